What follows belongs to an exercise in optimizing a design on an open flow for small area; a production flow would make more cautious choices.
RTL that was checked went through simulation tests only; none was proved equivalent to the original.
The runs stand in the order in which they began. Some may have run side by side, so a run need not build on the results above it, and the first need not be the original design.
The series may have gaps, and a smaller design here may also do less where the tests do not look.
Only the layout flow was run in run 1; the RTL was not checked for function there.
Power and IR drop assume default switching activity. The clock port is modelled as an ideal driver; clocking choices that lean on that would not hold on a real chip.

$ cat flow/run.sh
#!/bin/bash
# synth_recipe.tcl (not shown) runs the flow's synth.tcl, then flattens the netlist and writes it again
# the make line also repeats each setting of config.mk as NAME=value (left out here)
make -C /OpenROAD-flow-scripts/flow DESIGN_CONFIG=/design/flow/config.mk WORK_HOME=/design/flow/orfs CLKGATE_MAP_FILE= SYNTH_SCRIPT=/design/flow/synth_recipe.tcl finish
$ cat flow/config.mk
export PLATFORM = sky130hd
export DESIGN_NAME = param_synch_fifo
export DESIGN_NICKNAME = param_synch_fifo
export VERILOG_FILES = /design/flow/design.v
export SDC_FILE = /design/flow/constraint.sdc
export NUM_CORES = 4
export LEC_CHECK = 0
export CAP_MARGIN = 20
export CORE_MARGIN = 2
export CORE_UTILIZATION = 40
export SLEW_MARGIN = 20
$ cat flow/constraint.sdc
create_clock -name core_clock -period 5.0 [get_ports {clk}]
set_input_delay 1.0000 -clock core_clock [delete_from_list [all_inputs] [get_ports {clk}]]
set_output_delay 1.0000 -clock core_clock [all_outputs]
set_load 0.01 [all_outputs]
$ cat flow/design.v
module param_synch_fifo #(parameter WIDTH = 16,
													parameter DEPTH = 32,
													parameter PTR_WIDTH = 6) (clk,rstn,write,read,din,dout,empty,full);
input clk,rstn;
input write,read;
input [WIDTH-1:0] din;
output reg [WIDTH-1:0] dout;
output wire empty, full;
reg [WIDTH-1:0] mem [0:DEPTH-1];
reg [PTR_WIDTH-1:0] wr_ptr;
reg [PTR_WIDTH-1:0] rd_ptr;
integer i;
assign empty = (wr_ptr[PTR_WIDTH-1:0] == rd_ptr[PTR_WIDTH-1:0]) ? 1'b1 : 1'b0;
assign full = ((wr_ptr[PTR_WIDTH-1] == ~rd_ptr[PTR_WIDTH-1]) &&
							(wr_ptr[PTR_WIDTH-2:0] == rd_ptr[PTR_WIDTH-2:0])) ? 1'b1 : 1'b0;
always@(posedge clk or negedge rstn)
begin
		if(!rstn)
		begin
				dout <= {WIDTH{1'b0}};
				rd_ptr <= {PTR_WIDTH{1'b0}};
		end
		else
		begin
				if(read && !empty)
				begin
						dout <= mem[rd_ptr[PTR_WIDTH-2:0]];
						rd_ptr <= rd_ptr + 1'b1;
				end
				else
				begin
						dout <= dout;
						rd_ptr <= rd_ptr;
				end
		end
end
always@(posedge clk or negedge rstn)
begin
		if(!rstn)
		begin
				for(i=0;i<DEPTH;i=i+1)
				begin
						mem[i] <= {WIDTH{1'b0}};
				end
				wr_ptr <= {PTR_WIDTH{1'b0}};
		end
		else
		begin
				if(write && !full)
				begin
						mem[wr_ptr[PTR_WIDTH-2:0]] <= din;
						wr_ptr <= wr_ptr + 1'b1;
				end
				else
				begin
						mem[wr_ptr[PTR_WIDTH-2:0]] <= mem[wr_ptr[PTR_WIDTH-2:0]];
						wr_ptr <= wr_ptr;
				end
		end
end
endmodule
==> results.cfg, run 1 <==
[die]
die_w_um = 271
rows = 97
start_util = 0.405
dieArea_um2 = 73300
io_pins = 38
die_height_um = 271
core_region_area_um2 = 70300

[placement]
routabilityCongestion = 1.04
dp_hpwl_um = 108000
port_buffers = 37

[logic_synthesis]
synth.top_cell.area_share = 0.475
synth_cell_types = 79
synth_edf_count = 0
yosysWarnings = 2
yosysMostFrequentCell = nand2_1
yosys.area.top_type = dfrtp_1
synth_cells = 3049
synth.area.top_cells = dfrtp_1, o21ai_0, nand2_1
synth-async-reset-ratio = 1.00
synthesis.nets = 3081
synth_area_um2 = 28500
synth_common_cells = nand2_1, dfrtp_1, o21ai_0
ys_seq_area_frac = 0.475
synth.avg_cell_area_um2 = 9.33
yosys_register_bits = 540
ys.flop_type = dfrtp_1

[route]
drt_iter0_markers = 4291
firstDrtPassIters = 8
drc = 0
viasPerCell = 6.88
drt-total-wl_um = 158000
vias = 27700
wire_per_inst_um = 39.2
ant_nets = 0

[sta]
setup_violations = 0
rsz0062_at_grt = false
relSlewSlack = 0.155
hold_viol = 0
final_max_slew_viol_count = 0
period_minus_slack_ns = 4.27
clock_skew_ns = 0.0256
fmax_mhz = 234
tns_ns = 0
tightest_slew_ns = 1.27
timing.hold.ws_ns = 0.360
finalCritPeriodShare = 0.854

[global_route]
overflow = 0
grt_pass1_vias = 26300
grt_max_degree = 104
grt_usage = 0.426
grt_pass1_wl_um = 218000
antenna_found_initial = 8

[setup_path]
reg2reg_from = wr_ptr[3]
path_common_cell = buf_4
reg2reg_depth = 9
cp.required_ns = 5.46
timing.rr.end = mem[5][2]
path_class = flip-flop to flip-flop
cp_top_family = simple AND/OR/NAND/NOR gates
cp_slowest_cell = dfrtp_4
cp_slowest_stage_delay_ns = 0.76
critPathMaxFanout = 43
path_depth = 9
critPathLaunchType = flip-flop
crit_chain = buf_4 > nand2b_1 > buf_4 > a21oi_1 > nor4_1 > nand4b_1 > o21ai_1 > buf_4 > o21ai_0
reg2reg_slack_ns = 0.73
worstSetupEndpointType = flip-flop
crit_buf_inv = 3
crit_arrival_ns = 4.73

[cts]
insertion_delay_ns = 0.63
numCtsBuffers = 67
clk_pin_slew_ns = 0.06
cts-root-buf = clkbuf_16
cts_resized = 0
cts_tree = built
cts-htree-levels = 3
cts-hold-fix-buffers = 0
cts.sinks = 540
clockBufferDepth = 3
cts_setup_buffers = 0

[layout]
fillers = 6706
fin_nets = 3065
seqCellArea_um2 = 13500
drive_gt1_frac = 0.145
synthToLayoutAreaGrowth_pct = 15.0
multi_input_area_um2 = 13700

[worst_hold_path]
hp-class = input port to async pin

[pwr]
ir_drop_mv = 0.454
leakage_uw = 0.0142
powerDensity_nw_per_um2 = 856

[job]
maxCapViolations = 0

[run_status]
status = complete, no violations
[through the flow]
| step | cells | util | total power [uW] | area [um2] | setup slack, ns |
|---|---|---|---|---|---|
| 2_1_floorplan | 3049 | - | 15400 | 28500 | 1.26 |
| 3_3_place_gp | 3902 | 0.432 | 21800 | 30400 | 0.913 |
| 3_5_place_dp | 3903 | 0.432 | 22000 | 30400 | 1.02 |
| 6_report | 4032 | 0.466 | 28000 | 32700 | 0.729 |
| 4_1_cts | 4022 | 0.465 | 27200 | 32700 | 0.863 |
| 5_1_grt | 4023 | 0.465 | 28800 | 32700 | 0.732 |
[report_power, final]
part	leakage, uW	switching (uW)	total [uW]	internal [uW]
clock	0.00113	2070	5200	3140
combinational	0.00695	9350	13700	4350
sequential	0.00614	2580	9130	6550
total	0.0142	14000	28000	14000
[layout make-up]
| type | instances | area share |
|---|---|---|
| clock inverters | 28 | 0.0125 |
| repair buffers | 214 | 0.0553 |
| clock buffers | 91 | 0.0580 |
| multi-input cells | 2159 | 0.418 |
| inverters | 51 | 0.00585 |
| diodes | 9 | 0.000688 |
| well taps | 940 | 0.0359 |
| flip-flops and latches | 540 | 0.413 |
[placed cells by master, fill, tap and decap left out, drive strengths merged, types with 9 or more instances in the layout]
master / count
mux2: 86
diode: 9
and4: 13
and2: 12
nand2: 587
a22oi: 171
xnor2: 12
buf: 177
nand3b: 39
clkdlybuf4s50: 36
nand4: 25
a32oi: 44
dfrtp: 540
nand2b: 22
nor4: 10
clkbuf: 92
nor4bb: 18
nor3: 10
o2111ai: 17
a32o: 21
o22ai: 34
a22o: 42
o21ai: 520
nor2b: 18
inv: 54
a222oi: 25
o31ai: 10
mux2i: 107
ha: 12
o211ai: 9
bufinv: 9
clkinv: 14
nor3b: 10
or4: 13
nor2: 55
a221oi: 19
a21oi: 21
and4b: 15
nand3: 62
[state kept, by name, summed over array words and instances, names as in the netlist]
signal  count
dout       16
rd_ptr      6
wr_ptr      6
mem       512
[kinds of logic after synthesis]
kind of cell,synth area share
mux,0.0742
flops,0.475
buf+inv,0.0541
xor+xnor,0.00431
compound gates,0.231
simple gates,0.156
fa+ha+maj,0.00528
[per-layer routing]
layer,GRT usage,vias to the layer above,part of all wire
met5,0.00658,-,0.00018
met4,0.257,4,0.072
met3,0.160,588,0.13
met2,0.582,2163,0.40
met1,0.569,13900,0.39
li1,-,11100,-
[worst max-delay path by stage]
| stage | startpoint | to | slack, ns |
|---|---|---|---|
| 4_1_cts | wr_ptr[4] | empty | 0.86 |
| 3_3_place_gp | rd_ptr[0] | dout[15] | 0.91 |
| 2_1_floorplan | wr_ptr[2] | mem[28][13] | 1.26 |
| 3_5_place_dp | wr_ptr[3] | mem[24][2] | 1.02 |
| 6_report | wr_ptr[3] | mem[5][2] | 0.73 |
| 5_1_grt | wr_ptr[3] | mem[14][2] | 0.73 |
==> inputs of run 2 (changes only) <==
==> flow/design.v (replaced) <==
module param_synch_fifo #(parameter WIDTH = 16,
                          parameter DEPTH = 32,
                          parameter PTR_WIDTH = 6) (clk,rstn,write,read,din,dout,empty,full);
input clk,rstn;
input write,read;
input [WIDTH-1:0] din;
output reg [WIDTH-1:0] dout;
output wire empty, full;
localparam AW = PTR_WIDTH-1;
reg [WIDTH*DEPTH-1:0] sr;
reg [AW-1:0] idx;
reg e;
assign empty = e;
assign full = ~e & (&idx);
wire push = write & ~full;
wire pop  = read & ~e;
always @(posedge clk)
begin
		if (push)
				sr <= {sr[WIDTH*(DEPTH-1)-1:0], din};
end
always @(posedge clk)
begin
		if (push & ~pop)
				idx <= e ? {AW{1'b0}} : idx + 1'b1;
		else if (pop & ~push & (idx != {AW{1'b0}}))
				idx <= idx - 1'b1;
end
always @(posedge clk or negedge rstn)
begin
		if (!rstn)
				e <= 1'b1;
		else if (push)
				e <= 1'b0;
		else if (pop & (idx == {AW{1'b0}}))
				e <= 1'b1;
end
reg [WIDTH-1:0] rdata;
integer k;
always @(*)
begin
		rdata = pop ? {WIDTH{1'b0}} : dout;
		for (k = 0; k < DEPTH; k = k + 1)
				rdata = rdata | ({WIDTH{pop & (idx == k)}} & sr[WIDTH*k +: WIDTH]);
end
always @(posedge clk or negedge rstn)
begin
		if (!rstn)
				dout <= {WIDTH{1'b0}};
		else
				dout <= rdata;
end
endmodule
==> results.cfg, run 2 <==
[run_status]
status = complete, no violations

[die]
die_w_um = 226
dieArea_um2 = 51000
rows = 81
io_pins = 38
start_util = 0.404
core_region_area_um2 = 48700
die_height_um = 226

[global_route]
grt_pass1_wl_um = 78500
grt_pass1_vias = 11000
antenna_found_initial = 0
grt_usage = 0.217
grt_max_degree = 181
overflow = 0

[sta]
rsz0062_at_grt = false
fmax_mhz = 263
period_minus_slack_ns = 3.81
finalCritPeriodShare = 0.761
clock_skew_ns = 0.0156
final_max_slew_viol_count = 0
fin_ws_ns = 1.19
hold_viol = 0
tightest_slew_ns = 1.17
relSlewSlack = 0.220
setup_violations = 0

[logic_synthesis]
yosys.area.top_type = edfxtp_1
ys.flop_type = edfxtp_1
synth.area.top_cells = edfxtp_1, a22oi_1, dfrtp_1
synth_cells = 1087
synth-async-reset-ratio = 0.0318
synth_common_cells = edfxtp_1, a22oi_1, and3_1
synth.avg_cell_area_um2 = 18.1
synth_cell_types = 40
synth.top_cell.area_share = 0.789
yosysWarnings = 1
synth_edf_count = 517
yosysMostFrequentCell = edfxtp_1
ys_seq_area_frac = 0.811
synthesis.nets = 1114
yosys_register_bits = 534
synth_area_um2 = 19700

[layout]
largest_register_ffs = 512
fillers = 4068
top_regs = sr (512), dout (16), idx (5)
drive_gt1_frac = 0.116
n_antenna_cell = 0
regMostFlops = sr
synthToLayoutAreaGrowth_pct = 15.4
mostFrequentLayoutCell = edfxtp_1
layout_common_cells = edfxtp_1, a22oi_1, clkbuf_16, and3_1, nand4_1
final_area_um2 = 22700
fin_nets = 1166

[setup_path]
critPathLaunchType = input port
path_class = input port to flip-flop
worstSetupEndpointType = flip-flop
cp.required_ns = 5.46
critPathMaxFanout = 11
crit_arrival_ns = 4.26

[cts]
cts-hold-fix-buffers = 0
numCtsBuffers = 54
clockBufferDepth = 3
cts-htree-levels = 2
clk_pin_slew_ns = 0.06
insertion_delay_ns = 0.60
cts-root-buf = clkbuf_16
cts_resized = 0
cts.sinks = 534
cts_tree = built
cts_setup_buffers = 0

[route]
wire_per_inst_um = 30.0
drt-total-wl_um = 55400
vias = 11400
ant_nets = 0
drc = 0
drt_iter0_markers = 1775
viasPerCell = 6.14
firstDrtPassIters = 5

[pwr]
leakage_uw = 0.00777
powerDensity_nw_per_um2 = 463
ir_drop_mv = 0.270

[placement]
routabilityCongestion = 0.881
port_buffers = 37
dp_hpwl_um = 32900
post_dp_cell_area_um2 = 20900
preCtsSetupSlack_ns = 0.682

[worst_hold_path]
hp-class = flip-flop to flip-flop

[job]
maxCapViolations = 0
[run 2: changes by cell type after synthesis, moves of 44 or more]
cell,change
nand2_1,-567
dfrtp_1,-524
edfxtp_1,+517
o21ai_0,-477
clkbuf_1,-154
mux2i_1,-107
mux2_2,-83
and3_1,+48
inv_1,-45
a32oi_1,-44
nor2_1,-44
[run 2: worst paths after layout]
| path | startpoint | endpoint | slack [ns] | cells after the start |
|---|---|---|---|---|
| setup reg to reg | e | dout[1] | 1.40 | 5 |
| hold reg to reg | sr[441] | sr[457] | 0.44 | 0 |
| hold / removal | sr[441] | sr[457] | 0.44 | 0 |
| setup / recovery | read | dout[1] | 1.19 | 6 |
| max in group asynchronous | rstn | e | 3.84 | 2 |
| min in group asynchronous | rstn | dout[2] | 0.83 | 2 |
[run 2: cell families (layout without fill, tap and decap cells)]
group	Yosys count	in the layout	share of synthesized area
buf+inv	77	175	0.0170
flops	534	534	0.811
xor+xnor	1	1	0.000445
compound gates	251	251	0.0986
simple gates	216	216	0.0684
fa+ha+maj	7	7	0.00445
mux	1	1	0.000572
[run 2: routing by layer]
| metal | track usage | wire, um | up-vias |
|---|---|---|---|
| li1 | - | - | 4661 |
| met1 | 0.310 | 22800 | 5794 |
| met2 | 0.331 | 24900 | 785 |
| met3 | 0.0489 | 6080 | 111 |
| met4 | 0.0718 | 1560 | 0 |
| met5 | 0 | 0 | - |
[run 2: cell type report]
cell class	count	area [um2]	area share
tap	664	831	0.0366
clock inverter	15	151	0.00667
multi-input combinational	476	3440	0.152
clock buffer	87	1680	0.0739
timing repair buffer	67	633	0.0279
inverter	6	26.3	0.00116
sequential	534	16000	0.702
[run 2: report_power, final]
group,leakage [uW],total (uW),internal [uW],switching (uW)
Clock,0.000900,4120,2440,1680
Sequential,0.00525,5690,5390,298
Combinational,0.00161,701,291,410
[run 2: critical path, stage by stage]
cell and delay [ns]:
clkdlybuf4s50_1 0.62, and4bb_4 0.39, and3_1 0.54, a2111oi_0 1.00, nand3_1 0.15, or4_1 0.55
[run 2: stage by stage]
step	utilization	hold WS, ns	power, uW	cells	setup TNS, ns
floorplan	-	0.417	6060	1087	-2229.87
global placement	0.428	0.422	6450	1747	0
detailed placement	0.428	0.428	6460	1747	0
CTS	0.466	0.438	10600	1849	0
global route	0.466	0.450	10800	1849	0
finish	0.466	0.438	10500	1849	0
==> inputs of run 3 (changes only) <==
--- a/flow/config.mk
+++ b/flow/config.mk
@@ -7,5 +7,7 @@
 export LEC_CHECK = 0
 export CAP_MARGIN = 20
 export CORE_MARGIN = 2
-export CORE_UTILIZATION = 40
+export CORE_UTILIZATION = 65
+export CTS_BUF_LIST = sky130_fd_sc_hd__clkbuf_4
+export PLACE_DENSITY = 0.75
 export SLEW_MARGIN = 20
==> results.cfg, run 3 <==
[logic_synthesis]
synth.top_cell.area_share = 0.789
synthesis.nets = 1114
synth-async-reset-ratio = 0.0318
muxShareOfSynthArea = 0.000572
synth.area.top_cells = edfxtp_1, a22oi_1, dfrtp_1
ys_seq_area_frac = 0.811
synth.avg_cell_area_um2 = 18.1
synth_cell_types = 40
synth_edf_count = 517
yosys.area.top_type = edfxtp_1
synth_common_cells = edfxtp_1, a22oi_1, and3_1
synth-simple-area-share = 0.0684
synth_cells = 1087
yosysWarnings = 1
synth_xor_area_frac = 0.000445
synth_top_family_by_area = compound AO/OA/AOI/OAI gates
synth_area_um2 = 19700
synth_compound_area_frac = 0.0986
yosys_register_bits = 534
synth_fa_ha_area_frac = 0.00445
ys.flop_type = edfxtp_1
yosysMostFrequentCell = edfxtp_1

[global_route]
grt_pass1_vias = 12000
grt_max_degree = 127
grt_pass1_wl_um = 77100
antenna_found_initial = 3
overflow = 0
grt_usage = 0.347

[layout]
drive_gt1_frac = 0.199
synthToLayoutAreaGrowth_pct = 13.5
largest_register_ffs = 512
fin_nets = 1242
final_cells = 1713
regMostFlops = sr
mostFrequentLayoutCell = edfxtp_1
top_regs = sr (512), dout (16), idx (5)
layout_common_cells = edfxtp_1, clkbuf_4, a22oi_1, and3_1, nand4_1

[setup_path]
worstSetupEndpointType = primary output
cp_slowest_stage_delay_ns = 0.53
path_class = flip-flop to primary output
reg2reg_slack_ns = 1.35
endpoint = full
crit_start = idx[0]
cp.required_ns = 4.00
critPathLaunchType = flip-flop
cp_slowest_cell = clkdlybuf4s50_1
reg2reg_depth = 7
timing.rr.end = dout[11]
crit_chain = ha_2 > and3_4 > ha_4 > nand2b_4 > inv_1 > clkdlybuf4s50_1
crit_arrival_ns = 2.93
path_depth = 6
critPathMaxFanout = 11
reg2reg_from = idx[0]
cp_top_family = adder cells
crit_buf_inv = 2

[pwr]
ir_drop_mv = 0.245
net-switching-power_uw = 2480
p_int_uw = 7730
p_clk_frac = 0.376
p_seq_frac = 0.556
powerDensity_nw_per_um2 = 457
leakage_uw = 0.00791
netSwitchingFraction = 0.243
combPwrFrac = 0.069

[placement]
routabilityCongestion = 0.880
place_inst = 1470
dp_hpwl_um = 31200
preCtsSetupSlack_ns = 0.790
port_buffers = 37

[cts]
insertion_delay_ns = 0.82
cts_setup_buffers = 0
cts-htree-levels = 4
cts-hold-fix-buffers = 0
clk_pin_slew_ns = 0.07
clockBufferDepth = 3
cts_resized = 0
cts_tree = built
numCtsBuffers = 133
cts-root-buf = clkbuf_4
cts.sinks = 534

[die]
start_util = 0.662
core_region_area_um2 = 29700
die_w_um = 178
io_pins = 38
dieArea_um2 = 31700
rows = 63
die_height_um = 178

[route]
drc = 0
vias = 12400
firstDrtPassIters = 6
drt_iter0_markers = 2627
wire_per_inst_um = 31.2
drt-total-wl_um = 53500
ant_nets = 0
viasPerCell = 7.23

[sta]
rsz0062_at_grt = false
fmax_mhz = 254
fin_ws_ns = 1.07
setup_violations = 0
tightest_slew_ns = 1.29
final_max_slew_viol_count = 0
relSlewSlack = 0.143
hold_viol = 0
finalCritPeriodShare = 0.786
period_minus_slack_ns = 3.93
clock_skew_ns = 0.0865

[worst_hold_path]
hp-class = flip-flop to flip-flop

[run_status]
status = complete, no violations

[job]
maxCapViolations = 0
## run 3: how the worst min path moves through the flow
stage | from | to | slack (ns) | cells past startpoint
after global routing | sr[77] | sr[93] | 0.42 | 0
final | sr[20] | sr[36] | 0.42 | 0
after CTS | sr[77] | sr[93] | 0.38 | 0
after floorplan | sr[84] | sr[100] | 0.42 | 0
after global placement | sr[84] | sr[100] | 0.42 | 0
after detailed placement | sr[59] | sr[75] | 0.43 | 0
## run 3: metal layers
metal / GRT usage / part of all wire / up-vias
met2: 0.490 / 0.44 / 1248
met4: 0.149 / 0.041 / 0
met3: 0.126 / 0.16 / 182
met5: 0 / 0 / -
met1: 0.493 / 0.36 / 6056
li1: - / - / 4893
## run 3: layout make-up
type,instances,area (um2)
sequential,534,16000
fill,1680,7380
multi-input combinational,476,3440
clock buffer,201,1510
timing repair buffer,64,636
tap,390,488
clock inverter,40,278
inverter,6,26.3
antenna,2,5.00
## run 3: power by group through the flow
stage                     clock (uW)  sequential [uW]  combinational, uW
after floorplan                    0             5710                350
after CTS                       3860             5660                690
after global routing            4110             5690                744
final                           3840             5670                704
after detailed placement           0             5740                686
after global placement             0             5730                667
## run 3: cells by family (layout without fill, tap and decap cells)
kind of cell | after synthesis | after routing
AOI/OAI and AO/OA | 251 | 251
other | 0 | 2
and+or+nand+nor | 216 | 216
DFF | 534 | 534
adders and majority gates | 7 | 7
xor gates and xnor gates | 1 | 1
muxes | 1 | 1
buffers and inverters | 77 | 311
## run 3: metrics by stage
stage / utilization / hold slack (ns) / setup TNS [ns] / area (um2) / power, uW
2_1_floorplan: - / 0.417 / -2229.87 / 19700 / 6060
3_3_place_gp: 0.691 / 0.422 / 0 / 20500 / 6400
3_5_place_dp: 0.691 / 0.428 / 0 / 20500 / 6430
4_1_cts: 0.751 / 0.384 / 0 / 22300 / 10200
5_1_grt: 0.752 / 0.418 / 0 / 22300 / 10500
6_report: 0.752 / 0.416 / 0 / 22300 / 10200
==> inputs of run 4 (changes only) <==
--- a/flow/design.v
+++ b/flow/design.v
@@ -19,12 +19,11 @@
 		if (push)
 				sr <= {sr[WIDTH*(DEPTH-1)-1:0], din};
 end
+wire up = push & ~pop;
+wire dn = pop & ~push;
 always @(posedge clk)
 begin
-		if (push & ~pop)
-				idx <= e ? {AW{1'b0}} : idx + 1'b1;
-		else if (pop & ~push & (idx != {AW{1'b0}}))
-				idx <= idx - 1'b1;
+		idx <= e ? {AW{1'b0}} : idx + {{(AW-1){dn}}, up | dn};
 end
 always @(posedge clk or negedge rstn)
 begin
@@ -35,14 +34,28 @@
 		else if (pop & (idx == {AW{1'b0}}))
 				e <= 1'b1;
 end
-reg [WIDTH-1:0] rdata;
-integer k;
-always @(*)
-begin
-		rdata = pop ? {WIDTH{1'b0}} : dout;
-		for (k = 0; k < DEPTH; k = k + 1)
-				rdata = rdata | ({WIDTH{pop & (idx == k)}} & sr[WIDTH*k +: WIDTH]);
-end
+wire [DEPTH:0] sel;
+genvar g, b;
+generate
+		for (g = 0; g < DEPTH; g = g + 1) begin : gsel
+				assign sel[g] = pop & (idx == g);
+		end
+endgenerate
+assign sel[DEPTH] = ~pop;
+localparam NG = (DEPTH+1)/3;
+wire [WIDTH*(DEPTH+1)-1:0] src = {dout, sr};
+wire [WIDTH-1:0] rdata;
+generate
+		for (b = 0; b < WIDTH; b = b + 1) begin : gbit
+				wire [NG-1:0] p;
+				for (g = 0; g < NG; g = g + 1) begin : ggrp
+						fifo_aoi222 u (.a1(sel[3*g]),   .a2(src[WIDTH*(3*g)+b]),
+						               .b1(sel[3*g+1]), .b2(src[WIDTH*(3*g+1)+b]),
+						               .c1(sel[3*g+2]), .c2(src[WIDTH*(3*g+2)+b]), .y(p[g]));
+				end
+				assign rdata[b] = ~(&p);
+		end
+endgenerate
 always @(posedge clk or negedge rstn)
 begin
 		if (!rstn)
@@ -51,3 +64,8 @@
 				dout <= rdata;
 end
 endmodule
+module fifo_aoi222 (a1, a2, b1, b2, c1, c2, y);
+input a1, a2, b1, b2, c1, c2;
+output y;
+assign y = ~((a1 & a2) | (b1 & b2) | (c1 & c2));
+endmodule
--- a/flow/config.mk
+++ b/flow/config.mk
@@ -7,7 +7,10 @@
 export LEC_CHECK = 0
 export CAP_MARGIN = 20
 export CORE_MARGIN = 2
-export CORE_UTILIZATION = 65
-export CTS_BUF_LIST = sky130_fd_sc_hd__clkbuf_4
-export PLACE_DENSITY = 0.75
+export CORE_UTILIZATION = 55
+export CTS_BUF_LIST = sky130_fd_sc_hd__clkbuf_8
+export CTS_CLUSTER_DIAMETER = 50
+export CTS_CLUSTER_SIZE = 16
+export PLACE_DENSITY = 0.7
 export SLEW_MARGIN = 20
+export SYNTH_HIERARCHICAL = 1
==> results.cfg, run 4 <==
[sta]
rsz0062_at_grt = false
period_minus_slack_ns = 3.54
finalCritPeriodShare = 0.707
setup_violations = 0
tightest_slew_ns = 1.16
final_max_slew_viol_count = 0
fmax_mhz = 283
relSlewSlack = 0.229
hold_viol = 0
clock_skew_ns = 0.0152

[logic_synthesis]
yosysMostFrequentCell = edfxtp_1
synth_fa_ha_area_frac = 0.00269
synth_xor_area_frac = 0.000941
yosysWarnings = 7
synth-simple-area-share = 0.0379
synth_common_cells = edfxtp_1, a222oi_1, nand4_1
yosys.area.top_type = edfxtp_1
synth_cells = 877
synth_edf_count = 512
synth-async-reset-ratio = 0.0318
synth_top_family_by_area = compound AO/OA/AOI/OAI gates
synth_cell_types = 37
ys_seq_area_frac = 0.855
yosys_register_bits = 534
synthesis.nets = 901
synth.top_cell.area_share = 0.826
synth_compound_area_frac = 0.100
ys.flop_type = edfxtp_1
synth_area_um2 = 18600
muxShareOfSynthArea = 0
synth.area.top_cells = edfxtp_1, a222oi_1, dfrtp_1
synth.avg_cell_area_um2 = 21.2

[placement]
post_dp_cell_area_um2 = 19900
routabilityCongestion = 0.791
dp_hpwl_um = 23000
port_buffers = 37

[setup_path]
crit_arrival_ns = 2.54
reg2reg_depth = 5
reg2reg_from = e
cp_slowest_cell = dfxtp_1
worstSetupEndpointType = primary output
cp_slowest_stage_delay_ns = 0.73
critPathLaunchType = flip-flop
crit_chain = nand4b_1 > nor2_1 > clkdlybuf4s50_1
critPathMaxFanout = 17
timing.rr.end = sr[180]
reg2reg_slack_ns = 1.68
path_class = flip-flop to primary output
cp.required_ns = 4.00

[global_route]
antenna_found_initial = 0
use_met2 = 0.282
grt_usage = 0.196
grt_max_degree = 218
overflow = 0
grt_use_met1 = 0.319
grt_pass1_vias = 9130
grt-busiest-layer = met1
grtUsageMet3 = 0.0309
grt_pass1_wl_um = 53800

[cts]
cts-hold-fix-buffers = 0
cts_tree = built
cts-htree-levels = 2
cts.sinks = 534
cts_setup_buffers = 0
cts_resized = 0
numCtsBuffers = 48
cts-root-buf = clkbuf_8
insertion_delay_ns = 0.58
clk_pin_slew_ns = 0.09
clockBufferDepth = 3

[layout]
fillers = 2243
final_area_um2 = 20900
layout_common_cells = edfxtp_1, a222oi_1, nand4_1, clkbuf_8, nor2_1
top_regs = sr (512), dout (16), idx (5)
synthToLayoutAreaGrowth_pct = 12.6
drive_gt1_frac = 0.127
mostFrequentLayoutCell = edfxtp_1
regMostFlops = sr
post-route-util = 0.626
n_antenna_cell = 0
largest_register_ffs = 512
fin_nets = 1016

[run_status]
status = complete, no violations

[route]
vias = 9629
drt_iter0_markers = 2169
drc = 0
ant_nets = 0
drt-total-wl_um = 35200
viasPerCell = 6.54
wire_per_inst_um = 23.9
firstDrtPassIters = 9

[die]
die_height_um = 188
rows = 67
core_region_area_um2 = 33400
start_util = 0.556
dieArea_um2 = 35300
io_pins = 38
die_w_um = 188

[pwr]
powerDensity_nw_per_um2 = 483
p_int_uw = 7490
netSwitchingFraction = 0.260
leakage_uw = 0.00683
ir_drop_mv = 0.203
p_clk_frac = 0.283
p_seq_frac = 0.591
net-switching-power_uw = 2630
combPwrFrac = 0.127
total_power_uw = 10100

[worst_hold_path]
whs_path_depth = 0
hp-class = flip-flop to flip-flop
hold_end = sr[95]
min_from = sr[79]

[job]
maxCapViolations = 0
[run 4: cell types whose count changed after synthesis, moves of 14 or more]
cell	change
a2111oi_0	-14
and2_1	-23
nand3_1	-22
and3_1	-55
a22oi_1	-191
a222oi_1	+171
buf_2	-17
nor2_1	+37
clkbuf_1	-42
or4_1	-16
[run 4: metrics by stage]
step                      std cells  hold WS [ns]  TNS (ns)  setup WS, ns
after global routing           1472         0.445         0          1.34
after detailed placement       1390         0.431         0          1.07
after CTS                      1472         0.437         0          1.47
final                          1472         0.444         0          1.46
after global placement         1390         0.426         0          1.16
after floorplan                 877         0.425  -2168.30         -5.82
[run 4: worst max-delay path by stage]
stage          cells after the start  slack [ns]    from     end
3_5_place_dp                       5        1.07   write  sr[36]
2_1_floorplan                     12       -5.82   write  idx[4]
5_1_grt                            3        1.34  idx[2]    full
4_1_cts                            3        1.47  idx[1]    full
6_report                           3        1.46  idx[1]    full
3_3_place_gp                       5        1.16   write  sr[54]
[run 4: cell families (layout without fill, tap and decap cells)]
| family | after synthesis | in the layout |
|---|---|---|
| flip-flops | 534 | 534 |
| AO/OA/AOI/OAI | 192 | 192 |
| AND/OR/NAND/NOR | 132 | 132 |
| buffers and inverters | 13 | 160 |
| adder cells (fa/ha/maj) | 4 | 4 |
| XOR/XNOR | 2 | 2 |
[run 4: final cells by class]
type / count / area, um2 / share of cell area
multi-input cells: 330 / 2700 / 0.129
repair buffers: 73 / 666 / 0.0318
flip-flops and latches: 534 / 15900 / 0.759
clock inverters: 33 / 414 / 0.0198
clock buffers: 49 / 674 / 0.0322
well taps: 448 / 561 / 0.0268
inverters: 5 / 25.0 / 0.00119
[run 4: power groups by stage]
stage	Combinational, uW	Clock (uW)	Sequential [uW]
6_report	1280	2860	5980
5_1_grt	1390	3100	6050
4_1_cts	1280	2930	5970
3_5_place_dp	1270	0	6070
3_3_place_gp	1230	0	6020
2_1_floorplan	782	0	6010
[run 4: per-module statistics from Yosys (local to each module, per instance)]
module            cell area, um2  cells inside
fifo_aoi222                 10.0             1
param_synch_fifo           16800           701
[run 4: worst max-delay path, delay by kind of cell (launching register included)]
| family | cells | cell delay, ns |
|---|---|---|
| buf+inv | 1 | 0.60 |
| flops | 1 | 0.73 |
| simple gates | 2 | 0.63 |
[run 4: routing by layer]
metal / share of wire / wire [um] / vias up
met3: 0.080 / 2810 / 43
met4: 0.014 / 501 / 0
met5: 0 / 0 / -
met2: 0.44 / 15500 / 434
li1: - / - / 4273
met1: 0.46 / 16300 / 4879
==> inputs of run 5 (changes only) <==
==> flow/flow/run.sh (new file) <==
#!/bin/bash
# Own layout flow: the standard flow (standard.sh) with two changes:
#  - port buffers use the smallest buffer cell (buf_1) instead of the
#    default pick, still one buffer on every input and output port;
#  - clock tree synthesis without dummy loads, with clkbuf_8 leaf buffers.
# Each tool's output goes to a log in this folder.
set -o pipefail
cp standard.sh standard_sh_copy.log
export BUFFER_PORTS_ARGS="-buffer_cell sky130_fd_sc_hd__buf_1"
export CTS_ARGS="-sink_clustering_enable -repair_clock_nets -dont_use_dummy_load -buf_list sky130_fd_sc_hd__clkbuf_8 -sink_clustering_size 16 -sink_clustering_max_diameter 50"
bash standard.sh > standard_flow.log 2>&1
==> flow/standard.sh (new file) <==
#!/bin/bash
# synth_recipe.tcl (not shown) runs the flow's synth.tcl, then flattens the netlist and writes it again
# the make line also repeats each setting of config.mk as NAME=value (left out here)
make -C /OpenROAD-flow-scripts/flow DESIGN_CONFIG=/design/flow/config.mk WORK_HOME=/design/flow/orfs CLKGATE_MAP_FILE= SYNTH_SCRIPT=/design/flow/synth_recipe.tcl "${@:-finish}"
removed: flow/run.sh
==> results.cfg, run 5 <==
[run_status]
status = complete, no violations

[layout]
drive_gt1_frac = 0.101
synthToLayoutAreaGrowth_pct = 8.86
layout_common_cells = edfxtp_1, a222oi_1, nand4_1, clkbuf_8, nor2_1
fin_nets = 1008
mostFrequentLayoutCell = edfxtp_1
regMostFlops = sr
largest_register_ffs = 512
n_antenna_cell = 0
fillers = 2326
top_regs = sr (512), dout (16), idx (5)

[setup_path]
path_class = flip-flop to flip-flop
crit_buf_inv = 3
crit_arrival_ns = 3.47
critPathLaunchType = flip-flop
path_common_cell = buf_12
cp.required_ns = 5.18
cp_top_family = buffers and inverters
cp_slowest_stage_delay_ns = 0.56
critPathMaxFanout = 157
reg2reg_slack_ns = 1.71
worstSetupEndpointType = flip-flop
cp_slowest_cell = dfxtp_1
crit_chain = nand2_1 > nor2_1 > nor2_4 > buf_12 > buf_12 > buf_16

[route]
firstDrtPassIters = 10
drt-total-wl_um = 36400
ant_nets = 0
viasPerCell = 6.77
wire_per_inst_um = 25.5
vias = 9688
drc = 0
drt_iter0_markers = 2122

[worst_hold_path]
hp-class = input port to async pin

[job]
maxCapViolations = 0

[die]
die_w_um = 188
dieArea_um2 = 35300
rows = 67
io_pins = 38
die_height_um = 188
core_region_area_um2 = 33400
start_util = 0.556

[pwr]
leakage_uw = 0.00648
ir_drop_mv = 0.197
powerDensity_nw_per_um2 = 458

[logic_synthesis]
synthesis.nets = 901
synth_common_cells = edfxtp_1, a222oi_1, nand4_1
yosys_register_bits = 534
synth_cell_types = 37
synth-async-reset-ratio = 0.0318
synth.avg_cell_area_um2 = 21.2
synth_cells = 877
synth_area_um2 = 18600
ys.flop_type = edfxtp_1
ys_seq_area_frac = 0.855
synth.area.top_cells = edfxtp_1, a222oi_1, dfrtp_1
yosysWarnings = 7
synth_edf_count = 512
yosys.area.top_type = edfxtp_1
synth.top_cell.area_share = 0.826
yosysMostFrequentCell = edfxtp_1

[cts]
clk_pin_slew_ns = 0.10
cts-root-buf = clkbuf_8
cts-htree-levels = 2
cts-hold-fix-buffers = 0
cts_setup_buffers = 0
cts_resized = 0
insertion_delay_ns = 0.59
clockBufferDepth = 3
cts_tree = built
cts.sinks = 534
numCtsBuffers = 45

[sta]
hold_viol = 0
relSlewSlack = 0.300
rsz0062_at_grt = false
period_minus_slack_ns = 3.29
tns_ns = 0
finalCritPeriodShare = 0.658
final_max_slew_viol_count = 0
tightest_slew_ns = 1.04
clock_skew_ns = 0.0619
fmax_mhz = 304
setup_violations = 0
fin_ws_ns = 1.71

[global_route]
antenna_found_initial = 0
grt_pass1_vias = 9235
grt_max_degree = 239
grt_usage = 0.205
grt_pass1_wl_um = 55600
overflow = 0

[placement]
routabilityCongestion = 0.851
preCtsSetupSlack_ns = 1.35
port_buffers = 37
dp_hpwl_um = 24300
## run 5: cell counts after synthesis
No cell type changed its count.
## run 5: power breakdown
| part | total (uW) | switching [uW] | leakage, uW | internal, uW |
|---|---|---|---|---|
| Sequential | 6030 | 413 | 0.00525 | 5610 |
| Clock | 2070 | 1270 | 0.000324 | 806 |
| Combinational | 1180 | 764 | 0.000898 | 416 |
| Total | 9280 | 2440 | 0.00648 | 6840 |
## run 5: cell type report
class	instances	area [um2]	share of cell area
Tap cell	448	561	0.0277
Multi-Input combinational cell	330	2730	0.135
Inverter	5	25.0	0.00124
Timing Repair Buffer	68	420	0.0208
Sequential cell	534	15900	0.785
Clock buffer	45	619	0.0306
## run 5: through the flow
step | instances | cell area [um2] | util | power (uW) | hold slack (ns)
after floorplan | 877 | 18700 | - | 6790 | 0.425
after global placement | 1384 | 19600 | 0.586 | 7180 | 0.427
after detailed placement | 1384 | 19600 | 0.586 | 7270 | 0.432
after CTS | 1429 | 20200 | 0.604 | 9330 | 0.348
after global routing | 1430 | 20300 | 0.606 | 9690 | 0.366
final | 1430 | 20300 | 0.606 | 9280 | 0.369
## run 5: logic make-up (layout without fill, tap and decap cells)
logic type	Yosys count	after routing	synth area share
DFF	534	534	0.855
AOI/OAI and AO/OA	192	192	0.100
adders and majority gates	4	4	0.00269
buffers and inverters	13	118	0.00363
and+or+nand+nor	132	132	0.0379
xor gates and xnor gates	2	2	0.000942
## run 5: layer usage
layer / GRT usage / vias to the layer above / wire (um)
met4: 0.0421 / 0 / 561
met3: 0.0488 / 53 / 4050
met5: 0 / - / 0
met2: 0.278 / 526 / 15300
met1: 0.340 / 4889 / 16600
li1: - / 4220 / -
## run 5: Yosys stat by module (local to each module, per instance)
module / cells inside / area [um2]
param_synch_fifo: 701 / 16800
fifo_aoi222: 1 / 10.0
## run 5: worst reg2reg max path, delay by kind of cell, from the launching register on
kind / cells / cell delay [ns]
buffers and inverters: 3 / 1.57
DFF: 1 / 0.56
and+or+nand+nor: 3 / 0.60
## run 5: final timing paths
| check | cells after the start | to | start |
|---|---|---|---|
| hold / removal | 2 | dout[6] | rstn |
| min in group core_clock | 0 | sr[276] | sr[260] |
| hold reg to reg | 0 | sr[276] | sr[260] |
| setup reg to reg | 6 | sr[24] | idx[2] |
| setup / recovery | 6 | sr[24] | idx[2] |
| max in group asynchronous | 2 | e | rstn |
==> inputs of run 6 (changes only) <==
==> flow/design.v (replaced) <==
module param_synch_fifo #(parameter WIDTH = 16,
                          parameter DEPTH = 32,
                          parameter PTR_WIDTH = 6) (clk,rstn,write,read,din,dout,empty,full);
input clk,rstn;
input write,read;
input [WIDTH-1:0] din;
output reg [WIDTH-1:0] dout;
output wire empty, full;
localparam AW = PTR_WIDTH-1;
reg [AW-1:0] idx;
reg e;
reg p;
assign empty = e;
assign full = ~e & (&idx);
wire push = write & ~full;
wire pop  = read & ~e;
wire pushn = ~push;
always @(posedge clk or negedge rstn)
begin
		if (!rstn)
				p <= 1'b0;
		else
				p <= ~p;
end
wire [WIDTH-1:0] word [0:DEPTH];
assign word[0] = din ^ {WIDTH{p}};
genvar g, b;
generate
		for (g = 0; g < DEPTH; g = g + 1) begin : gw
				reg [WIDTH-1:0] w;
				wire [WIDTH-1:0] nx;
				for (b = 0; b < WIDTH; b = b + 1) begin : gb
						fifo_o22ai u (.a1(word[g][b]), .a2(pushn), .b1(w[b]), .b2(push), .y(nx[b]));
				end
				always @(posedge clk)
						w <= nx;
				assign word[g+1] = w;
		end
endgenerate
wire up = push & ~pop;
wire dn = pop & ~push;
always @(posedge clk)
begin
		idx <= e ? {AW{1'b0}} : idx + {{(AW-1){dn}}, up | dn};
end
always @(posedge clk or negedge rstn)
begin
		if (!rstn)
				e <= 1'b1;
		else if (push)
				e <= 1'b0;
		else if (pop & (idx == {AW{1'b0}}))
				e <= 1'b1;
end
wire [DEPTH:0] sel;
generate
		for (g = 0; g < DEPTH; g = g + 1) begin : gsel
				assign sel[g] = pop & (idx == g);
		end
endgenerate
assign sel[DEPTH] = ~pop;
localparam NG = (DEPTH+1)/3;
wire [WIDTH-1:0] src [0:DEPTH];
generate
		for (g = 0; g < DEPTH; g = g + 1) begin : gsrc
				assign src[g] = word[g+1];
		end
endgenerate
assign src[DEPTH] = dout;
wire [WIDTH-1:0] rdata;
wire fix = pop & p;
generate
		for (b = 0; b < WIDTH; b = b + 1) begin : gbit
				wire [NG-1:0] q;
				for (g = 0; g < NG; g = g + 1) begin : ggrp
						fifo_aoi222 u (.a1(sel[3*g]),   .a2(src[3*g][b]),
						               .b1(sel[3*g+1]), .b2(src[3*g+1][b]),
						               .c1(sel[3*g+2]), .c2(src[3*g+2][b]), .y(q[g]));
				end
				assign rdata[b] = ~(&q) ^ fix;
		end
endgenerate
always @(posedge clk or negedge rstn)
begin
		if (!rstn)
				dout <= {WIDTH{1'b0}};
		else
				dout <= rdata;
end
endmodule
module fifo_o22ai (a1, a2, b1, b2, y);
input a1, a2, b1, b2;
output y;
assign y = ~((a1 | a2) & (b1 | b2));
endmodule
module fifo_aoi222 (a1, a2, b1, b2, c1, c2, y);
input a1, a2, b1, b2, c1, c2;
output y;
assign y = ~((a1 & a2) | (b1 & b2) | (c1 & c2));
endmodule
==> flow/run.sh (new file) <==
#!/bin/bash
# synth_recipe.tcl (not shown) runs the flow's synth.tcl, then flattens the netlist and writes it again
# the make line also repeats each setting of config.mk as NAME=value (left out here)
make -C /OpenROAD-flow-scripts/flow DESIGN_CONFIG=/design/flow/config.mk WORK_HOME=/design/flow/orfs CLKGATE_MAP_FILE= SYNTH_SCRIPT=/design/flow/synth_recipe.tcl finish
removed: flow/flow/run.sh
removed: flow/standard.sh
==> results.cfg, run 6 <==
[run_status]
status = complete, no violations

[layout]
drive_gt1_frac = 0.0770
final_area_um2 = 19100
regMostFlops = gw.w
fin_nets = 1550
largest_register_ffs = 512
post-route-util = 0.625
fillers = 2532
layout_common_cells = dfxtp_1, o22ai_1, a222oi_1, clkbuf_8, clkdlybuf4s50_1
mostFrequentLayoutCell = dfxtp_1
top_regs = gw.w (512), dout (16), idx (5)
synthToLayoutAreaGrowth_pct = 12.3
n_antenna_cell = 0

[setup_path]
reg2reg_from = idx[3]
path_class = flip-flop to primary output
crit_arrival_ns = 2.48
reg2reg_slack_ns = 1.65
reg2reg_depth = 12
cp.required_ns = 4.00
critPathMaxFanout = 11
timing.rr.end = idx[4]
worstSetupEndpointType = primary output
critPathLaunchType = flip-flop

[die]
dieArea_um2 = 32300
core_region_area_um2 = 30500
io_pins = 38
rows = 64
start_util = 0.556
die_height_um = 180
die_w_um = 180

[route]
firstDrtPassIters = 7
drt_iter0_markers = 2191
vias = 14100
wire_per_inst_um = 25.5
ant_nets = 0
drc = 0
drt-total-wl_um = 49500
viasPerCell = 7.26

[sta]
tightest_slew_ns = 1.13
hold_viol = 0
period_minus_slack_ns = 3.48
rsz0062_at_grt = false
final_max_slew_viol_count = 0
finalCritPeriodShare = 0.695
fmax_mhz = 288
tns_ns = 0
setup_violations = 0
clock_skew_ns = 0.0188
relSlewSlack = 0.247

[logic_synthesis]
synth_area_um2 = 17000
synth.top_cell.area_share = 0.610
ys_seq_area_frac = 0.636
synth.area.top_cells = dfxtp_1, o22ai_1, a222oi_1
yosysWarnings = 7
synth.avg_cell_area_um2 = 12.0
synth_common_cells = dfxtp_1, o22ai_1, a222oi_1
yosys.area.top_type = dfxtp_1
synth_edf_count = 0
synth_cells = 1410
synth_cell_types = 35
yosysMostFrequentCell = dfxtp_1
synth-async-reset-ratio = 0.0336
ys.flop_type = dfxtp_1
synthesis.nets = 1436
yosys_register_bits = 535

[cts]
cts_tree = built
numCtsBuffers = 42
cts-root-buf = clkbuf_8
insertion_delay_ns = 0.59
cts-htree-levels = 2
cts-hold-fix-buffers = 0
clk_pin_slew_ns = 0.10
cts.sinks = 535
cts_resized = 0
cts_setup_buffers = 0
clockBufferDepth = 3

[global_route]
grt_usage = 0.293
grt_max_degree = 275
grt_pass1_vias = 13200
overflow = 0
antenna_found_initial = 0
grt_pass1_wl_um = 75500

[worst_hold_path]
hold_end = gw[31].w[2]
hp-class = flip-flop to flip-flop
whs_path_depth = 1
min_from = gw[31].w[2]

[placement]
routabilityCongestion = 0.901
post_dp_cell_area_um2 = 18300
port_buffers = 37
dp_hpwl_um = 29700

[pwr]
leakage_uw = 0.00692
powerDensity_nw_per_um2 = 635
ir_drop_mv = 0.362

[job]
maxCapViolations = 0
-- run 6: cell count changes after synthesis, moves of 16 or more --
cell      previous run  this run
edfxtp_1           512         0
nand3_1              2        19
o22ai_1              0       512
nor3_1               8        24
nand4_1             50        32
dfxtp_1              5       517
nor2_1              48        26
xor2_1               1        33
-- run 6: power by group --
| part | total, uW | internal, uW | switching, uW |
|---|---|---|---|
| Sequential | 7310 | 5870 | 1430 |
| Combinational | 2490 | 1210 | 1280 |
| Clock | 2320 | 947 | 1370 |
-- run 6: Yosys stat by module, one instance, submodules excluded --
module | times used | area, um2
param_synch_fifo | 1 | 12000
fifo_aoi222 | 176 | 10.0
fifo_o22ai | 512 | 6.26
-- run 6: worst max path at each step --
| stage | from | endpoint | slack (ns) | cells after the start |
|---|---|---|---|---|
| final | idx[3] | full | 1.52 | 3 |
| after floorplan | idx[3] | gw[0].w[0] | -7.95 | 6 |
| after detailed placement | read | dout[10] | 1.24 | 10 |
| after global routing | idx[1] | full | 1.44 | 3 |
| after global placement | read | dout[8] | 1.29 | 10 |
| after CTS | idx[1] | full | 1.50 | 3 |
-- run 6: cell type report --
cell class              instances  area, um2  share of cell area
well taps                     396        495              0.0260
multi-input cells             860       6160               0.323
clock buffers                  45        619              0.0325
clock inverters                21        161             0.00847
repair buffers                 78        786              0.0412
flip-flops and latches        535      10800               0.567
inverters                       7       33.8             0.00177
-- run 6: logic make-up (layout without fill, tap and decap cells) --
| kind of cell | after synthesis | after routing | share of synthesized area |
|---|---|---|---|
| AO/OA/AOI/OAI | 694 | 694 | 0.295 |
| XOR/XNOR | 34 | 34 | 0.0175 |
| adder cells (fa/ha/maj) | 6 | 6 | 0.00486 |
| buffers and inverters | 15 | 151 | 0.00501 |
| flip-flops | 535 | 535 | 0.636 |
| AND/OR/NAND/NOR | 126 | 126 | 0.0416 |
-- run 6: per-layer routing --
layer  vias to the layer above  part of all wire  track usage
met5                         -                 0            0
met4                         0             0.048        0.151
met3                       128             0.097       0.0490
met2                       710              0.45        0.442
met1                      6843              0.41        0.407
li1                       6412                 -            -
-- run 6: metrics by stage --
step	setup slack, ns	hold slack, ns	instances	power, uW
6_report	1.52	0.444	1942	12100
5_1_grt	1.44	0.453	1942	12700
4_1_cts	1.50	0.443	1941	12100
3_5_place_dp	1.24	0.428	1875	9790
3_3_place_gp	1.29	0.419	1875	9660
2_1_floorplan	-7.95	0.411	1410	8720
-- run 6: worst max-delay path: stages, from the launching register on --
cell	delay (ns)
dfxtp_1	0.77
nand4_2	0.25
nor3b_2	0.30
clkdlybuf4s50_1	0.57
==> inputs of run 7 (changes only) <==
==> flow/flow/run.sh (new file) <==
#!/bin/bash
# Own layout flow: the standard flow (standard.sh) with two changes:
#  - port buffers use the smallest buffer cell (buf_1) instead of the
#    default pick, still one buffer on every input and output port;
#  - clock tree synthesis without dummy loads, with clkbuf_8 leaf buffers.
# Each tool's output goes to a log in this folder.
set -o pipefail
cp standard.sh standard_sh_copy.log
export BUFFER_PORTS_ARGS="-buffer_cell sky130_fd_sc_hd__buf_1"
export CTS_ARGS="-sink_clustering_enable -repair_clock_nets -dont_use_dummy_load -buf_list sky130_fd_sc_hd__clkbuf_8 -sink_clustering_size 16 -sink_clustering_max_diameter 50"
bash standard.sh > standard_flow.log 2>&1
==> flow/standard.sh (new file) <==
#!/bin/bash
# synth_recipe.tcl (not shown) runs the flow's synth.tcl, then flattens the netlist and writes it again
# the make line also repeats each setting of config.mk as NAME=value (left out here)
make -C /OpenROAD-flow-scripts/flow DESIGN_CONFIG=/design/flow/config.mk WORK_HOME=/design/flow/orfs CLKGATE_MAP_FILE= SYNTH_SCRIPT=/design/flow/synth_recipe.tcl "${@:-finish}"
removed: flow/run.sh
==> results.cfg, run 7 <==
[sta]
tightest_slew_ns = 1.18
relSlewSlack = 0.215
rsz0062_at_grt = false
hold_viol = 0
clock_skew_ns = 0.0651
final_max_slew_viol_count = 0
period_minus_slack_ns = 3.30
finalCritPeriodShare = 0.661
fmax_mhz = 303
setup_violations = 0

[placement]
routabilityCongestion = 0.914
place_inst = 1863
dp_hpwl_um = 28900
port_buffers = 37
post_dp_cell_area_um2 = 17900

[pwr]
ir_drop_mv = 0.351
p_seq_frac = 0.623
combPwrFrac = 0.204
leakage_uw = 0.00660
netSwitchingFraction = 0.337
p_clk_frac = 0.173
powerDensity_nw_per_um2 = 630
net-switching-power_uw = 3930
p_int_uw = 7730

[cts]
cts_tree = built
numCtsBuffers = 42
cts.sinks = 535
cts-htree-levels = 2
clockBufferDepth = 3
cts-root-buf = clkbuf_8
cts_setup_buffers = 0
insertion_delay_ns = 0.59
cts_resized = 0
cts-hold-fix-buffers = 0
clk_pin_slew_ns = 0.10

[layout]
drive_gt1_frac = 0.0695
synthToLayoutAreaGrowth_pct = 9.07
fin_nets = 1538
fillers = 2556
top_regs = gw.w (512), dout (16), idx (5)
largest_register_ffs = 512
multi_input_area_um2 = 6180
final_cells = 1906
regMostFlops = gw.w
layout_common_cells = dfxtp_1, o22ai_1, a222oi_1, clkbuf_8, buf_1
seqCellArea_um2 = 10800
mostFrequentLayoutCell = dfxtp_1
post-route-util = 0.607
n_antenna_cell = 0
final_area_um2 = 18500

[global_route]
antenna_found_initial = 0
grt_usage = 0.283
grt_pass1_wl_um = 73300
grt_max_degree = 277
overflow = 0
grt_pass1_vias = 12900

[route]
vias = 14100
wire_per_inst_um = 25.2
viasPerCell = 7.39
ant_nets = 0
drt-total-wl_um = 48000
route.met3.wl_um = 4480
firstDrtPassIters = 8
drt_iter0_markers = 2349
highest_layer = met4
wl_met1_um = 19700
route.met2.wl_um = 21800
drc = 0

[logic_synthesis]
synth.top_cell.area_share = 0.610
synth-simple-area-share = 0.0416
yosysWarnings = 7
yosysMostFrequentCell = dfxtp_1
ys_seq_area_frac = 0.636
synth_edf_count = 0
synth-async-reset-ratio = 0.0336
synth_compound_area_frac = 0.295
synthesis.nets = 1436
synth_cells = 1410
ys.flop_type = dfxtp_1
synth_common_cells = dfxtp_1, o22ai_1, a222oi_1
synth_fa_ha_area_frac = 0.00486
synth.area.top_cells = dfxtp_1, o22ai_1, a222oi_1
yosys.area.top_type = dfxtp_1
synth_cell_types = 35
muxShareOfSynthArea = 0
synth.avg_cell_area_um2 = 12.0
synth_top_family_by_area = compound AO/OA/AOI/OAI gates
synth_area_um2 = 17000
synth_xor_area_frac = 0.0175
yosys_register_bits = 535

[setup_path]
cp.required_ns = 5.46
crit_arrival_ns = 3.76
critPathMaxFanout = 20
worstSetupEndpointType = flip-flop
path_class = flip-flop to flip-flop
critPathLaunchType = flip-flop

[job]
maxCapViolations = 0

[die]
rows = 64
io_pins = 38
die_height_um = 180
dieArea_um2 = 32300
start_util = 0.556
core_region_area_um2 = 30500
die_w_um = 180

[run_status]
status = complete, no violations

[worst_hold_path]
hp-class = input port to async pin
==> run 7: final timing paths <==
path	startpoint	to	slack (ns)	cells after the start
setup / recovery	idx[1]	idx[4]	1.70	12
hold / removal	rstn	dout[5]	0.41	2
setup reg to reg	idx[1]	idx[4]	1.70	12
hold reg to reg	gw[31].w[6]	gw[31].w[6]	0.44	1
max in group asynchronous	rstn	e	4.20	2
min in group core_clock	gw[31].w[6]	gw[31].w[6]	0.44	1
==> run 7: metrics by stage <==
step	worst slack, ns	TNS [ns]	hold slack, ns	total power [uW]
2_1_floorplan	-7.95	-4069.75	0.411	8720
3_3_place_gp	1.46	0	0.421	9520
3_5_place_dp	1.40	0	0.428	9650
4_1_cts	1.68	0	0.404	11600
5_1_grt	1.45	0	0.431	12200
6_report	1.70	0	0.409	11700
==> run 7: power groups by stage <==
stage | logic (uW) | clock network, uW | registers, uW
3_3_place_gp | 2240 | 0 | 7280
5_1_grt | 2580 | 2220 | 7450
4_1_cts | 2340 | 2050 | 7230
2_1_floorplan | 1850 | 0 | 6880
6_report | 2380 | 2020 | 7260
3_5_place_dp | 2330 | 0 | 7320
==> run 7: logic make-up (layout without fill, tap and decap cells) <==
kind of cell	count (synthesis)	count (layout)
buffers and inverters	15	115
AND/OR/NAND/NOR	126	126
AO/OA/AOI/OAI	694	694
XOR/XNOR	34	34
flip-flops	535	535
adder cells (fa/ha/maj)	6	6
==> run 7: cell type report <==
class / instances / area share
well taps: 396 / 0.0268
multi-input cells: 860 / 0.334
repair buffers: 66 / 0.0230
inverters: 7 / 0.00182
flip-flops and latches: 535 / 0.583
clock buffers: 42 / 0.0312
==> run 7: critical path: stages, from the launching register on <==
cell      delay [ns]
dfxtp_1         0.75
nand4_2         0.32
nor3b_2         0.30
nand2b_4        0.36
ha_1            0.29
inv_1           0.06
ha_1            0.15
inv_1           0.05
fa_1            0.37
nor2b_1         0.18
o21a_1          0.14
o21ai_0         0.07
a21oi_1         0.14
==> run 7: layer usage <==
metal  vias to the layer above  track usage
met5                         -            0
met4                         0        0.116
met3                       105       0.0365
met2                       683        0.437
met1                      6909        0.405
li1                       6382            -
==> run 7: per-module statistics from Yosys, one instance, submodules excluded <==
module,cell area [um2],times used,flip-flops and latches
param_synch_fifo,12000,1,535
fifo_o22ai,6.26,512,0
fifo_aoi222,10.0,176,0
==> inputs of run 8 (changes only) <==
--- a/flow/flow/run.sh
+++ b/flow/flow/run.sh
@@ -7,5 +7,5 @@
 set -o pipefail
 cp standard.sh standard_sh_copy.log
 export BUFFER_PORTS_ARGS="-buffer_cell sky130_fd_sc_hd__buf_1"
-export CTS_ARGS="-sink_clustering_enable -repair_clock_nets -dont_use_dummy_load -buf_list sky130_fd_sc_hd__clkbuf_8 -sink_clustering_size 16 -sink_clustering_max_diameter 50"
+export CTS_ARGS="-sink_clustering_enable -repair_clock_nets -dont_use_dummy_load -buf_list sky130_fd_sc_hd__clkbuf_8 -sink_clustering_size 18 -sink_clustering_max_diameter 45"
 bash standard.sh > standard_flow.log 2>&1
==> flow/config.mk (replaced) <==
export PLATFORM = sky130hd
export DESIGN_NAME = param_synch_fifo
export DESIGN_NICKNAME = param_synch_fifo
export VERILOG_FILES = /design/flow/design.v
export SDC_FILE = /design/flow/constraint.sdc
export NUM_CORES = 4
export LEC_CHECK = 0
export CAP_MARGIN = 5
export CORE_MARGIN = 2
export CORE_UTILIZATION = 65
export PLACE_DENSITY = 0.75
export SLEW_MARGIN = 5
export SYNTH_HIERARCHICAL = 1
==> results.cfg, run 8 <==
[route]
drc = 0
firstDrtPassIters = 7
viasPerCell = 7.59
ant_nets = 0
drt_iter0_markers = 2509
vias = 13900
drt-total-wl_um = 46500
wire_per_inst_um = 25.3

[die]
core_region_area_um2 = 25800
dieArea_um2 = 27400
io_pins = 38
rows = 59
die_w_um = 166
die_height_um = 166
start_util = 0.657

[sta]
rsz0062_at_grt = false
relSlewSlack = 0.166
fmax_mhz = 281
finalCritPeriodShare = 0.713
tightest_slew_ns = 1.25
setup_violations = 0
period_minus_slack_ns = 3.56
clock_skew_ns = 0.0808
final_max_slew_viol_count = 0
fin_ws_ns = 1.44
hold_viol = 0

[pwr]
powerDensity_nw_per_um2 = 635
ir_drop_mv = 0.429
leakage_uw = 0.00655

[logic_synthesis]
synthesis.nets = 1436
synth_cells = 1410
synth.top_cell.area_share = 0.610
ys.flop_type = dfxtp_1
ys_seq_area_frac = 0.636
yosys_register_bits = 535
yosysMostFrequentCell = dfxtp_1
yosys.area.top_type = dfxtp_1
synth-async-reset-ratio = 0.0336
synth_edf_count = 0
synth.avg_cell_area_um2 = 12.0
synth_common_cells = dfxtp_1, o22ai_1, a222oi_1
synth_cell_types = 35
synth_area_um2 = 17000
yosysWarnings = 7
synth.area.top_cells = dfxtp_1, o22ai_1, a222oi_1

[placement]
dp_hpwl_um = 27600
port_buffers = 37
routabilityCongestion = 0.882
preCtsSetupSlack_ns = 1.44

[cts]
clk_pin_slew_ns = 0.10
cts-htree-levels = 2
clockBufferDepth = 3
cts.sinks = 535
cts_tree = built
cts-root-buf = clkbuf_8
cts_resized = 0
insertion_delay_ns = 0.61
cts_setup_buffers = 0
numCtsBuffers = 44
cts-hold-fix-buffers = 0

[setup_path]
critPathLaunchType = flip-flop
cp_top_family = simple AND/OR/NAND/NOR gates
crit_arrival_ns = 4.03
cp_slowest_stage_delay_ns = 0.71
cp.required_ns = 5.47
cp_slowest_cell = dfxtp_1
path_class = flip-flop to flip-flop
crit_chain = nand4_2 > nor3b_2 > nand2b_4 > ha_1 > inv_1 > ha_1 > inv_1 > fa_1 > nor2b_1 > o21a_1 > o21ai_0 > a21oi_1
critPathMaxFanout = 69
worstSetupEndpointType = flip-flop
crit_buf_inv = 2

[layout]
fin_nets = 1530
n_antenna_cell = 0
regMostFlops = gw.w
drive_gt1_frac = 0.0692
mostFrequentLayoutCell = dfxtp_1
synthToLayoutAreaGrowth_pct = 8.29
post-route-util = 0.712
top_regs = gw.w (512), dout (16), idx (5)
layout_common_cells = dfxtp_1, o22ai_1, a222oi_1, clkbuf_8, buf_1
largest_register_ffs = 512

[global_route]
grt_usage = 0.327
overflow = 0
grt_pass1_wl_um = 72300
grt_max_degree = 271
grt_pass1_vias = 12900
antenna_found_initial = 0

[job]
maxCapViolations = 0

[run_status]
status = complete, no violations

[worst_hold_path]
hp-class = input port to async pin
run 8: cell counts after synthesis:
No cell type changed its count.
run 8: Yosys stat by module, one instance, submodules excluded:
module	cells inside	flops+latches
param_synch_fifo	722	535
fifo_aoi222	1	0
fifo_o22ai	1	0
run 8: cells by family after synthesis:
| logic type | after synthesis | synth area share |
|---|---|---|
| flops | 535 | 0.636 |
| xor+xnor | 34 | 0.0175 |
| buf+inv | 15 | 0.00501 |
| compound gates | 694 | 0.295 |
| simple gates | 126 | 0.0416 |
| fa+ha+maj | 6 | 0.00486 |
run 8: final timing paths:
check | depth (start not counted) | slack, ns | startpoint | to
max reg2reg | 12 | 1.44 | idx[1] | idx[4]
min reg2reg | 1 | 0.42 | gw[10].w[3] | gw[11].w[3]
min | 2 | 0.37 | rstn | dout[11]
min in group core_clock | 1 | 0.42 | gw[10].w[3] | gw[11].w[3]
max | 12 | 1.44 | idx[1] | idx[4]
max in group asynchronous | 2 | 4.28 | rstn | e
run 8: layout make-up:
| type | instances | area, um2 |
|---|---|---|
| tap | 335 | 419 |
| clock buffer | 44 | 606 |
| inverter | 7 | 33.8 |
| timing repair buffer | 56 | 319 |
| sequential | 535 | 10800 |
| fill | 1974 | 7450 |
| multi-input combinational | 860 | 6200 |
run 8: metal layers:
layer | share of wire | global-route usage | wire, um | up-vias
met5 | 0 | 0 | 0 | -
li1 | - | - | - | 6373
met3 | 0.094 | 0.0476 | 4370 | 121
met4 | 0.041 | 0.132 | 1920 | 0
met1 | 0.40 | 0.456 | 18600 | 6754
met2 | 0.46 | 0.516 | 21600 | 687
run 8: per-stage QoR:
stage          power [uW]  setup TNS (ns)  instance area [um2]  instances  hold slack, ns
6_report            11700               0                18400       1837           0.373
5_1_grt             12300               0                18400       1837           0.372
4_1_cts             11600               0                18400       1837           0.357
3_5_place_dp         9620               0                17800       1793           0.427
3_3_place_gp         9460               0                17800       1793           0.421
2_1_floorplan        8720        -4069.75                17000       1410           0.411
run 8: power breakdown:
group	switching [uW]	internal (uW)
registers	1370	5880
clock network	1270	788
logic	1290	1090
total	3920	7750
==> inputs of run 9 (changes only) <==
==> flow/flow/run.sh (replaced) <==
#!/bin/bash
# Own layout flow: the standard flow (standard.sh) with two changes:
#  - port buffers use the smallest buffer cell (buf_1) instead of the
#    default pick, still one buffer on every input and output port;
#  - clock tree synthesis without dummy loads, with clkbuf_16 leaf buffers.
# Each tool's output goes to a log in this folder.
set -o pipefail
cp standard.sh standard_sh_copy.log
export BUFFER_PORTS_ARGS="-buffer_cell sky130_fd_sc_hd__buf_1"
export CTS_ARGS="-sink_clustering_enable -repair_clock_nets -dont_use_dummy_load -buf_list sky130_fd_sc_hd__clkbuf_16 -sink_clustering_size 30 -sink_clustering_max_diameter 80"
bash standard.sh > standard_flow.log 2>&1
==> flow/config.mk (replaced) <==
export PLATFORM = sky130hd
export DESIGN_NAME = param_synch_fifo
export DESIGN_NICKNAME = param_synch_fifo
export VERILOG_FILES = /design/flow/design.v
export SDC_FILE = /design/flow/constraint.sdc
export NUM_CORES = 4
export LEC_CHECK = 0
export CAP_MARGIN = 20
export CORE_MARGIN = 2
export CORE_UTILIZATION = 55
export PLACE_DENSITY = 0.7
export SLEW_MARGIN = 20
export SYNTH_HIERARCHICAL = 1
==> results.cfg, run 9 <==
[run_status]
status = complete, no violations

[logic_synthesis]
ys_seq_area_frac = 0.636
synth_common_cells = dfxtp_1, o22ai_1, a222oi_1
synth_cells = 1410
synth-async-reset-ratio = 0.0336
yosys_register_bits = 535
synth_cell_types = 35
yosys.area.top_type = dfxtp_1
synth.top_cell.area_share = 0.610
ys.flop_type = dfxtp_1
yosysWarnings = 7
synth.area.top_cells = dfxtp_1, o22ai_1, a222oi_1
synth.avg_cell_area_um2 = 12.0
synthesis.nets = 1436
yosysMostFrequentCell = dfxtp_1
synth_edf_count = 0
synth_area_um2 = 17000

[layout]
layout_common_cells = dfxtp_1, o22ai_1, a222oi_1, buf_1, xor2_1
largest_register_ffs = 512
regMostFlops = gw.w
fin_nets = 1517
top_regs = gw.w (512), dout (16), idx (5)
final_area_um2 = 18500
drive_gt1_frac = 0.0564
mostFrequentLayoutCell = dfxtp_1
synthToLayoutAreaGrowth_pct = 8.76
n_antenna_cell = 0

[cts]
insertion_delay_ns = 0.55
cts.sinks = 535
cts-hold-fix-buffers = 0
cts_tree = built
cts_setup_buffers = 0
cts_resized = 0
numCtsBuffers = 21
cts-htree-levels = 1
cts-root-buf = clkbuf_16
clk_pin_slew_ns = 0.11
clockBufferDepth = 3

[die]
die_w_um = 180
rows = 64
start_util = 0.556
core_region_area_um2 = 30500
io_pins = 38
dieArea_um2 = 32300
die_height_um = 180

[sta]
relSlewSlack = 0.208
hold_viol = 0
clock_skew_ns = 0.0289
finalCritPeriodShare = 0.652
tightest_slew_ns = 1.19
final_max_slew_viol_count = 0
setup_violations = 0
timing.hold.ws_ns = 0.444
rsz0062_at_grt = false
fmax_mhz = 307
period_minus_slack_ns = 3.26

[route]
ant_nets = 0
wire_per_inst_um = 25.3
vias = 13900
drc = 0
drt-total-wl_um = 47700
firstDrtPassIters = 9
drt_iter0_markers = 2489
viasPerCell = 7.39

[setup_path]
crit_arrival_ns = 3.76
critPathMaxFanout = 20
cp_slowest_cell = dfxtp_1
crit_chain = nand4_2 > nor3b_2 > nand2b_4 > ha_1 > inv_1 > ha_1 > inv_1 > fa_1 > nor2b_1 > o21a_1 > o21ai_0 > a21oi_1
path_class = flip-flop to flip-flop
cp.required_ns = 5.50
critPathLaunchType = flip-flop
reg2reg_slack_ns = 1.74
cp_top_family = simple AND/OR/NAND/NOR gates
cp_slowest_stage_delay_ns = 0.76
worstSetupEndpointType = flip-flop
crit_buf_inv = 2

[global_route]
grt_usage = 0.280
antenna_found_initial = 0
grt_max_degree = 277
grt_pass1_wl_um = 72800
grt_pass1_vias = 12700
overflow = 0

[pwr]
powerDensity_nw_per_um2 = 629
ir_drop_mv = 0.391
leakage_uw = 0.00655

[placement]
routabilityCongestion = 0.914
post_dp_cell_area_um2 = 17900
dp_hpwl_um = 28900
port_buffers = 37

[worst_hold_path]
hp-class = flip-flop to flip-flop

[job]
maxCapViolations = 0
==> run 9: power breakdown <==
part	switching, uW	total [uW]	internal [uW]	leakage (uW)
registers	1390	7260	5870	0.00458
clock network	1220	1980	762	0.000259
logic	1280	2370	1100	0.00172
==> run 9: cell type report <==
type / instances / area (um2)
inverter: 7 / 33.8
fill: 2551 / 12000
clock buffer: 21 / 526
sequential: 535 / 10800
timing repair buffer: 66 / 427
tap: 396 / 495
multi-input combinational: 860 / 6180
==> run 9: metal layers <==
layer  up-vias  GRT usage  wire length, um  share of wire
met4         0     0.0972             1770          0.037
li1       6357          -                -              -
met3        88     0.0284             4110          0.086
met5         -          0                0              0
met1      6847      0.406            20000           0.42
met2       643      0.439            21800           0.46
==> run 9: final timing paths <==
path | to | cells past startpoint | from
worst max-delay path | idx[4] | 12 | idx[1]
worst min register to register | gw[31].w[6] | 1 | gw[31].w[6]
worst min-delay path | gw[31].w[6] | 1 | gw[31].w[6]
min in group asynchronous | dout[6] | 2 | rstn
max in group asynchronous | e | 2 | rstn
worst max register to register | idx[4] | 12 | idx[1]
==> run 9: through the flow <==
step | power, uW | TNS (ns) | util | std cells | worst slack (ns)
floorplan | 8720 | -4069.75 | - | 1410 | -7.95
global placement | 9520 | 0 | 0.587 | 1863 | 1.46
detailed placement | 9650 | 0 | 0.587 | 1863 | 1.40
CTS | 11600 | 0 | 0.604 | 1884 | 1.72
global route | 12200 | 0 | 0.605 | 1885 | 1.49
finish | 11600 | 0 | 0.605 | 1885 | 1.74
==> run 9: worst reg2reg max path: cells and delay by family (launching register included) <==
family	cells	cell delay (ns)
compound gates	3	0.35
buf+inv	2	0.11
fa+ha+maj	3	0.82
simple gates	4	1.16
flops	1	0.76
==> run 9: Yosys stat by module (local to each module, per instance) <==
module | copies in the design | cell area (um2) | cells inside | flip-flops and latches
fifo_aoi222 | 176 | 10.0 | 1 | 0
fifo_o22ai | 512 | 6.26 | 1 | 0
param_synch_fifo | 1 | 12000 | 722 | 535
==> run 9: logic make-up after synthesis <==
logic type,Yosys count,synth area share
compound gates,694,0.295
flops,535,0.636
simple gates,126,0.0416
xor+xnor,34,0.0175
buf+inv,15,0.00501
fa+ha+maj,6,0.00486
==> inputs of run 10 (changes only) <==
==> flow/config.mk (replaced) <==
export PLATFORM = sky130hd
export DESIGN_NAME = param_synch_fifo
export DESIGN_NICKNAME = param_synch_fifo
export VERILOG_FILES = /design/flow/design.v
export SDC_FILE = /design/flow/constraint.sdc
export NUM_CORES = 4
export LEC_CHECK = 0
export CAP_MARGIN = 5
export CORE_MARGIN = 2
export CORE_UTILIZATION = 65
export PLACE_DENSITY = 0.75
export SLEW_MARGIN = 5
export SYNTH_HIERARCHICAL = 1
==> results.cfg, run 10 <==
[layout]
final_area_um2 = 18300
synthToLayoutAreaGrowth_pct = 7.82
mostFrequentLayoutCell = dfxtp_1
largest_register_ffs = 512
fin_nets = 1507
n_antenna_cell = 0
multi_input_area_um2 = 6200
final_cells = 1814
top_regs = gw.w (512), dout (16), idx (5)
layout_common_cells = dfxtp_1, o22ai_1, a222oi_1, buf_1, xor2_1
post-route-util = 0.708
regMostFlops = gw.w
drive_gt1_frac = 0.0548
fillers = 1966
seqCellArea_um2 = 10800

[logic_synthesis]
ys.flop_type = dfxtp_1
synth_edf_count = 0
synth-async-reset-ratio = 0.0336
ys_seq_area_frac = 0.636
synth.area.top_cells = dfxtp_1, o22ai_1, a222oi_1
synth_area_um2 = 17000
synth.avg_cell_area_um2 = 12.0
synth_common_cells = dfxtp_1, o22ai_1, a222oi_1
yosysWarnings = 7
yosys.area.top_type = dfxtp_1
yosys_register_bits = 535
yosysMostFrequentCell = dfxtp_1
synth.top_cell.area_share = 0.610
synth_cell_types = 35
synth_cells = 1410
synthesis.nets = 1436

[placement]
routabilityCongestion = 0.882
post_dp_cell_area_um2 = 17800
port_buffers = 37
place_inst = 1793
dp_hpwl_um = 27600

[job]
maxCapViolations = 0

[sta]
period_minus_slack_ns = 3.52
relSlewSlack = 0.174
hold_viol = 0
clock_skew_ns = 0.0307
setup_violations = 0
rsz0062_at_grt = false
fmax_mhz = 284
tightest_slew_ns = 1.24
tns_ns = 0
finalCritPeriodShare = 0.704
final_max_slew_viol_count = 0
timing.hold.ws_ns = 0.408

[setup_path]
critPathMaxFanout = 69
cp.required_ns = 5.47
path_class = flip-flop to flip-flop
crit_arrival_ns = 3.99
critPathLaunchType = flip-flop
worstSetupEndpointType = flip-flop
reg2reg_depth = 12

[global_route]
grt_max_degree = 271
grt_usage = 0.323
grt_pass1_wl_um = 71600
overflow = 0
antenna_found_initial = 0
grt_pass1_vias = 12600

[worst_hold_path]
hp-class = input port to async pin

[route]
firstDrtPassIters = 11
wire_per_inst_um = 25.5
drc = 0
viasPerCell = 7.60
vias = 13800
drt_iter0_markers = 2539
drt-total-wl_um = 46200
ant_nets = 0

[cts]
cts-htree-levels = 1
cts_resized = 0
numCtsBuffers = 21
cts_tree = built
cts-hold-fix-buffers = 0
cts-root-buf = clkbuf_16
clockBufferDepth = 3
cts_setup_buffers = 0
clk_pin_slew_ns = 0.11
insertion_delay_ns = 0.55
cts.sinks = 535

[pwr]
ir_drop_mv = 0.513
powerDensity_nw_per_um2 = 633
leakage_uw = 0.00649

[die]
die_w_um = 166
core_region_area_um2 = 25800
io_pins = 38
dieArea_um2 = 27400
die_height_um = 166
start_util = 0.657
rows = 59

[run_status]
status = complete, no violations
run 10: Yosys stat by module (local to each module, per instance):
module,area [um2],flip-flops and latches,times used,cells
fifo_o22ai,6.26,0,512,1
param_synch_fifo,12000,535,1,722
fifo_aoi222,10.0,0,176,1
run 10: path summary, 6_finish.rpt:
path	slack, ns	start	end
worst max register to register	1.48	idx[1]	idx[4]
worst min-delay path	0.41	rstn	dout[6]
worst min register to register	0.44	gw[31].w[4]	gw[31].w[4]
max in group asynchronous	4.27	rstn	e
min in group core_clock	0.44	gw[31].w[4]	gw[31].w[4]
worst max-delay path	1.48	idx[1]	idx[4]
run 10: final cells by class:
type                       count  share of cell area
clock buffer                  21              0.0287
inverter                       7             0.00185
multi-input combinational    860               0.339
sequential                   535               0.590
tap                          335              0.0229
timing repair buffer          56              0.0174
run 10: per-stage QoR:
| stage | setup WS (ns) | total power [uW] |
|---|---|---|
| 2_1_floorplan | -7.95 | 8720 |
| 3_3_place_gp | 1.55 | 9460 |
| 3_5_place_dp | 1.44 | 9620 |
| 4_1_cts | 1.46 | 11500 |
| 5_1_grt | 1.25 | 12100 |
| 6_report | 1.48 | 11600 |
run 10: logic make-up (layout without fill, tap and decap cells):
family          Yosys count  in the layout  synth area share
fa+ha+maj                 6              6           0.00486
xor+xnor                 34             34            0.0175
buf+inv                  15             84           0.00501
flops                   535            535             0.636
compound gates          694            694             0.295
simple gates            126            126            0.0416
run 10: power by group:
part | switching (uW) | leakage [uW] | internal (uW) | total (uW)
Clock | 1210 | 0.000259 | 762 | 1970
Combinational | 1290 | 0.00166 | 1090 | 2380
Sequential | 1370 | 0.00458 | 5870 | 7240
Total | 3870 | 0.00649 | 7720 | 11600
run 10: per-layer routing:
metal | vias up | part of all wire | track usage
li1 | 6317 | - | -
met5 | - | 0 | 0
met4 | 0 | 0.043 | 0.125
met1 | 6707 | 0.41 | 0.461
met2 | 654 | 0.47 | 0.511
met3 | 109 | 0.084 | 0.0346
run 10: critical path: stages, from the launching register on:
cell and delay [ns]:
dfxtp_1 0.73, nand4_2 0.28, nor3b_2 0.29, nand2b_4 0.66, ha_1 0.35, inv_1 0.06, ha_1 0.15, inv_1 0.05
fa_1 0.37, nor2b_1 0.16, o21a_1 0.14, o21ai_0 0.07, a21oi_1 0.14
==> inputs of run 11 (changes only) <==
==> flow/flow/run.sh (replaced) <==
#!/bin/bash
# Own layout flow: the standard flow (standard.sh) with these changes:
#  - port buffers use the smallest buffer cell (buf_1) instead of the
#    default pick, still one buffer on every input and output port;
#  - clock tree synthesis without dummy loads, with clkbuf_16 buffers;
#  - after global routing, cells on paths with positive slack are
#    downsized (ORFS's RECOVER_POWER step, any footprint).
# Each tool's output goes to a log in this folder.
set -o pipefail
cp standard.sh standard_sh_copy.log
export BUFFER_PORTS_ARGS="-buffer_cell sky130_fd_sc_hd__buf_1"
export CTS_ARGS="-sink_clustering_enable -repair_clock_nets -dont_use_dummy_load -buf_list sky130_fd_sc_hd__clkbuf_16 -sink_clustering_size 30 -sink_clustering_max_diameter 80"
export RECOVER_POWER=100
export MATCH_CELL_FOOTPRINT=0
bash standard.sh > standard_flow.log 2>&1
==> results.cfg, run 11 <==
[layout]
n_antenna_cell = 0
fin_nets = 1507
synthToLayoutAreaGrowth_pct = 7.53
top_regs = gw.w (512), dout (16), idx (5)
largest_register_ffs = 512
regMostFlops = gw.w
mostFrequentLayoutCell = dfxtp_1
final_cells = 1814
layout_common_cells = dfxtp_1, o22ai_1, a222oi_1, buf_1
drive_gt1_frac = 0.0467

[logic_synthesis]
synth_compound_area_frac = 0.295
yosysMostFrequentCell = dfxtp_1
synth.area.top_cells = dfxtp_1, o22ai_1, a222oi_1
muxShareOfSynthArea = 0
yosys.area.top_type = dfxtp_1
yosysWarnings = 7
synth_fa_ha_area_frac = 0.00486
yosys_register_bits = 535
ys.flop_type = dfxtp_1
synth-simple-area-share = 0.0416
ys_seq_area_frac = 0.636
synth.avg_cell_area_um2 = 12.0
synth_top_family_by_area = compound AO/OA/AOI/OAI gates
synth_xor_area_frac = 0.0175
synth_common_cells = dfxtp_1, o22ai_1, a222oi_1
synthesis.nets = 1436
synth.top_cell.area_share = 0.610
synth_cell_types = 35
synth_edf_count = 0
synth_area_um2 = 17000
synth_cells = 1410
synth-async-reset-ratio = 0.0336

[route]
vias = 13800
viasPerCell = 7.60
ant_nets = 0
drt-total-wl_um = 46400
firstDrtPassIters = 9
drt_iter0_markers = 2444
wire_per_inst_um = 25.6
drc = 0

[global_route]
grt_max_degree = 271
grtUsageMet3 = 0.0346
grt_pass1_vias = 12600
grt_usage = 0.323
use_met2 = 0.511
overflow = 0
grt-busiest-layer = met2
grt_pass1_wl_um = 71600
grt_use_met1 = 0.461
antenna_found_initial = 0

[cts]
clk_pin_slew_ns = 0.11
cts.sinks = 535
cts-htree-levels = 1
numCtsBuffers = 21
cts_resized = 0
cts-root-buf = clkbuf_16
clockBufferDepth = 3
cts-hold-fix-buffers = 0
cts_tree = built
insertion_delay_ns = 0.56
cts_setup_buffers = 0

[worst_hold_path]
min_from = gw[31].w[2]
hp-class = flip-flop to flip-flop
whs_path_depth = 1
hold_end = gw[31].w[2]

[pwr]
ir_drop_mv = 0.516
leakage_uw = 0.00645
powerDensity_nw_per_um2 = 635

[sta]
hold_viol = 0
clock_skew_ns = 0.0333
setup_violations = 0
timing.hold.ws_ns = 0.440
finalCritPeriodShare = 0.811
relSlewSlack = -0.0593
fmax_mhz = 247
rsz0062_at_grt = false
final_max_slew_viol_count = 40
tightest_slew_ns = 1.59
period_minus_slack_ns = 4.06

[placement]
routabilityCongestion = 0.882
place_inst = 1793
port_buffers = 37
dp_hpwl_um = 27600

[setup_path]
critPathMaxFanout = 18
crit_arrival_ns = 4.52
cp.required_ns = 5.46
reg2reg_depth = 9
reg2reg_from = e
critPathLaunchType = flip-flop
path_class = flip-flop to flip-flop
timing.rr.end = dout[13]
worstSetupEndpointType = flip-flop
cp_slowest_stage_delay_ns = 0.95
reg2reg_slack_ns = 0.94
cp_slowest_cell = a222oi_1
crit_chain = nor2b_1 > inv_1 > or3_1 > nor2_1 > clkbuf_1 > a222oi_1 > nand4_1 > nor3_1 > xor2_1

[run_status]
so.violations = capacitance limit, slew limit
status = finished with violations

[die]
core_region_area_um2 = 25800
die_w_um = 166
io_pins = 38
die_height_um = 166
dieArea_um2 = 27400
start_util = 0.657
rows = 59

[job]
maxCapViolations = 1
==> run 11: cell counts after synthesis <==
No cell type changed its count.
==> run 11: metal layers <==
layer	routed length, um	part of all wire
met5	0	0
met4	1950	0.042
met3	4220	0.091
met2	21500	0.46
met1	18700	0.40
==> run 11: worst max path at each step <==
stage,start,to,slack [ns],cells past startpoint
floorplan,idx[3],gw[0].w[0],-7.95,6
global placement,read,dout[5],1.55,9
detailed placement,read,dout[5],1.44,9
CTS,idx[1],idx[4],1.46,12
global route,idx[1],gw[13].w[13],0.64,6
finish,e,dout[13],0.94,9
==> run 11: cells by family (layout without fill, tap and decap cells) <==
group           count (synthesis)  count (layout)
fa+ha+maj                       6               6
xor+xnor                       34              34
flops                         535             535
simple gates                  126             126
compound gates                694             694
buf+inv                        15              84
==> run 11: cell type report <==
cell class	instances	area (um2)
inverter	7	33.8
clock buffer	21	526
sequential	535	10800
tap	335	419
multi-input combinational	860	6180
fill	1976	7580
timing repair buffer	56	294
==> run 11: Yosys stat by module, one instance, submodules excluded <==
module,flops+latches,cells inside,cell area (um2)
param_synch_fifo,535,722,12000
fifo_aoi222,0,1,10.0
fifo_o22ai,0,1,6.26
==> run 11: metrics by stage <==
step | util | area, um2 | setup TNS [ns] | setup WS, ns | power (uW)
3_5_place_dp | 0.688 | 17800 | 0 | 1.44 | 9620
3_3_place_gp | 0.688 | 17800 | 0 | 1.55 | 9460
4_1_cts | 0.708 | 18300 | 0 | 1.46 | 11500
6_report | 0.707 | 18300 | 0 | 0.944 | 11600
2_1_floorplan | - | 17000 | -4069.75 | -7.95 | 8720
5_1_grt | 0.707 | 18300 | 0 | 0.643 | 12100
==> run 11: power by group <==
group / switching (uW) / internal [uW]
sequential: 1360 / 5870
combinational: 1290 / 1080
clock: 1210 / 762
==> run 11: critical path: cells and delay by family (launching register included) <==
family / cells / cell delay [ns]
AND/OR/NAND/NOR: 5 / 0.94
AO/OA/AOI/OAI: 1 / 0.95
buffers and inverters: 2 / 1.16
flip-flops: 1 / 0.76
XOR/XNOR: 1 / 0.17
==> inputs of run 12 (changes only) <==
==> flow/flow/run.sh (replaced) <==
#!/bin/bash
# Own layout flow: the standard flow (standard.sh) with these changes:
#  - port buffers use the smallest buffer cell (buf_1) instead of the
#    default pick, still one buffer on every input and output port;
#  - clock tree synthesis without dummy loads, with clkbuf_16 buffers;
# Each tool's output goes to a log in this folder.
set -o pipefail
cp standard.sh standard_sh_copy.log
export BUFFER_PORTS_ARGS="-buffer_cell sky130_fd_sc_hd__buf_1"
export CTS_ARGS="-sink_clustering_enable -repair_clock_nets -dont_use_dummy_load -buf_list sky130_fd_sc_hd__clkbuf_16 -sink_clustering_size 34 -sink_clustering_max_diameter 90"
bash standard.sh > standard_flow.log 2>&1
==> results.cfg, run 12 <==
[layout]
post-route-util = 0.706
multi_input_area_um2 = 6200
fillers = 1978
n_antenna_cell = 0
seqCellArea_um2 = 10800
top_regs = gw.w (512), dout (16), idx (5)
mostFrequentLayoutCell = dfxtp_1
drive_gt1_frac = 0.0535
largest_register_ffs = 512
synthToLayoutAreaGrowth_pct = 7.53
regMostFlops = gw.w
layout_common_cells = dfxtp_1, o22ai_1, a222oi_1, buf_1, xor2_1
fin_nets = 1505
final_cells = 1812

[pwr]
p_int_uw = 7650
leakage_uw = 0.00646
ir_drop_mv = 0.489
combPwrFrac = 0.207
p_seq_frac = 0.629
total_power_uw = 11500
net-switching-power_uw = 3860
p_clk_frac = 0.165
powerDensity_nw_per_um2 = 631
netSwitchingFraction = 0.335

[logic_synthesis]
ys_seq_area_frac = 0.636
synth-async-reset-ratio = 0.0336
synth_area_um2 = 17000
synth_cells = 1410
yosys.area.top_type = dfxtp_1
yosysMostFrequentCell = dfxtp_1
synthesis.nets = 1436
synth.top_cell.area_share = 0.610
synth_cell_types = 35
yosysWarnings = 7
yosys_register_bits = 535
synth.area.top_cells = dfxtp_1, o22ai_1, a222oi_1
synth_edf_count = 0
synth_common_cells = dfxtp_1, o22ai_1, a222oi_1
ys.flop_type = dfxtp_1
synth.avg_cell_area_um2 = 12.0

[global_route]
grt_pass1_wl_um = 71900
overflow = 0
grt_usage = 0.324
grt_pass1_vias = 12700
antenna_found_initial = 0
grt_max_degree = 271

[setup_path]
path_class = flip-flop to flip-flop
reg2reg_slack_ns = 1.49
crit_buf_inv = 2
cp_slowest_stage_delay_ns = 0.74
reg2reg_depth = 12
reg2reg_from = idx[1]
critPathLaunchType = flip-flop
worstSetupEndpointType = flip-flop
crit_arrival_ns = 3.98
cp_top_family = simple AND/OR/NAND/NOR gates
cp_slowest_cell = dfxtp_1
timing.rr.end = idx[4]
crit_chain = nand4_2 > nor3b_2 > nand2b_4 > ha_1 > inv_1 > ha_1 > inv_1 > fa_1 > nor2b_1 > o21a_1 > o21ai_0 > a21oi_1
critPathMaxFanout = 69
cp.required_ns = 5.48

[sta]
period_minus_slack_ns = 3.51
tightest_slew_ns = 1.27
tns_ns = 0
clock_skew_ns = 0.0424
relSlewSlack = 0.154
finalCritPeriodShare = 0.701
setup_violations = 0
rsz0062_at_grt = false
final_max_slew_viol_count = 0
hold_viol = 0
fmax_mhz = 285

[cts]
cts_resized = 0
cts_tree = built
insertion_delay_ns = 0.56
cts.sinks = 535
clk_pin_slew_ns = 0.12
cts-root-buf = clkbuf_16
clockBufferDepth = 3
cts_setup_buffers = 0
numCtsBuffers = 19
cts-hold-fix-buffers = 0
cts-htree-levels = 1

[die]
core_region_area_um2 = 25800
start_util = 0.657
io_pins = 38
rows = 59
dieArea_um2 = 27400
die_height_um = 166
die_w_um = 166

[route]
drc = 0
viasPerCell = 7.61
vias = 13800
drt_iter0_markers = 2676
drt-total-wl_um = 46400
firstDrtPassIters = 10
ant_nets = 0
wire_per_inst_um = 25.6

[placement]
dp_hpwl_um = 27600
place_inst = 1793
routabilityCongestion = 0.882
port_buffers = 37

[worst_hold_path]
hp-class = input port to async pin

[job]
maxCapViolations = 0

[run_status]
status = complete, no violations
[run 12: cell counts after synthesis]
Identical to the previous run, type by type.
[run 12: logic make-up (layout without fill, tap and decap cells)]
family | Yosys count | in the layout | synth area share
fa+ha+maj | 6 | 6 | 0.00486
simple gates | 126 | 126 | 0.0416
xor+xnor | 34 | 34 | 0.0175
flops | 535 | 535 | 0.636
compound gates | 694 | 694 | 0.295
buf+inv | 15 | 82 | 0.00501
[run 12: stage by stage]
step	area (um2)	hold WS, ns	setup slack, ns
detailed placement	17800	0.427	1.44
finish	18300	0.404	1.49
global placement	17800	0.421	1.55
CTS	18300	0.403	1.48
global route	18300	0.409	1.25
floorplan	17000	0.411	-7.95
[run 12: worst register-to-register path: cells and delay by family, from the launching register on]
kind / cells / cell delay (ns)
buffers and inverters: 2 / 0.12
and+or+nand+nor: 4 / 1.38
AOI/OAI and AO/OA: 3 / 0.35
DFF: 1 / 0.74
adders and majority gates: 3 / 0.88
[run 12: layout make-up]
class	count	share of cell area
sequential	535	0.592
multi-input combinational	860	0.340
clock buffer	19	0.0260
tap	335	0.0230
timing repair buffer	56	0.0175
inverter	7	0.00185
[run 12: Yosys stat by module, one instance, submodules excluded]
| module | copies in the design | cells inside | area, um2 |
|---|---|---|---|
| fifo_aoi222 | 176 | 1 | 10.0 |
| fifo_o22ai | 512 | 1 | 6.26 |
| param_synch_fifo | 1 | 722 | 12000 |
[run 12: per-layer routing]
layer  track usage  up-vias  share of wire
li1              -     6314              -
met1         0.461     6746           0.41
met2         0.514      624           0.47
met3        0.0330       99          0.082
met4         0.132        0          0.044
met5             0        -              0
[run 12: worst max path at each step]
stage,startpoint,to,depth (start not counted)
global placement,read,dout[5],9
CTS,idx[1],idx[4],12
floorplan,idx[3],gw[0].w[0],6
detailed placement,read,dout[5],9
global route,idx[1],idx[4],12
finish,idx[1],idx[4],12
[run 12: power groups by stage]
stage / combinational (uW) / sequential [uW] / clock (uW)
6_report: 2380 / 7240 / 1900
5_1_grt: 2590 / 7430 / 2040
4_1_cts: 2340 / 7200 / 1910
3_5_place_dp: 2330 / 7290 / 0
3_3_place_gp: 2230 / 7240 / 0
2_1_floorplan: 1850 / 6880 / 0
==> inputs of run 13 (changes only) <==
==> flow/flow/run.sh (replaced) <==
#!/bin/bash
# Own layout flow: the standard flow (standard.sh) with two changes:
#  - port buffers use the smallest buffer cell (buf_1) instead of the
#    default pick, still one buffer on every input and output port;
#  - clock tree synthesis without dummy loads, with clkbuf_16 leaf buffers.
# Each tool's output goes to a log in this folder.
set -o pipefail
cp standard.sh standard_sh_copy.log
export BUFFER_PORTS_ARGS="-buffer_cell sky130_fd_sc_hd__buf_1"
export CTS_ARGS="-sink_clustering_enable -repair_clock_nets -dont_use_dummy_load -buf_list sky130_fd_sc_hd__clkbuf_16 -sink_clustering_size 30 -sink_clustering_max_diameter 80"
bash standard.sh > standard_flow.log 2>&1
--- a/flow/config.mk
+++ b/flow/config.mk
@@ -8,6 +8,7 @@
 export CAP_MARGIN = 5
 export CORE_MARGIN = 2
 export CORE_UTILIZATION = 65
+export GPL_TIMING_DRIVEN = 0
 export PLACE_DENSITY = 0.75
 export SLEW_MARGIN = 5
 export SYNTH_HIERARCHICAL = 1
==> results.cfg, run 13 <==
[pwr]
leakage_uw = 0.00665
p_seq_frac = 0.612
p_int_uw = 7790
powerDensity_nw_per_um2 = 623
netSwitchingFraction = 0.330
total_power_uw = 11600
ir_drop_mv = 0.361
combPwrFrac = 0.219
net-switching-power_uw = 3830
p_clk_frac = 0.169

[logic_synthesis]
synth_area_um2 = 17000
synth_cell_types = 35
synth_cells = 1410
synth_fa_ha_area_frac = 0.00486
ys_seq_area_frac = 0.636
synth.avg_cell_area_um2 = 12.0
synth.top_cell.area_share = 0.610
synthesis.nets = 1436
yosysWarnings = 7
muxShareOfSynthArea = 0
ys.flop_type = dfxtp_1
synth_edf_count = 0
synth_compound_area_frac = 0.295
synth.area.top_cells = dfxtp_1, o22ai_1, a222oi_1
yosysMostFrequentCell = dfxtp_1
synth-async-reset-ratio = 0.0336
synth-simple-area-share = 0.0416
synth_xor_area_frac = 0.0175
yosys.area.top_type = dfxtp_1
synth_top_family_by_area = compound AO/OA/AOI/OAI gates
synth_common_cells = dfxtp_1, o22ai_1, a222oi_1
yosys_register_bits = 535

[setup_path]
worstSetupEndpointType = flip-flop
cp.required_ns = 5.39
crit_arrival_ns = 4.44
critPathLaunchType = flip-flop
critPathMaxFanout = 177
path_class = flip-flop to flip-flop

[cts]
cts.sinks = 535
cts_setup_buffers = 0
insertion_delay_ns = 0.55
cts-htree-levels = 1
cts_tree = built
cts-hold-fix-buffers = 0
clockBufferDepth = 3
numCtsBuffers = 21
cts_resized = 0
cts-root-buf = clkbuf_16
clk_pin_slew_ns = 0.11

[sta]
tightest_slew_ns = 1.34
hold_viol = 0
fmax_mhz = 247
rsz0062_at_grt = false
period_minus_slack_ns = 4.05
finalCritPeriodShare = 0.809
relSlewSlack = 0.104
final_max_slew_viol_count = 0
setup_violations = 0
timing.hold.ws_ns = 0.441
clock_skew_ns = 0.0194

[placement]
port_buffers = 37
routabilityCongestion = 0.846
dp_hpwl_um = 29200
post_dp_cell_area_um2 = 18100

[job]
maxCapViolations = 0

[layout]
largest_register_ffs = 512
layout_common_cells = dfxtp_1, o22ai_1, a222oi_1, buf_1, xor2_1
synthToLayoutAreaGrowth_pct = 9.77
top_regs = gw.w (512), dout (16), idx (5)
regMostFlops = gw.w
final_area_um2 = 18600
mostFrequentLayoutCell = dfxtp_1
n_antenna_cell = 0
drive_gt1_frac = 0.0668
fin_nets = 1525

[run_status]
status = complete, no violations

[die]
die_height_um = 166
core_region_area_um2 = 25800
die_w_um = 166
io_pins = 38
dieArea_um2 = 27400
start_util = 0.657
rows = 59

[route]
ant_nets = 0
drc = 0
drt-total-wl_um = 45400
vias = 13900
wire_per_inst_um = 24.8
wl_met1_um = 18100
viasPerCell = 7.59
firstDrtPassIters = 9
drt_iter0_markers = 2290
route.met3.wl_um = 3740
highest_layer = met4
route.met2.wl_um = 21900

[global_route]
overflow = 0
grt_pass1_wl_um = 70200
grt_usage = 0.314
antenna_found_initial = 0
grt_pass1_vias = 12900
grt_max_degree = 178

[worst_hold_path]
hp-class = flip-flop to flip-flop
## run 13: kinds of logic (layout without fill, tap and decap cells)
group / count (synthesis) / count (layout)
xor+xnor: 34 / 34
simple gates: 126 / 126
compound gates: 694 / 694
flops: 535 / 535
fa+ha+maj: 6 / 6
buf+inv: 15 / 102
## run 13: power groups by stage
stage          logic [uW]  registers [uW]  clock network (uW)
2_1_floorplan        1850            6880                   0
3_3_place_gp         2380            7110                   0
3_5_place_dp         2490            7170                   0
4_1_cts              2510            7070                1990
5_1_grt              2770            7300                2120
6_report             2550            7110                1960
## run 13: layout make-up
type,count,area [um2]
plain buffers,8,58.8
clock buffers,21,526
fillers,1881,7200
inverters,7,33.8
multi-input cells,860,6190
flip-flops and latches,535,10800
well taps,335,419
repair buffers,66,604
## run 13: final timing paths
kind | from | to | slack, ns | depth (start not counted)
worst max-delay path | idx[2] | gw[27].w[4] | 0.95 | 10
worst min-delay path | gw[31].w[10] | gw[31].w[10] | 0.44 | 1
worst max register to register | idx[2] | gw[27].w[4] | 0.95 | 10
worst min register to register | gw[31].w[10] | gw[31].w[10] | 0.44 | 1
max in group asynchronous | rstn | dout[7] | 4.03 | 1
min in group asynchronous | rstn | dout[8] | 0.50 | 1
## run 13: stage by stage
step                       util  cells  setup slack [ns]  setup TNS [ns]
after floorplan               -   1410             -7.95        -4069.75
after global placement    0.679   1782            -15.35        -7834.51
after detailed placement  0.700   1811             0.667               0
after CTS                 0.721   1832             0.975               0
after global routing      0.721   1832             0.644               0
final                     0.721   1832             0.955               0
## run 13: modules after synthesis (local to each module, per instance)
module	cell area, um2	flops+latches
fifo_aoi222	10.0	0
param_synch_fifo	12000	535
fifo_o22ai	6.26	0
## run 13: worst max-delay path, cell delays in order (launching register included)
cell	delay [ns]
dfxtp_1	0.34
buf_4	0.19
nand4_2	0.15
nor3b_2	0.07
nand2b_4	0.38
buf_16	0.36
buf_16	0.26
inv_8	0.57
buf_16	0.53
buf_16	0.54
o22ai_1	0.21
## run 13: routing by layer
layer | vias to the layer above | GRT usage
li1 | 6379 | -
met1 | 6843 | 0.435
met2 | 599 | 0.514
met3 | 81 | 0.0330
met4 | 0 | 0.116
met5 | - | 0
==> inputs of run 14 (changes only) <==
--- a/flow/config.mk
+++ b/flow/config.mk
@@ -8,6 +8,7 @@
 export CAP_MARGIN = 5
 export CORE_MARGIN = 2
 export CORE_UTILIZATION = 65
+export GPL_ROUTABILITY_DRIVEN = 0
 export GPL_TIMING_DRIVEN = 0
 export PLACE_DENSITY = 0.75
 export SLEW_MARGIN = 5
==> results.cfg, run 14 <==
[worst_hold_path]
hp-class = flip-flop to flip-flop

[cts]
cts-hold-fix-buffers = 0
cts_resized = 0
clk_pin_slew_ns = 0.11
cts_setup_buffers = 0
cts-root-buf = clkbuf_16
numCtsBuffers = 21
clockBufferDepth = 3
cts_tree = built
insertion_delay_ns = 0.55
cts.sinks = 535
cts-htree-levels = 1

[setup_path]
path_depth = 10
crit_chain = buf_4 > nand4_2 > nor3b_2 > nand2b_4 > buf_16 > buf_16 > inv_8 > buf_16 > buf_16 > o22ai_1
critPathMaxFanout = 177
path_class = flip-flop to flip-flop
crit_buf_inv = 6
endpoint = gw[27].w[4]
timing.rr.end = gw[27].w[4]
path_common_cell = buf_16
cp.required_ns = 5.39
worstSetupEndpointType = flip-flop
cp_slowest_cell = inv_8
critPathLaunchType = flip-flop
cp_slowest_stage_delay_ns = 0.57
cp_top_family = buffers and inverters
reg2reg_slack_ns = 0.95
reg2reg_from = idx[2]
crit_start = idx[2]
crit_arrival_ns = 4.44
reg2reg_depth = 10

[die]
die_w_um = 166
rows = 59
die_height_um = 166
core_region_area_um2 = 25800
start_util = 0.657
dieArea_um2 = 27400
io_pins = 38

[layout]
drive_gt1_frac = 0.0668
seqCellArea_um2 = 10800
mostFrequentLayoutCell = dfxtp_1
multi_input_area_um2 = 6190
largest_register_ffs = 512
layout_common_cells = dfxtp_1, o22ai_1, a222oi_1, buf_1, xor2_1
synthToLayoutAreaGrowth_pct = 9.77
fin_nets = 1525
fillers = 1881
regMostFlops = gw.w
post-route-util = 0.721
n_antenna_cell = 0
top_regs = gw.w (512), dout (16), idx (5)

[sta]
finalCritPeriodShare = 0.809
tightest_slew_ns = 1.34
period_minus_slack_ns = 4.05
clock_skew_ns = 0.0194
final_max_slew_viol_count = 0
timing.hold.ws_ns = 0.441
rsz0062_at_grt = false
relSlewSlack = 0.104
setup_violations = 0
hold_viol = 0
fmax_mhz = 247

[logic_synthesis]
yosysMostFrequentCell = dfxtp_1
synth_common_cells = dfxtp_1, o22ai_1, a222oi_1
yosysWarnings = 7
yosys.area.top_type = dfxtp_1
synth_cell_types = 35
synth_cells = 1410
synth_area_um2 = 17000
synth.area.top_cells = dfxtp_1, o22ai_1, a222oi_1
yosys_register_bits = 535
ys.flop_type = dfxtp_1
synth-async-reset-ratio = 0.0336
ys_seq_area_frac = 0.636
synth.top_cell.area_share = 0.610
synthesis.nets = 1436
synth_edf_count = 0
synth.avg_cell_area_um2 = 12.0

[global_route]
overflow = 0
grt_usage = 0.314
grt-busiest-layer = met2
grt_pass1_wl_um = 70200
grt_use_met1 = 0.435
use_met2 = 0.514
grt_max_degree = 178
antenna_found_initial = 0
grtUsageMet3 = 0.0330
grt_pass1_vias = 12900

[job]
maxCapViolations = 0

[route]
viasPerCell = 7.59
drc = 0
ant_nets = 0
drt_iter0_markers = 2290
wire_per_inst_um = 24.8
drt-total-wl_um = 45400
vias = 13900
firstDrtPassIters = 9

[placement]
port_buffers = 37
dp_hpwl_um = 29200

[pwr]
net-switching-power_uw = 3830
ir_drop_mv = 0.361
p_seq_frac = 0.612
leakage_uw = 0.00665
combPwrFrac = 0.219
powerDensity_nw_per_um2 = 623
netSwitchingFraction = 0.330
p_int_uw = 7790
p_clk_frac = 0.169

[run_status]
status = complete, no violations
-- run 14: worst min-delay path by stage --
stage,from,end,cells past startpoint,slack (ns)
2_1_floorplan,gw[31].w[0],gw[31].w[0],1,0.41
3_3_place_gp,gw[31].w[13],gw[31].w[13],1,0.42
3_5_place_dp,gw[31].w[12],gw[31].w[12],1,0.43
4_1_cts,gw[31].w[14],gw[31].w[14],1,0.44
5_1_grt,gw[31].w[4],gw[31].w[4],1,0.46
6_report,gw[31].w[10],gw[31].w[10],1,0.44
-- run 14: cell type report --
cell class,instances,share of cell area
timing repair buffer,66,0.0324
tap,335,0.0225
multi-input combinational,860,0.332
inverter,7,0.00181
clock buffer,21,0.0282
sequential,535,0.580
buffer,8,0.00316
-- run 14: power groups by stage --
stage / Clock [uW] / Combinational, uW / Sequential (uW)
global route: 2120 / 2770 / 7300
global placement: 0 / 2380 / 7110
floorplan: 0 / 1850 / 6880
finish: 1960 / 2550 / 7110
CTS: 1990 / 2510 / 7070
detailed placement: 0 / 2490 / 7170
-- run 14: worst reg2reg max path, delay by kind of cell, from the launching register on --
kind,cells,cell delay (ns)
buf+inv,6,2.61
simple gates,3,0.61
compound gates,1,0.35
flops,1,0.34
-- run 14: through the flow --
| stage | setup TNS [ns] | total power [uW] | std cells | cell area (um2) | setup slack (ns) |
|---|---|---|---|---|---|
| floorplan | -4069.75 | 8720 | 1410 | 17000 | -7.95 |
| global placement | -7834.51 | 9500 | 1782 | 17500 | -15.35 |
| detailed placement | 0 | 9660 | 1811 | 18100 | 0.667 |
| CTS | 0 | 11600 | 1832 | 18600 | 0.975 |
| global route | 0 | 12200 | 1832 | 18600 | 0.644 |
| finish | 0 | 11600 | 1832 | 18600 | 0.955 |
-- run 14: layer usage --
metal	share of wire	up-vias
met5	0	-
met2	0.48	599
met4	0.037	0
li1	-	6379
met1	0.40	6843
met3	0.082	81
-- run 14: per-module statistics from Yosys (local to each module, per instance) --
module	flip-flops and latches	copies in the design	area [um2]
param_synch_fifo	535	1	12000
fifo_aoi222	0	176	10.0
fifo_o22ai	0	512	6.26
-- run 14: kinds of logic (layout without fill, tap and decap cells) --
group           after synthesis  count (layout)  share of synthesized area
fa+ha+maj                     6               6                    0.00486
buf+inv                      15             102                    0.00501
simple gates                126             126                     0.0416
flops                       535             535                      0.636
xor+xnor                     34              34                     0.0175
compound gates              694             694                      0.295

port drivers added, routing unchanged:
No port has a modelled driver above. Below, the same layouts with a new extraction and two added sets of constraints.
Step 1 (the two cells are an assumption about what drives the block):
set clk [get_ports {clk}]
set_driving_cell -lib_cell sky130_fd_sc_hd__clkbuf_16 $clk
set_driving_cell -lib_cell sky130_fd_sc_hd__buf_2 [delete_from_list [all_inputs] $clk]
Step 2 times the ports against the registers' clock, not the clock port: input delays grow and output delays shrink by t, the midpoint of the rising clock arrivals with the driver on.
Three values: no drivers, after step 1, after step 2; two values: the first two.
| run | shift t [ns] | slack for setup (ns) | worst setup path at the end | worst register clock-pin slew, ns | worst slew at a driven data input, ns |
|---|---|---|---|---|---|
| run 1 | 0.697 | 0.729 / 0.729 / 0.729 | register to register | 0.07 / 0.07 | 0.07 |
| run 2 | 0.646 | 1.194 / 1.225 / 0.579 | input to register | 0.06 / 0.06 | 0.04 |
| run 3 | 0.834 | 1.070 / 1.022 / 0.620 | input to register | 0.08 / 0.08 | 0.04 |
| run 4 | 0.617 | 1.463 / 1.420 / 0.956 | input to register | 0.10 / 0.10 | 0.03 |
| run 5 | 0.611 | 1.711 / 1.711 / 1.336 | input to register | 0.10 / 0.10 | 0.03 |
| run 6 | 0.625 | 1.524 / 1.476 / 1.080 | input to register | 0.10 / 0.10 | 0.05 |
| run 7 | 0.603 | 1.696 / 1.696 / 1.324 | input to register | 0.10 / 0.10 | 0.04 |
| run 8 | 0.615 | 1.437 / 1.437 / 1.363 | input to register | 0.11 / 0.11 | 0.03 |
| run 9 | 0.592 | 1.738 / 1.738 / 1.301 | input to register | 0.11 / 0.11 | 0.04 |
| run 10 | 0.586 | 1.479 / 1.479 / 1.419 | input to register | 0.11 / 0.11 | 0.03 |
| run 11 | 0.589 | 0.944 / 0.944 / 0.523 | input to register | 0.11 / 0.11 | 0.03 |
| run 12 | 0.595 | 1.494 / 1.494 / 1.390 | input to register | 0.12 / 0.12 | 0.03 |
| run 13 | 0.590 | 0.955 / 0.955 / 0.632 | input to register | 0.11 / 0.11 | 0.04 |
| run 14 | 0.590 | 0.955 / 0.955 / 0.632 | input to register | 0.11 / 0.11 | 0.04 |
For run 2, which loses most, drivers alone change the setup slack by +0.031 ns; drivers and shift together by -0.615 ns.
